This design comes from an exercise in tuning for small area on the open sky130 flow, not from production work.
Where RTL was checked, it was by simulation tests only, not by an equivalence proof against the original.
Runs are listed by start time; runs that overlapped did not see each other's results, and the first one shown may already differ from the original design.
The series may have gaps, and a smaller design here may also do less where the tests do not look.
Function not checked in runs 3, 4 and 6: the RTL went through the layout flow alone.
The clock cells of runs 6 and 8 to 15 come from the design's own scripts or RTL, not from TritonCTS.
The flow treats the clock pin as an ideal source. Dropping or thinning the clock tree relies on that and would not hold on a real chip.
No activity file was given, so power comes from the tool's default toggle rates.

<file path="design/flow/run.sh">
#!/bin/bash
# synth_recipe.tcl (not shown) runs the flow's synth.tcl, then flattens the netlist and writes it again
# the make line also repeats each setting of config.mk as NAME=value (left out here)
make -C /OpenROAD-flow-scripts/flow DESIGN_CONFIG=/design/flow/config.mk WORK_HOME=/design/flow/orfs CLKGATE_MAP_FILE= SYNTH_SCRIPT=/design/flow/synth_recipe.tcl finish
</file>
<file path="design/flow/config.mk">
export PLATFORM = sky130hd
export DESIGN_NAME = video
export DESIGN_NICKNAME = video
export VERILOG_FILES = /design/flow/design.v
export SDC_FILE = /design/flow/constraint.sdc
export NUM_CORES = 4
export LEC_CHECK = 0
export CAP_MARGIN = 20
export CORE_MARGIN = 2
export CORE_UTILIZATION = 40
export SLEW_MARGIN = 20
</file>
<file path="design/flow/constraint.sdc">
create_clock -name core_clock -period 5.0 [get_ports {clk}]
set_input_delay 1.0000 -clock core_clock [delete_from_list [all_inputs] [get_ports {clk}]]
set_output_delay 1.0000 -clock core_clock [all_outputs]
set_load 0.01 [all_outputs]
</file>
<file path="design/flow/design.v">
module video(input clk, reset,
             input [1:0] pixelmem_data,
             output reg [16:0] pixelmem_address,
             output reg [1:0] dacout);
reg [31:0] counter;  
reg [16:0] line;  
reg [16:0] x; 
reg [16:0] pixelmem_address_pre;
always @(posedge clk)
begin
    if(reset == 1'b1)
    begin
            counter <= 32'b0;
            {line, pixelmem_address, 
            pixelmem_address_pre, x} <= 17'b0;
            dacout <= 2'b0;
    end
    else if(reset == 1'b0)
    begin
        counter <= counter + 1;
        if(counter <= 32'd46)
            dacout <= 2'b00;
        else if(counter > 32'd46)
        begin
            if(counter <= 32'd105)
            begin
                dacout <= 2'b01;
            end
            else if(counter <= 32'd620)
            begin
                    x <= x + 1;
                    if(((x > 17'd320) || (line > 17'd239)))
                    begin
                        pixelmem_address_pre <= pixelmem_address;
                        if(line > 17'd241) begin
                            dacout <= 2'b00;
                        end
                        else
                            dacout <= 2'b01;
                    end
                    else
                    begin
                        pixelmem_address <= (x + pixelmem_address_pre);
                        dacout <= pixelmem_data;
                    end
            end
            else if(counter < 32'd634)
            begin
                dacout <= 2'b01;
            end
            if(counter == 32'd634)
            begin
                x <= 17'd0;
                counter <= 32'd00;
                if(line == 17'd262)
                begin
                    line <= 17'd0;
                    pixelmem_address_pre <= 17'd0;
                end
                else
                    line <= line + 1;
            end
        end
    end
end
endmodule  
</file>
==> flow_metrics.tcl, run 1 <==
set metrics [dict create \
    grt_pass1_wl_mm 19.49 \
    setup_viol 0 \
    fin_ws_ns 1.905 \
    ys_types 62 \
    drv_cap 0 \
    area_growth_pct 11.37 \
    clkSinkCount 102 \
    async_reset_ff_share_pct 0 \
    cp.arrival_ns 3.37 \
    tns_ns 0 \
    timing.rr.start "counter[1]" \
    grt_start_max_net_pins 49 \
    hold_viol_final 0 \
    netSwitchingFraction_pct 20.62 \
    diodes 0 \
    internal_power_uw 1184 \
    vias 4311 \
    cts_tree "yes" \
    overflow 0 \
    hold-path-cell-count 2 \
    num_rows 42 \
    netlist_instances 619 \
    wl_per_cell_um 14.10 \
    total_power_uw 1492 \
    ys_ff_latch 102 \
    place_hpwl_mm 8.027 \
    gp_congestion 0.8361 \
    period_share_pct 61.91 \
    seqPwrFrac_pct 54.9 \
    worst_r2r_path_depth 8 \
    synth.largest_area_cell "dfxtp_1" \
    root_buffer "clkbuf_16" \
    finClkSkew_ns 0.007805 \
    clk_transition_reported_paths_ns 0.06 \
    die_h_um 119.7 \
    hold_buffers 0 \
    post-route-drc-count 0 \
    fmax_mhz 323.1 \
    postCtsSetupRepairBufs 0 \
    dp.cells 797 \
    crit_fanout 15 \
    yosys_warnings 1 \
    numCtsBuffers 9 \
    powerDensity_nw_per_um2 250.4 \
    antenna_found_initial 0 \
    grt_pass1_vias 4026 \
    drive_above_1_share_pct 5.189 \
    start_util_pct 40.72 \
    drv_slew 0 \
    ios 23 \
    worstMarginPinSlew_ns 0.9875 \
    hp-start "pixelmem_address[8]" \
    n_fill_cell 1308 \
    peakVddDrop_v 0.0001563 \
    grt_util_all_layers_pct 16.71 \
    cts_resized 0 \
    vias_per_cell 5.309 \
    core_area_um2 13140 \
    dieArea_um2 14320 \
    dr.pass1.iters 5 \
    yosys_most_used_dff "dfxtp_1" \
    drt_first_iter_violations 203 \
    synth_edf_count 0 \
    synthTopCellsByCount "nor2_1, dfxtp_1, xnor2_1" \
    crit_path_end_kind "flip-flop" \
    h-tree-depth 3 \
    fp.dieW_um 119.7 \
    final_cell_count_no_fill 812 \
    r2r_slack_ns 1.90 \
    p_sw_uw 307.6 \
    power_frac_clock_pct 43.3 \
    crit_type "flip-flop to flip-flop" \
    hold_end "pixelmem_address[8]" \
    finish.net_count 662 \
    leakagePower_uw 0.002265 \
    layout_min_cycle_time_ns 3.095 \
    run_status "finished clean" \
    preCtsSetupSlack_ns 1.644 \
    synth.avg_cell_area_um2 8.643 \
    regToRegEndpoint "pixelmem_address[13]" \
    p_comb_share_pct 1.8 \
    holdCritPathClass "flip-flop to flip-flop" \
    clk_path_buf_depth 2 \
    synth_top_area_share_pct 38.17 \
    setup.worst_path.start_class "flip-flop" \
    netlist_area_um2 5350 \
    ys_seq_area_share_pct 38.17 \
    synthesis.nets 649 \
    worstPathRequired_ns 5.27 \
    insertion_delay_ns 0.35 \
    port-buffer-count 22 \
    relSlewSlack_pct 33.96 \
    final_core_util_pct 45.35 \
    grt_setup_unrepaired "no" \
    post-synth-top-count-cell "nor2_1" \
    ant_nets 0 \
    synth_area_leaders "dfxtp_1, nor2_1, xnor2_1" \
    wl_mm 11.45 \
]
==> cell type report <==
type	count	area, µm²	share of cell area, %
clock buffers	14	264.0	4.431
well taps	176	220.2	3.696
repair buffers	24	235.2	3.948
inverters	18	67.56	1.134
flip-flops and latches	102	2042	34.27
clock inverters	1	5.005	0.08400
multi-input cells	477	3124	52.44
==> through the flow <==
stage          hold WS, ns  instance area, µm²
5_1_grt             0.5025                5958
6_report            0.4767                5958
3_5_place_dp        0.4643                5689
2_1_floorplan       0.4627                5350
3_3_place_gp        0.4659                5689
4_1_cts             0.4762                5958
==> sequential cells by signal, indices dropped and copies added (netlist names) <==
register	flops
x	17
counter	32
line	17
pixelmem_address_pre	17
pixelmem_address	17
dacout	2
==> power by group through the flow <==
stage                     clock network [µW]  registers (µW)  logic (µW)
after floorplan                            0             835        20.7
after global placement                     0             836        27.6
after detailed placement                   0             837        28.0
after CTS                                673             818        28.2
after global routing                     700             818        31.1
final                                    646             819        27.3
==> worst max path at each step <==
stage,from,slack (ns),endpoint,cells after the start
floorplan,x[0],2.79,pixelmem_address[16],10
global placement,reset,1.70,x[1],3
detailed placement,reset,1.64,counter[10],3
CTS,counter[1],1.90,pixelmem_address[13],8
global route,counter[1],1.62,pixelmem_address[13],8
finish,counter[1],1.90,pixelmem_address[13],8
==> worst max-delay path: stages (launching register included) <==
cell       delay [ns]
dfxtp_1          0.44
inv_1            0.12
ha_1             0.20
o21bai_1         0.13
a21oi_1          0.09
o2111ai_1        0.44
nand4_1          0.83
or2_2            0.62
o22ai_1          0.16
==> kinds of logic (layout without fill, tap and decap cells) <==
logic type	count (synthesis)	in the layout	share of synthesized area, %
AOI/OAI and AO/OA	75	75	9.191
xor gates and xnor gates	66	66	10.80
adders and majority gates	26	26	6.221
buffers and inverters	40	57	3.484
DFF	102	102	38.17
muxes	25	25	4.677
and+or+nand+nor	285	285	27.46
==> metal layers <==
layer | vias to the layer above | part of all wire [%] | GRT usage [%]
met5 | - | 0 | 0
met4 | 0 | 2.6 | 7.574
met3 | 19 | 1.8 | 2.662
met2 | 43 | 46 | 26.54
met1 | 2041 | 49 | 22.34
li1 | 2208 | - | -
==> layout by cell type, fill, tap and decap left out, types with 18 or more instances in the layout <==
| master | count |
|---|---|
| nor2_1 | 110 |
| xnor2_1 | 42 |
| clkdlybuf4s50_1 | 22 |
| nor3_1 | 18 |
| mux2i_1 | 25 |
| a21oi_1 | 22 |
| inv_1 | 18 |
| dfxtp_1 | 102 |
| nand3_1 | 21 |
| xor2_1 | 24 |
| nand2_1 | 33 |
| o21ai_0 | 18 |
| nor4_1 | 19 |
| ha_1 | 25 |
==> run 2, diff against run 1 <==
==> design/flow/design.v (replaced) <==
module video(input clk, reset,
             input [1:0] pixelmem_data,
             output reg [16:0] pixelmem_address,
             output reg [1:0] dacout);
reg [9:0] cnt;    
reg [4:0] vb;     
function le10(input [9:0] x, input [9:0] k);
    integer i;
    reg r;
    begin
        r = 1'b1;
        for (i = 0; i < 10; i = i + 1)
            r = k[i] ? (~x[i] | r) : (~x[i] & r);
        le10 = r;
    end
endfunction
reg [10:0] cc;
reg [17:0] ac;
reg [5:0]  vc;
reg [9:0]  cnt_inc;
reg [16:0] addr_inc;
reg [4:0]  vb_inc;
integer j;
always @* begin
    cc[0] = 1'b1;
    for (j = 0; j < 10; j = j + 1) begin
        cnt_inc[j] = cnt[j] ^ cc[j];
        cc[j+1] = cc[j] & cnt[j];
    end
    ac[0] = 1'b1;
    for (j = 0; j < 17; j = j + 1) begin
        addr_inc[j] = pixelmem_address[j] ^ ac[j];
        ac[j+1] = ac[j] & pixelmem_address[j];
    end
    vc[0] = 1'b1;
    for (j = 0; j < 5; j = j + 1) begin
        vb_inc[j] = vb[j] ^ vc[j];
        vc[j+1] = vc[j] & vb[j];
    end
end
wire at_end  = cnt[9] & cnt[6] & cnt[5] & cnt[4] & cnt[3] & cnt[1];  
wire hs      = le10(cnt, 10'd46);
wire act     = ~le10(cnt, 10'd105) & le10(cnt, 10'd620);
wire first   = (cnt == 10'd106);
wire early   = le10(cnt, 10'd426);
wire vis     = ~|vb;
wire last    = pixelmem_address[16] & pixelmem_address[13] &
               pixelmem_address[11] & pixelmem_address[10];  
wire vsync   = vb[4] | (vb[3] & (vb[2] | (vb[1] & vb[0])));  
always @(posedge clk) begin
    if (reset) begin
        cnt <= 10'd0;
        vb <= 5'd0;
        pixelmem_address <= 17'd0;
        dacout <= 2'b00;
    end else begin
        cnt <= at_end ? 10'd0 : cnt_inc;
        if (at_end) begin
            if (!vis)
                vb <= vb_inc;
            else if (last)
                vb <= 5'd9;
        end
        if (vis && act && early) begin
            if (first) begin
                if (last)
                    pixelmem_address <= 17'd0;
            end else
                pixelmem_address <= addr_inc;
        end
        if (hs)
            dacout <= 2'b00;
        else if (act && early && vis)
            dacout <= pixelmem_data;
        else if (act && vsync)
            dacout <= 2'b00;
        else
            dacout <= 2'b01;
    end
end
endmodule
==> flow_metrics.tcl, run 2 <==
set metrics [dict create \
    run_status "finished clean" \
    cpMostUsedCell "ha_1" \
    synth_compound_area_share_pct 16.07 \
    cts_tree "yes" \
    diodes 0 \
    largest_reg_flops 17 \
    vias_per_cell 5.412 \
    post-synth-top-count-cell "dfxtp_1" \
    finClkSkew_ns 0.004515 \
    period_share_pct 70.36 \
    ys_types 38 \
    drv_cap 0 \
    port-buffer-count 22 \
    synth.avg_cell_area_um2 9.390 \
    ys_ff_latch 34 \
    powerDensity_nw_per_um2 215.3 \
    synth_edf_count 0 \
    busiest_layer "met1" \
    drv_slew 0 \
    grt_pass1_wl_mm 6.679 \
    clk_path_buf_depth 2 \
    yosys.area_share.xor_xnor_pct 0.4572 \
    layout_min_cycle_time_ns 3.518 \
    finish.net_count 259 \
    antenna_found_initial 0 \
    synthSimpleGateAreaFrac_pct 19.60 \
    peakVddDrop_v 0.0001754 \
    holdCritPathClass "flip-flop to flip-flop" \
    tns_ns 0 \
    dieArea_um2 5358 \
    synthTopCellsByCount "dfxtp_1, ha_1, a21oi_1" \
    gp_congestion 0.7769 \
    wl_per_cell_um 13.71 \
    async_reset_ff_share_pct 0 \
    grt_start_max_net_pins 20 \
    synthAdderAreaFrac_pct 20.90 \
    fin_ws_ns 1.482 \
    reg.largest.list "pixelmem_address: 17 flops, cnt: 10 flops, vb: 5 flops" \
    wl_mm 3.799 \
    final_cell_mix "dfxtp_1, ha_1, clkdlybuf4s50_1, a21oi_1, nand4_1" \
    synth_top_family_by_area "adder cells" \
    hold_viol_final 0 \
    crit_path_end_kind "flip-flop" \
    h-tree-depth 2 \
    cts_resized 0 \
    synthesis.nets 240 \
    largest_register "pixelmem_address" \
    crit_type "flip-flop to flip-flop" \
    grt_util_all_layers_pct 15.86 \
    yosys_most_used_dff "dfxtp_1" \
    ios 23 \
    die_h_um 73.20 \
    gr-usage-met1_pct 23.01 \
    fp.dieW_um 73.20 \
    numCtsBuffers 5 \
    final_core_util_pct 47.65 \
    relSlewSlack_pct 45.64 \
    crit_fanout 4 \
    grtUsageMet2_pct 22.32 \
    drive_above_1_share_pct 6.278 \
    final_common_cell "dfxtp_1" \
    worst_hold_slack_ns 0.4899 \
    postCtsSetupRepairBufs 0 \
    muxShareOfSynthArea_pct 1.045 \
    place_hpwl_mm 2.695 \
    clk_transition_reported_paths_ns 0.07 \
    ant_nets 0 \
    ys_seq_area_share_pct 35.53 \
    cp_slowest_cell "dfxtp_1" \
    synth.largest_area_cell "dfxtp_1" \
    grt_pass1_vias 1414 \
    max_stage_delay_ns 0.33 \
    netlist_area_um2 1916 \
    root_buffer "clkbuf_8" \
    insertion_delay_ns 0.28 \
    overflow 0 \
    dr.pass1.iters 4 \
    worstPathRequired_ns 5.14 \
    vias 1499 \
    start_util_pct 41.10 \
    synth_area_leaders "dfxtp_1, ha_1, a21oi_1" \
    area_growth_pct 15.94 \
    setup_viol 0 \
    drt_first_iter_violations 99 \
    setup.worst_path.start_class "flip-flop" \
    yosys_warnings 1 \
    grt_setup_unrepaired "no" \
    netlist_instances 204 \
    preCtsSetupSlack_ns 1.466 \
    leakagePower_uw 0.0009288 \
    core_area_um2 4661 \
    clkSinkCount 34 \
    hold_buffers 0 \
    cp.arrival_ns 3.66 \
    path_cells "ha_1 > ha_1 > ha_1 > ha_1 > ha_1 > ha_1 > ha_1 > ha_1 > ha_1 > ha_1 > ha_1 > ha_1 > ha_1 > ha_1 > ha_1 > nor3b_1 > nand2_1 > o221ai_2" \
    grt_util_met3_pct 4.420 \
    fmax_mhz 284.3 \
    worstMarginPinSlew_ns 0.8108 \
    num_rows 25 \
    post-route-drc-count 0 \
    synth_top_area_share_pct 35.53 \
]
==> run 2: layout make-up <==
type	count	area [µm²]
multi-input combinational	144	1112
clock buffer	7	76.32
sequential	34	680.7
timing repair buffer	23	227.7
tap	54	67.56
fill	454	2440
inverter	15	56.30
==> run 2: critical path: cells and delay by family (launching register included) <==
kind / cells / cell delay [ns]
AO/OA/AOI/OAI: 1 / 0.10
adder cells (fa/ha/maj): 15 / 2.72
flip-flops: 1 / 0.33
AND/OR/NAND/NOR: 2 / 0.25
==> run 2: cell families (layout without fill, tap and decap cells) <==
kind of cell / Yosys count / count (layout)
and+or+nand+nor: 60 / 60
AOI/OAI and AO/OA: 49 / 49
xor gates and xnor gates: 1 / 1
adders and majority gates: 32 / 32
muxes: 2 / 2
buffers and inverters: 26 / 45
DFF: 34 / 34
==> run 2: where the power goes <==
| group | internal, µW | total (µW) | switching [µW] |
|---|---|---|---|
| Sequential | 273 | 275 | 2.45 |
| Clock | 95.8 | 187 | 91.3 |
| Combinational | 6.69 | 15.7 | 9.02 |
| Total | 375 | 478 | 103 |
==> run 2: final timing paths <==
kind,startpoint,to,slack (ns),cells after the start
max,pixelmem_address[0],pixelmem_address[16],1.48,18
min,cnt[0],cnt[0],0.49,1
max reg2reg,pixelmem_address[0],pixelmem_address[16],1.48,18
min reg2reg,cnt[0],cnt[0],0.49,1
==> run 2: per-layer routing <==
layer / up-vias / wire (µm)
met5: - / 0
li1: 773 / -
met1: 691 / 1912
met4: 0 / 41
met3: 6 / 143
met2: 29 / 1702
==> run 2: metrics by stage <==
stage | cell area (µm²) | instances | total power, µW
final | 2221 | 277 | 478.2
after global routing | 2221 | 277 | 502.2
after CTS | 2221 | 277 | 489.5
after detailed placement | 2145 | 270 | 297.2
after global placement | 2145 | 270 | 297.0
after floorplan | 1916 | 204 | 290.9
==> run 3, diff against run 2 <==
==> design/flow/design.v (replaced) <==
module video(input clk, reset,
             input [1:0] pixelmem_data,
             output reg [16:0] pixelmem_address,
             output reg [1:0] dacout);
reg [9:0] cnt;    
reg [4:0] vb;     
function le10(input [9:0] x, input [9:0] k);
    integer i;
    reg r;
    begin
        r = 1'b1;
        for (i = 0; i < 10; i = i + 1)
            r = k[i] ? (~x[i] | r) : (~x[i] & r);
        le10 = r;
    end
endfunction
wire at_end  = cnt[9] & cnt[6] & cnt[5] & cnt[4] & cnt[3] & cnt[1];  
wire hs      = le10(cnt, 10'd46);
wire act     = ~le10(cnt, 10'd105) & le10(cnt, 10'd620);    
wire a1      = ~le10(cnt, 10'd105) & le10(cnt, 10'd426);    
wire a1i     = ~le10(cnt, 10'd106) & le10(cnt, 10'd426);    
wire vis     = ~(vb[4] | vb[3]);
wire last    = pixelmem_address[16] & pixelmem_address[13] &
               pixelmem_address[11] & pixelmem_address[10];  
wire vsync   = vb[4] | vb[2] | (vb[1] & vb[0]);              
reg [10:0] cc;
reg [17:0] ac;
reg [5:0]  vc;
reg [9:0]  cnt_inc;
reg [16:0] addr_inc;
reg [4:0]  vb_inc;
integer j;
always @* begin
    cc[0] = 1'b1;
    for (j = 0; j < 10; j = j + 1) begin
        cnt_inc[j] = cnt[j] ^ cc[j];
        cc[j+1] = cc[j] & cnt[j];
    end
    ac[0] = vis & a1i;
    for (j = 0; j < 17; j = j + 1) begin
        addr_inc[j] = pixelmem_address[j] ^ ac[j];
        ac[j+1] = ac[j] & pixelmem_address[j];
    end
    vc[0] = at_end & ~vis;
    for (j = 0; j < 5; j = j + 1) begin
        vb_inc[j] = vb[j] ^ vc[j];
        vc[j+1] = vc[j] & vb[j];
    end
end
wire wrap = vis & a1 & last;     
wire vload = at_end & vis & last;   
always @(posedge clk) begin
    if (reset) begin
        cnt <= 10'd0;
        vb <= 5'd0;
        pixelmem_address <= 17'd0;
        dacout <= 2'b00;
    end else begin
        cnt <= at_end ? 10'd0 : cnt_inc;
        vb <= vb_inc | {1'b0, vload, 2'b00, vload};
        pixelmem_address <= addr_inc & ~{wrap, 2'b00, wrap, 1'b0, wrap, wrap, 10'b0};
        if (hs)
            dacout <= 2'b00;
        else if (a1 && vis)
            dacout <= pixelmem_data;
        else if (act && vsync)
            dacout <= 2'b00;
        else
            dacout <= 2'b01;
    end
end
endmodule
==> design/flow/flow/run.sh (new file) <==
#!/bin/bash
# Standard layout, but with the smallest buffer on the ports.
export BUFFER_PORTS_ARGS="-buffer_cell sky130_fd_sc_hd__buf_1"
bash standard.sh finish > standard_flow.log 2>&1
==> design/flow/standard.sh (new file) <==
#!/bin/bash
# synth_recipe.tcl (not shown) runs the flow's synth.tcl, then flattens the netlist and writes it again
# the make line also repeats each setting of config.mk as NAME=value (left out here)
make -C /OpenROAD-flow-scripts/flow DESIGN_CONFIG=/design/flow/config.mk WORK_HOME=/design/flow/orfs CLKGATE_MAP_FILE= SYNTH_SCRIPT=/design/flow/synth_recipe.tcl "${@:-finish}"
--- a/design/flow/config.mk
+++ b/design/flow/config.mk
@@ -9,3 +9,6 @@
 export CORE_MARGIN = 2
 export CORE_UTILIZATION = 40
+export CTS_BUF_LIST = sky130_fd_sc_hd__clkbuf_8
+export CTS_CLUSTER_DIAMETER = 200
+export CTS_CLUSTER_SIZE = 40
 export SLEW_MARGIN = 20
removed: design/flow/run.sh
==> flow_metrics.tcl, run 3 <==
set metrics [dict create \
    yosys_most_used_dff "dfxtp_1" \
    synth_top_family_by_area "adder cells" \
    port-buffer-count 22 \
    timing.rr.start "cnt[1]" \
    clk_transition_reported_paths_ns 0.06 \
    dieArea_um2 4543 \
    final_common_cell "dfxtp_1" \
    final_cell_mix "dfxtp_1, ha_1, buf_1, nor2b_1, and2_1" \
    hp-start "cnt[0]" \
    drv_slew 0 \
    vias 1090 \
    cts_resized 0 \
    synthesis.nets 185 \
    worstMarginPinSlew_ns 0.4066 \
    post-synth-top-count-cell "dfxtp_1" \
    yosys_warnings 1 \
    synth_compound_area_share_pct 8.249 \
    setup.worst_path.start_class "flip-flop" \
    wl_per_cell_um 11.96 \
    powerDensity_nw_per_um2 261.8 \
    startpoint "cnt[1]" \
    largest_register "pixelmem_address" \
    h-tree-depth 2 \
    largest_reg_flops 17 \
    busiest_layer "met2" \
    async_reset_ff_share_pct 0 \
    synthAdderAreaFrac_pct 24.12 \
    synthSimpleGateAreaFrac_pct 21.01 \
    drive_above_1_share_pct 8.523 \
    num_rows 23 \
    netSwitchingFraction_pct 20.21 \
    muxShareOfSynthArea_pct 0 \
    netlist_area_um2 1608 \
    yosys.area_share.xor_xnor_pct 1.634 \
    seqPwrFrac_pct 57.1 \
    run_status "finished clean" \
    multi_input_area_um2 892.1 \
    crit_path_end_kind "flip-flop" \
    finClkSkew_ns 0.004119 \
    cts_tree "yes" \
    postCtsSetupRepairBufs 0 \
    grt_util_all_layers_pct 13.32 \
    n_fill_cell 376 \
    relSlewSlack_pct 72.64 \
    grt_util_met3_pct 6.333 \
    preCtsSetupSlack_ns 0.2137 \
    die_h_um 67.40 \
    area_growth_pct 14.32 \
    synth_top_area_share_pct 42.33 \
    ios 23 \
    synth.avg_cell_area_um2 10.72 \
    overflow 0 \
    grt_setup_unrepaired "no" \
    synth.largest_area_cell "dfxtp_1" \
    reg.largest.list "pixelmem_address: 17 flops, cnt: 10 flops, vb: 5 flops" \
    period_share_pct 93.40 \
    place_hpwl_mm 2.109 \
    vias_per_cell 4.823 \
    diodes 0 \
    crit_type "flip-flop to flip-flop" \
    fp.dieW_um 67.40 \
    synth_area_leaders "dfxtp_1, ha_1, nor2b_1" \
    hold_viol_final 0 \
    ys_ff_latch 34 \
    grtUsageMet2_pct 20.67 \
    numCtsBuffers 5 \
    layout_min_cycle_time_ns 4.670 \
    dr.pass1.iters 4 \
    hold_buffers 0 \
    grt_pass1_vias 968 \
    synthTopCellsByCount "dfxtp_1, ha_1, nor2b_1" \
    netlist_instances 150 \
    worstPathRequired_ns 5.17 \
    start_util_pct 40.78 \
    grt_start_max_net_pins 25 \
    antenna_found_initial 0 \
    internal_power_uw 383.9 \
    fin_ws_ns 0.3301 \
    root_buffer "clkbuf_8" \
    drt_first_iter_violations 38 \
    fmax_mhz 214.1 \
    post-route-drc-count 0 \
    insertion_delay_ns 0.28 \
    grt_pass1_wl_mm 4.312 \
    synth_edf_count 0 \
    wl_mm 2.703 \
    peakVddDrop_v 0.0001522 \
    ys_seq_area_share_pct 42.33 \
    leakagePower_uw 0.0008832 \
    ant_nets 0 \
    finish.net_count 212 \
    drv_cap 0 \
    power_frac_clock_pct 40.1 \
    crit_fanout 4 \
    gr-usage-met1_pct 15.83 \
    cp.arrival_ns 4.84 \
    ys_types 33 \
    p_sw_uw 97.22 \
    holdCritPathClass "flip-flop to flip-flop" \
    seq_area_um2 680.7 \
    core_area_um2 3943 \
    tns_ns 0 \
    clkSinkCount 34 \
    p_comb_share_pct 2.7 \
    setup_viol 0 \
    gp_congestion 0.8586 \
    clk_path_buf_depth 2 \
]
[run 3: changes by cell type after synthesis, moves of 3 or more]
| cell | delta |
|---|---|
| buf_2 | -3 |
| nor2b_1 | +16 |
| inv_1 | -7 |
| a21oi_1 | -20 |
| o21ai_0 | -6 |
| nand2_1 | -5 |
| and2_1 | +4 |
| o21ai_1 | -9 |
| nand4_1 | -14 |
[run 3: cell type report]
type / count / share of cell area [%]
Inverter: 8 / 1.634
Tap cell: 50 / 3.404
Sequential cell: 34 / 37.03
Multi-Input combinational cell: 105 / 48.54
Clock buffer: 6 / 4.493
Timing Repair Buffer: 23 / 4.901
[run 3: critical path, stage by stage (launching register included)]
cell and delay (ns):
dfxtp_1 0.38, ha_1 0.19, inv_1 0.05, ha_1 0.21, nor2b_4 0.16, o2111ai_4 0.15
nand2b_4 0.12, a21oi_1 0.06, ha_1 0.19, ha_1 0.18, ha_1 0.18, ha_1 0.19
ha_1 0.18, ha_1 0.18, ha_1 0.18, ha_1 0.18, ha_1 0.18, ha_1 0.18
ha_1 0.18, ha_1 0.19, ha_1 0.19, ha_1 0.18, ha_1 0.18, ha_1 0.19
xor2_1 0.16, and2_1 0.15
[run 3: stage by stage]
step | hold WS (ns) | total power, µW | util [%] | cell area (µm²) | instances
3_3_place_gp | 0.4563 | 292.2 | 44.34 | 1748 | 220
5_1_grt | 0.5011 | 504.3 | 46.62 | 1838 | 226
4_1_cts | 0.4687 | 487.3 | 46.43 | 1831 | 226
2_1_floorplan | 0.4244 | 288.1 | - | 1608 | 150
6_report | 0.4725 | 481.2 | 46.62 | 1838 | 226
3_5_place_dp | 0.4553 | 293.6 | 44.34 | 1748 | 220
[run 3: logic make-up after synthesis]
kind of cell	count (synthesis)
compound gates	13
xor+xnor	3
fa+ha+maj	31
buf+inv	11
flops	34
simple gates	58
[run 3: worst paths after layout]
| path | endpoint | slack, ns | cells past startpoint |
|---|---|---|---|
| min reg2reg | cnt[0] | 0.47 | 1 |
| max | pixelmem_address[16] | 0.33 | 25 |
| min | cnt[0] | 0.47 | 1 |
| max reg2reg | pixelmem_address[16] | 0.33 | 25 |
[run 3: per-layer routing]
layer  vias to the layer above  part of all wire, %
met5                         -                    0
met2                        23                   45
met3                         5                  6.8
li1                        567                    -
met1                       495                   47
met4                         0                  1.4
[run 3: power by group through the flow]
stage	Combinational (µW)	Clock, µW	Sequential [µW]
after floorplan	7.62	0	280
after global placement	11.4	0	281
after detailed placement	12.6	0	281
after CTS	12.8	200	275
after global routing	14.8	215	275
final	13.0	193	275
==> run 4, diff against run 3 <==
==> design/flow/run.sh (new file) <==
#!/bin/bash
# synth_recipe.tcl (not shown) runs the flow's synth.tcl, then flattens the netlist and writes it again
# the make line also repeats each setting of config.mk as NAME=value (left out here)
make -C /OpenROAD-flow-scripts/flow DESIGN_CONFIG=/design/flow/config.mk WORK_HOME=/design/flow/orfs CLKGATE_MAP_FILE= SYNTH_SCRIPT=/design/flow/synth_recipe.tcl finish
--- a/design/flow/config.mk
+++ b/design/flow/config.mk
@@ -9,5 +9,5 @@
 export CORE_MARGIN = 2
 export CORE_UTILIZATION = 40
-export CTS_BUF_LIST = sky130_fd_sc_hd__clkbuf_8
+export CTS_BUF_LIST = sky130_fd_sc_hd__clkbuf_4
 export CTS_CLUSTER_DIAMETER = 200
 export CTS_CLUSTER_SIZE = 40
removed: design/flow/flow/run.sh
removed: design/flow/standard.sh
==> flow_metrics.tcl, run 4 <==
set metrics [dict create \
    drive_above_1_share_pct 7.345 \
    post-route-drc-count 0 \
    p_sw_uw 92.59 \
    grtUsageMet2_pct 23.27 \
    largest_reg_flops 17 \
    grt_pass1_wl_mm 4.788 \
    gp_congestion 0.8664 \
    post-synth-top-count-cell "dfxtp_1" \
    cts_tree "yes" \
    core_area_um2 3943 \
    tns_ns 0 \
    grt_start_max_net_pins 25 \
    finish.net_count 211 \
    wl_per_cell_um 11.75 \
    clk_transition_reported_paths_ns 0.09 \
    wl_mm 2.668 \
    synth_area_leaders "dfxtp_1, ha_1, nor2b_1" \
    dieArea_um2 4543 \
    worst_r2r_path_depth 25 \
    fmax_mhz 214.6 \
    worstPathRequired_ns 5.23 \
    max_stage_delay_ns 0.38 \
    place_hpwl_mm 2.130 \
    cpMostUsedCell "ha_1" \
    die_h_um 67.40 \
    worstMarginPinSlew_ns 0.8315 \
    start_util_pct 40.78 \
    netlist_instances 150 \
    synthTopCellsByCount "dfxtp_1, ha_1, nor2b_1" \
    netlist_area_um2 1608 \
    peakVddDrop_v 0.0001001 \
    regToRegEndpoint "pixelmem_address[16]" \
    cp.arrival_ns 4.89 \
    cp_slowest_cell "dfxtp_1" \
    ys_seq_area_share_pct 42.33 \
    hold_buffers 0 \
    num_rows 23 \
    crit_fanout 4 \
    period_share_pct 93.20 \
    antenna_found_initial 0 \
    grt_pass1_vias 1042 \
    crit_path_end_kind "flip-flop" \
    root_buffer "clkbuf_4" \
    synth.avg_cell_area_um2 10.72 \
    clk_path_buf_depth 2 \
    ant_nets 0 \
    preCtsSetupSlack_ns 0.2292 \
    insertion_delay_ns 0.33 \
    seqPwrFrac_pct 65.2 \
    setup_viol 0 \
    grt_setup_unrepaired "no" \
    r2r_slack_ns 0.34 \
    crit_type "flip-flop to flip-flop" \
    ys_ff_latch 34 \
    p_comb_share_pct 3.0 \
    ios 23 \
    netSwitchingFraction_pct 22.00 \
    internal_power_uw 328.3 \
    yosys_most_used_dff "dfxtp_1" \
    hp-start "cnt[0]" \
    drt_first_iter_violations 33 \
    holdCritPathClass "flip-flop to flip-flop" \
    n_fill_cell 363 \
    multi_input_area_um2 887.1 \
    synthesis.nets 185 \
    startpoint "cnt[1]" \
    power_frac_clock_pct 31.8 \
    synth.largest_area_cell "dfxtp_1" \
    relSlewSlack_pct 44.39 \
    drv_cap 0 \
    yosys_warnings 1 \
    async_reset_ff_share_pct 0 \
    area_growth_pct 20.00 \
    overflow 0 \
    ys_types 33 \
    final_cell_count_no_fill 227 \
    synth_top_area_share_pct 42.33 \
    design_area_um2 1929 \
    vias 1093 \
    fp.dieW_um 67.40 \
    gr-usage-met1_pct 17.59 \
    drv_slew 0 \
    layout_min_cycle_time_ns 4.660 \
    timing.rr.start "cnt[1]" \
    busiest_layer "met2" \
    leakagePower_uw 0.0009130 \
    dr.pass1.iters 4 \
    grt_util_all_layers_pct 14.62 \
    synth_edf_count 0 \
    seq_area_um2 680.7 \
    run_status "finished clean" \
    clkSinkCount 34 \
    diodes 0 \
    fin_ws_ns 0.3401 \
    final_cell_mix "dfxtp_1, ha_1, clkdlybuf4s50_1, nor2b_1, and2_1" \
    h-tree-depth 2 \
    port-buffer-count 22 \
    place_area_um2 1878 \
    grt_util_met3_pct 5.667 \
    vias_per_cell 4.815 \
    setup.worst_path.start_class "flip-flop" \
    reg.largest.list "pixelmem_address: 17 flops, cnt: 10 flops, vb: 5 flops" \
    powerDensity_nw_per_um2 218.2 \
    crit_end "pixelmem_address[16]" \
    hold_viol_final 0 \
    final_common_cell "dfxtp_1" \
    finClkSkew_ns 0.009927 \
    dp.cells 219 \
    largest_register "pixelmem_address" \
    numCtsBuffers 5 \
]
run 4: cell type report:
cell class | count | share of cell area [%]
well taps | 50 | 3.243
clock buffers | 5 | 1.946
flip-flops and latches | 34 | 35.28
repair buffers | 22 | 11.41
clock inverters | 3 | 0.5837
multi-input cells | 105 | 45.98
inverters | 8 | 1.556
run 4: worst min path at each step:
stage / end / slack (ns) / cells past startpoint
final: cnt[0] / 0.47 / 1
after global routing: cnt[0] / 0.51 / 1
after CTS: cnt[0] / 0.47 / 1
after detailed placement: cnt[0] / 0.45 / 1
after global placement: cnt[0] / 0.45 / 1
after floorplan: cnt[0] / 0.42 / 1
run 4: layer usage:
| metal | wire length (µm) | vias up |
|---|---|---|
| met3 | 132 | 6 |
| met1 | 1242 | 497 |
| met2 | 1241 | 21 |
| li1 | - | 569 |
| met4 | 52 | 0 |
| met5 | 0 | - |
run 4: power by group through the flow:
stage	registers, µW	logic [µW]	clock network, µW
finish	275	12.7	134
detailed placement	281	12.7	0
global placement	281	12.9	0
floorplan	280	7.62	0
CTS	275	12.9	144
global route	275	14.8	156
run 4: critical path: cells and delay by family, from the launching register on:
| kind | cells | cell delay [ns] |
|---|---|---|
| compound gates | 2 | 0.21 |
| xor+xnor | 1 | 0.15 |
| fa+ha+maj | 18 | 3.31 |
| buf+inv | 1 | 0.05 |
| flops | 1 | 0.38 |
| simple gates | 3 | 0.48 |
run 4: kinds of logic after synthesis:
family | count (synthesis) | share of synthesized area (%)
AO/OA/AOI/OAI | 13 | 8.249
XOR/XNOR | 3 | 1.635
adder cells (fa/ha/maj) | 31 | 24.12
buffers and inverters | 11 | 2.646
flip-flops | 34 | 42.33
AND/OR/NAND/NOR | 58 | 21.01
run 4: per-stage QoR:
step	hold WS (ns)	utilization [%]	power [µW]
finish	0.4655	48.94	420.9
CTS	0.4720	48.87	431.3
global placement	0.4463	47.64	293.7
global route	0.5122	48.94	446.0
detailed placement	0.4518	47.64	293.7
floorplan	0.4244	-	288.1
run 4: timing repair:
| item | in CTS | in global routing |
|---|---|---|
| setup endpoints to repair | 0 | 1 |
| buffers inserted | 0 | 0 |
| hold endpoints to repair | 0 | 0 |
| gates resized for setup | 0 | 1 |
==> run 5, diff against run 4 <==
==> design/flow/design.v (replaced) <==
module video(input clk, reset,
             input [1:0] pixelmem_data,
             output reg [16:0] pixelmem_address,
             output reg [1:0] dacout);
reg [9:0] k;
reg [4:0] vb;
reg [10:0] kc;
reg [17:0] ac;
reg [5:0]  vc;
reg [9:0]  k_inc;
reg [16:0] a_inc;
reg [4:0]  vb_inc;
integer j;
wire vis   = ~(vb[4] | vb[3]);
wire a1i   = k[9] & (~k[8] | (~k[7] & ~k[6]));             
wire a1    = a1i | (~k[9] & kc[7]);                         
wire act   = k[9] | kc[7] | ~(k[7] | k[3] | k[2] | k[1]);   
wire hs    = ~k[9] & ((k[8] & ~k[6]) |
                      (k[6] & ~(k[5] | k[4] | k[3] | k[2])));  
wire at_end = ~k[9] & ~k[8] & kc[4];                        
wire last  = pixelmem_address[16] & pixelmem_address[13] &
             pixelmem_address[11] & pixelmem_address[10];   
wire vsync = vb[4] | vb[2] | (vb[1] & vb[0]);               
wire wrap  = vis & a1 & last;     
wire vload = at_end & vis & last;   
always @* begin
    kc[0] = 1'b1;
    for (j = 0; j < 10; j = j + 1) begin
        k_inc[j] = k[j] ^ kc[j];
        kc[j+1] = kc[j] & k[j];
    end
    ac[0] = vis & a1i;
    for (j = 0; j < 17; j = j + 1) begin
        a_inc[j] = pixelmem_address[j] ^ ac[j];
        ac[j+1] = ac[j] & pixelmem_address[j];
    end
    vc[0] = at_end & ~vis;
    for (j = 0; j < 5; j = j + 1) begin
        vb_inc[j] = vb[j] ^ vc[j];
        vc[j+1] = vc[j] & vb[j];
    end
end
always @(posedge clk) begin
    if (reset) begin
        k <= 10'd405;
        vb <= 5'd0;
        pixelmem_address <= 17'd0;
        dacout <= 2'b00;
    end else begin
        k <= k_inc | {1'b0, at_end, at_end, 4'b0, at_end, 1'b0, at_end};
        vb <= vb_inc | {1'b0, vload, 2'b00, vload};
        pixelmem_address <= a_inc & ~{wrap, 2'b00, wrap, 1'b0, wrap, wrap, 10'b0};
        dacout[1] <= vis & a1 & pixelmem_data[1];
        dacout[0] <= (vis & a1) ? pixelmem_data[0] : ~(hs | (act & vsync));
    end
end
endmodule
--- a/design/flow/config.mk
+++ b/design/flow/config.mk
@@ -9,6 +9,3 @@
 export CORE_MARGIN = 2
 export CORE_UTILIZATION = 40
-export CTS_BUF_LIST = sky130_fd_sc_hd__clkbuf_4
-export CTS_CLUSTER_DIAMETER = 200
-export CTS_CLUSTER_SIZE = 40
 export SLEW_MARGIN = 20
==> flow_metrics.tcl, run 5 <==
set metrics [dict create \
    run_status "finished clean" \
    largest_register "pixelmem_address" \
    yosys_warnings 1 \
    netSwitchingFraction_pct 19.41 \
    ant_nets 0 \
    fmax_mhz 250.6 \
    die_h_um 64.03 \
    gp_congestion 0.7334 \
    leakagePower_uw 0.0008099 \
    port-buffer-count 22 \
    gr-usage-met1_pct 14.63 \
    numCtsBuffers 5 \
    ys_seq_area_share_pct 47.22 \
    clk_path_buf_depth 2 \
    p_comb_share_pct 2.8 \
    drt_first_iter_violations 33 \
    hold_end "k[0]" \
    final_cell_count_no_fill 197 \
    largest_reg_flops 17 \
    drv_cap 0 \
    ys_ff_latch 34 \
    root_buffer "clkbuf_4" \
    overflow 0 \
    hp-start "k[0]" \
    netlist_area_um2 1441 \
    core_area_um2 3390 \
    area_growth_pct 22.92 \
    worstPathRequired_ns 5.22 \
    cp.arrival_ns 4.21 \
    crit_path_end_kind "flip-flop" \
    dr.pass1.iters 3 \
    tns_ns 0 \
    crit_fanout 4 \
    post-route-drc-count 0 \
    start_util_pct 42.52 \
    fp.dieW_um 64.03 \
    wl_per_cell_um 11.31 \
    yosys_most_used_dff "dfxtp_1" \
    synthTopCellsByCount "dfxtp_1, ha_1, nor2b_1" \
    drv_slew 0 \
    busiest_layer "met2" \
    synth_area_leaders "dfxtp_1, ha_1, nor2b_1" \
    hold-path-cell-count 1 \
    clkSinkCount 34 \
    netlist_instances 126 \
    timing.rr.start "k[8]" \
    synth.largest_area_cell "dfxtp_1" \
    vias 924 \
    worstMarginPinSlew_ns 0.5427 \
    startpoint "k[8]" \
    finish.net_count 183 \
    ys_types 30 \
    seqPwrFrac_pct 56.3 \
    dieArea_um2 4100 \
    grtUsageMet2_pct 20.44 \
    synth_edf_count 0 \
    regToRegEndpoint "pixelmem_address[16]" \
    diodes 0 \
    reg.largest.list "pixelmem_address: 17 flops, k: 10 flops, vb: 5 flops" \
    postCtsSetupRepairBufs 0 \
    holdCritPathClass "flip-flop to flip-flop" \
    h-tree-depth 2 \
    grt_util_met3_pct 7.218 \
    synthesis.nets 158 \
    worst_r2r_path_depth 20 \
    finClkSkew_ns 0.007175 \
    place_hpwl_mm 1.637 \
    post-synth-top-count-cell "dfxtp_1" \
    clk_transition_reported_paths_ns 0.10 \
    vias_per_cell 4.690 \
    r2r_slack_ns 1.01 \
    drive_above_1_share_pct 9.934 \
    powerDensity_nw_per_um2 279.0 \
    relSlewSlack_pct 63.82 \
    dp.cells 190 \
    layout_min_cycle_time_ns 3.990 \
    wl_mm 2.228 \
    crit_type "flip-flop to flip-flop" \
    n_fill_cell 306 \
    synth.avg_cell_area_um2 11.44 \
    grt_pass1_vias 951 \
    setup.worst_path.start_class "flip-flop" \
    seq_area_um2 680.7 \
    grt_pass1_wl_mm 4.050 \
    final_cell_mix "dfxtp_1, ha_1, clkdlybuf4s50_1, nor2b_1, clkbuf_4" \
    hold_buffers 0 \
    power_frac_clock_pct 40.9 \
    final_common_cell "dfxtp_1" \
    period_share_pct 79.81 \
    cts_tree "yes" \
    p_sw_uw 95.92 \
    total_power_uw 494.2 \
    hold_viol_final 0 \
    peakVddDrop_v 0.0001445 \
    ios 23 \
    synth_top_area_share_pct 47.22 \
    insertion_delay_ns 0.32 \
    antenna_found_initial 0 \
    setup_viol 0 \
    async_reset_ff_share_pct 0 \
    grt_util_all_layers_pct 13.11 \
    internal_power_uw 398.3 \
    cts_resized 0 \
    num_rows 21 \
    grt_setup_unrepaired "no" \
    multi_input_area_um2 725.7 \
    grt_start_max_net_pins 32 \
]
[run 5: cell families after synthesis]
kind of cell / count (synthesis) / synth area share (%)
DFF: 34 / 47.22
buffers and inverters: 7 / 2.430
adders and majority gates: 28 / 24.31
AOI/OAI and AO/OA: 10 / 4.775
xor gates and xnor gates: 3 / 1.823
and+or+nand+nor: 44 / 19.44
[run 5: how the worst max path moves through the flow]
stage | end | slack, ns
floorplan | pixelmem_address[16] | 1.24
global placement | pixelmem_address[16] | 1.03
detailed placement | pixelmem_address[16] | 1.02
CTS | pixelmem_address[16] | 0.98
global route | pixelmem_address[16] | 0.76
finish | pixelmem_address[16] | 1.01
[run 5: worst max-delay path: stages (launching register included)]
cell and delay (ns):
dfxtp_1 0.40, o21ai_1 0.12, and3_1 0.21, ha_1 0.18, ha_1 0.18, ha_1 0.18, ha_1 0.18, ha_1 0.18
ha_1 0.18, ha_1 0.18, ha_1 0.18, ha_1 0.18, ha_1 0.18, ha_1 0.18, ha_1 0.18, ha_1 0.18
ha_1 0.18, ha_1 0.17, ha_1 0.18, xor2_1 0.14, and2_1 0.15
[run 5: layout make-up]
class	count	area share [%]
Multi-Input combinational cell	85	40.96
Sequential cell	34	38.42
Timing Repair Buffer	22	12.15
Tap cell	46	3.249
Clock buffer	6	2.895
Clock inverter	1	1.695
Inverter	3	0.6356
[run 5: per-stage QoR]
| stage | utilization (%) | worst slack (ns) | instance area, µm² | hold slack [ns] |
|---|---|---|---|---|
| after floorplan | - | 1.239 | 1441 | 0.3623 |
| after global placement | 50.02 | 1.030 | 1695 | 0.3713 |
| after detailed placement | 50.02 | 1.021 | 1695 | 0.3780 |
| after CTS | 52.42 | 0.9821 | 1777 | 0.4021 |
| after global routing | 52.27 | 0.7568 | 1772 | 0.4257 |
| final | 52.27 | 1.010 | 1772 | 0.3976 |
[run 5: power groups by stage]
stage                     Clock, µW  Sequential, µW  Combinational, µW
after floorplan                   0             284               9.90
after global placement            0             285               13.9
after detailed placement          0             285               14.3
after CTS                       211             279               14.6
after global routing            227             279               16.7
final                           202             278               13.7
[run 5: routing by layer]
metal / wire length (µm) / up-vias
li1: - / 482
met1: 1080 / 420
met2: 992 / 17
met3: 109 / 5
met4: 44 / 0
met5: 0 / -
==> run 6, diff against run 5 <==
==> design/flow/design.v (replaced) <==
module video(input clk, reset,
             input [1:0] pixelmem_data,
             output [16:0] pixelmem_address,
             output reg [1:0] dacout);
reg [9:0]  k;
reg [16:0] a;
reg        blank;
assign pixelmem_address = {a[16:5], a[4:0] & {5{~blank}}};
reg [10:0] kc;
reg [17:0] ac;
reg [9:0]  k_inc;
reg [16:0] a_inc;
integer j;
wire vis   = ~blank;
wire a1i   = k[9] & (~k[8] | (~k[7] & ~k[6]));             
wire a1    = a1i | (~k[9] & kc[7]);                         
wire act   = k[9] | kc[7] | ~(k[7] | k[3] | k[2] | k[1]);   
wire hs    = ~k[9] & ((k[8] & ~k[6]) |
                      (k[6] & ~(k[5] | k[4] | k[3] | k[2])));  
wire at_end = ~k[9] & ~k[8] & kc[4];                        
wire last  = a[16] & a[13] & a[11] & a[10];                 
wire vsync = blank & (a[4] | a[3] | a[2] | a[1]);           
wire wrap  = vis & a1 & last;            
wire bstart = vis & at_end & last;       
wire bend  = blank & at_end & a[4] & a[2] & a[1];   
always @* begin
    kc[0] = 1'b1;
    for (j = 0; j < 10; j = j + 1) begin
        k_inc[j] = k[j] ^ kc[j];
        kc[j+1] = kc[j] & k[j];
    end
    ac[0] = (vis & a1i) | (blank & at_end);
    for (j = 0; j < 17; j = j + 1) begin
        a_inc[j] = a[j] ^ ac[j];
        ac[j+1] = ac[j] & a[j];
    end
end
always @(posedge clk) begin
    if (reset) begin
        k <= 10'd405;
        a <= 17'd0;
        blank <= 1'b0;
        dacout <= 2'b00;
    end else begin
        k <= k_inc | {1'b0, at_end, at_end, 4'b0, at_end, 1'b0, at_end};
        a <= a_inc & ~{wrap, 2'b00, wrap, 1'b0, wrap, wrap, 5'b0, {5{bend}}};
        blank <= bstart | (blank & ~bend);
        dacout[1] <= vis & a1 & pixelmem_data[1];
        dacout[0] <= (vis & a1) ? pixelmem_data[0] : ~(hs | (act & vsync));
    end
end
endmodule
==> design/flow/flow/run.sh (new file) <==
#!/bin/bash
# Own layout flow: the standard flow (standard synthesis unchanged) with
#  - the smallest buffer (buf_1) on every input and output port,
#  - combinational cells downsized to drive strength 1 before the floorplan's
#    timing repair, which sizes back up whatever the timing needs,
#  - a single clock buffer from the clock port to all registers instead of
#    TritonCTS's H-tree (34 registers need no tree).
# Each tool's output lands in the ORFS logs under orfs/logs; make's own output
# goes to standard_flow.log here.
set -euo pipefail
F="$(cd "$(dirname "$0")" && pwd)"
export BUFFER_PORTS_ARGS="-buffer_cell sky130_fd_sc_hd__buf_1"
export PRE_FLOORPLAN_TCL="$F/downsize.tcl"
export PRE_CTS_TCL="$F/cts_single.tcl"
export CLOCK_BUFFER_CELL="${CLOCK_BUFFER_CELL:-sky130_fd_sc_hd__clkbuf_16}"
bash standard.sh finish > standard_flow.log 2>&1
==> design/flow/flow/cts_single.tcl (new file) <==
# Replace TritonCTS with one clock buffer: clk -> buffer -> every register.
set block [ord::get_db_block]
set db [ord::get_db]
set clknet [$block findNet clk]
set master [$db findMaster $::env(CLOCK_BUFFER_CELL)]
set buf [odb::dbInst_create $block $master clkbuf_root]
set newnet [odb::dbNet_create $block clknet_root]
$newnet setSigType CLOCK
foreach it [$clknet getITerms] {
  $it disconnect
  $it connect $newnet
}
[$buf findITerm A] connect $clknet
[$buf findITerm X] connect $newnet
set sx 0; set sy 0; set n 0
foreach it [$newnet getITerms] {
  set i [$it getInst]
  if {[$i getName] eq "clkbuf_root"} { continue }
  set bb [$i getBBox]
  incr sx [expr {([$bb xMin] + [$bb xMax]) / 2}]
  incr sy [expr {([$bb yMin] + [$bb yMax]) / 2}]
  incr n
}
$buf setLocation [expr {$sx / $n}] [expr {$sy / $n}]
$buf setPlacementStatus PLACED
puts "cts_single.tcl: $::env(CLOCK_BUFFER_CELL) drives $n clock pins"
proc clock_tree_synthesis {args} {
  puts "cts_single.tcl: clock_tree_synthesis skipped (single buffer inserted)"
}
==> design/flow/flow/downsize.tcl (new file) <==
# Downsize every combinational cell to its drive-strength-1 variant.
set n 0
foreach inst [get_cells *] {
  set ref [get_property $inst ref_name]
  if {[regexp {^(sky130_fd_sc_hd__([a-z0-9]+))_([0-9]+)$} $ref -> base fn drive]} {
    if {$drive == 1 || [string match df* $fn] || [string match *clk* $fn] || [string match conb $fn]} { continue }
    set cand [get_lib_cells -quiet */${base}_1]
    if {$cand ne ""} {
      replace_cell $inst [lindex $cand 0]
      incr n
    }
  }
}
puts "downsize.tcl: downsized $n cells"
==> design/flow/standard.sh (new file) <==
#!/bin/bash
# synth_recipe.tcl (not shown) runs the flow's synth.tcl, then flattens the netlist and writes it again
# the make line also repeats each setting of config.mk as NAME=value (left out here)
make -C /OpenROAD-flow-scripts/flow DESIGN_CONFIG=/design/flow/config.mk WORK_HOME=/design/flow/orfs CLKGATE_MAP_FILE= SYNTH_SCRIPT=/design/flow/synth_recipe.tcl "${@:-finish}"
removed: design/flow/run.sh
==> flow_metrics.tcl, run 6 <==
set metrics [dict create \
    crit_fanout 2 \
    reg.largest.list "a: 17 flops, k: 10 flops, dacout: 2 flops" \
    drive_above_1_share_pct 1.471 \
    crit_type "flip-flop to flip-flop" \
    dr_wl_met2_um 974 \
    relSlewSlack_pct 41.49 \
    insertion_delay_ns 0.17 \
    hold_buffers 0 \
    cts_resized 0 \
    place_area_um2 1430 \
    finish.net_count 166 \
    final_common_cell "dfxtp_1" \
    path_cells "ha_1 > ha_1 > ha_1 > nor3b_1 > a22o_1 > ha_1 > ha_1 > ha_1 > ha_1 > ha_1 > ha_1 > ha_1 > ha_1 > ha_1 > ha_1 > ha_1 > ha_1 > ha_1 > ha_1 > ha_1 > ha_1 > xor2_1 > and2_1" \
    largest_register "a" \
    cpMostUsedCell "ha_1" \
    port-buffer-count 22 \
    run_status "finished clean" \
    grt_start_max_net_pins 31 \
    overflow 0 \
    leakagePower_uw 0.0007043 \
    post-route-drc-count 0 \
    highest_layer "met4" \
    place_hpwl_mm 1.583 \
    grt_util_all_layers_pct 10.91 \
    dieArea_um2 3836 \
    fmax_mhz 217.5 \
    core_area_um2 3284 \
    grt_setup_unrepaired "no" \
    antenna_found_initial 0 \
    design_area_um2 1455 \
    worstPathRequired_ns 5.07 \
    timing.rr.start "k[0]" \
    n_fill_cell 338 \
    holdCritPathClass "flip-flop to flip-flop" \
    layout_min_cycle_time_ns 4.597 \
    drv_cap 0 \
    netlist_instances 128 \
    gp_congestion 0.8165 \
    period_share_pct 91.94 \
    routed-wl-met3_um 84 \
    ios 23 \
    r2r_slack_ns 0.40 \
    clk_transition_reported_paths_ns 0.11 \
    worstMarginPinSlew_ns 0.8776 \
    wl_met1_um 891 \
    vias_per_cell 4.720 \
    grt_pass1_wl_mm 3.256 \
    wl_mm 1.982 \
    synthesis.nets 156 \
    setup_viol 0 \
    final_cell_mix "dfxtp_1, ha_1, buf_1, nor2b_1, and2_1" \
    peakVddDrop_v 0.0001450 \
    hp-start "k[0]" \
    drv_slew 0 \
    dr.pass1.iters 4 \
    num_rows 21 \
    regToRegEndpoint "a[16]" \
    hold_end "k[0]" \
    grt_pass1_vias 760 \
    diodes 0 \
    setup.worst_path.start_class "flip-flop" \
    postCtsSetupRepairBufs 0 \
    start_util_pct 40.88 \
    fp.dieW_um 61.94 \
    vias 859 \
    cp.arrival_ns 4.67 \
    tns_ns 0 \
    finClkSkew_ns 0.003556 \
    largest_reg_flops 17 \
    die_h_um 61.94 \
    yosys_warnings 1 \
    hold_viol_final 0 \
    max_stage_delay_ns 0.33 \
    powerDensity_nw_per_um2 242.8 \
    cp_slowest_cell "dfxtp_1" \
    ant_nets 0 \
    crit_path_end_kind "flip-flop" \
    wl_per_cell_um 10.89 \
    worst_r2r_path_depth 23 \
    drt_first_iter_violations 28 \
    hold-path-cell-count 1 \
]
run 6: cell types whose count changed in the layout (fill, tap and decap cells not counted), moves of 4 or more:
cell	before	now
and2_1	4	10
buf_1	0	22
clkbuf_4	5	0
clkdlybuf4s50_1	21	0
dfxtp_1	34	30
ha_1	28	24
run 6: power breakdown:
group          switching, µW  internal, µW  leakage (µW)  total [µW]
clock network           57.7          37.2     0.0000123        94.8
registers               2.84           243      0.000243         246
logic                   6.46          5.80      0.000449        12.3
total                   67.0           286      0.000704         353
run 6: cell type report:
type / instances / area (µm²) / share of cell area (%)
tap: 46 / 57.56 / 3.955
buffer: 1 / 25.02 / 1.720
sequential: 30 / 600.6 / 41.27
multi-input combinational: 82 / 681.9 / 46.86
timing repair buffer: 23 / 90.09 / 6.191
run 6: worst max path at each step:
| stage | startpoint | end | cells after the start | slack, ns |
|---|---|---|---|---|
| 6_report | k[0] | a[16] | 23 | 0.40 |
| 5_1_grt | k[0] | a[16] | 23 | 0.18 |
| 4_1_cts | k[0] | a[16] | 23 | 0.36 |
| 3_5_place_dp | k[0] | a[16] | 23 | 0.37 |
| 3_3_place_gp | k[0] | a[16] | 23 | 0.46 |
| 2_1_floorplan | k[0] | a[16] | 23 | 0.60 |
run 6: layer usage:
| layer | global-route usage (%) | vias to the layer above |
|---|---|---|
| li1 | - | 446 |
| met1 | 12.91 | 395 |
| met2 | 21.65 | 16 |
| met5 | 0 | - |
| met3 | 0.8282 | 2 |
| met4 | 1.520 | 0 |
run 6: critical path, delay by kind of cell, from the launching register on:
family / cells / cell delay, ns
AOI/OAI and AO/OA: 1 / 0.26
xor gates and xnor gates: 1 / 0.16
adders and majority gates: 19 / 3.45
DFF: 1 / 0.33
and+or+nand+nor: 2 / 0.30
run 6: metrics by stage:
stage,std cells,setup WS [ns],hold slack (ns),total power (µW),util (%)
floorplan,128,0.5978,0.3623,260.7,-
finish,182,0.4028,0.4036,353.4,44.30
global placement,181,0.4581,0.3719,264.2,43.54
CTS,182,0.3609,0.3814,337.4,44.30
global route,182,0.1835,0.4270,371.7,44.30
detailed placement,181,0.3712,0.3820,264.6,43.54
==> run 7, diff against run 6 <==
==> design/flow/design.v (replaced) <==
module video(input clk, reset,
             input [1:0] pixelmem_data,
             output [16:0] pixelmem_address,
             output reg [1:0] dacout);
reg [9:0]  k;
reg [10:0] h;
reg [10:0] kc;
reg [11:0] hc;
reg [9:0]  k_inc;
reg [10:0] h_inc;
integer j;
wire last   = h[10] & h[7] & (h[6] | (h[5] & h[4]));       
wire blank  = last & (h[6] | h[3] | h[2] | h[1] | h[0]);   
wire vis    = ~blank;
wire vsync  = last & (h[6] | h[3] | h[2] | (h[1] & h[0]));  
wire a1i    = k[9] & (~k[8] | (~k[7] & ~k[6]));            
wire a1     = a1i | (~k[9] & kc[7]);                        
wire act    = k[9] | kc[7] | ~(k[7] | k[3] | k[2] | k[1]);  
wire hs     = ~k[9] & ((k[8] & ~k[6]) |
                       (k[6] & ~(k[5] | k[4] | k[3] | k[2])));  
wire at_end = ~k[9] & ~k[8] & kc[4];                       
wire wrap   = vis & a1 & last;            
wire bend   = at_end & last & h[6] & h[2] & h[1] & h[0];   
wire inc    = (vis & a1i & kc[6]) | (last & at_end);
wire lowon  = vis & a1i;                  
assign pixelmem_address = {h[10:7], h[6] & ~last, h[5:4] | {2{last}},
                           h[3:0] & {4{~last}}, k[5:0] & {6{lowon}}};
always @* begin
    kc[0] = 1'b1;
    for (j = 0; j < 10; j = j + 1) begin
        k_inc[j] = k[j] ^ kc[j];
        kc[j+1] = kc[j] & k[j];
    end
    hc[0] = inc;
    for (j = 0; j < 11; j = j + 1) begin
        h_inc[j] = h[j] ^ hc[j];
        hc[j+1] = hc[j] & h[j];
    end
end
always @(posedge clk) begin
    if (reset) begin
        k <= 10'd405;
        h <= 11'd0;
        dacout <= 2'b00;
    end else begin
        k <= k_inc | {1'b0, at_end, at_end, 4'b0, at_end, 1'b0, at_end};
        h <= (h_inc & ~{wrap, 2'b00, wrap, bend, wrap, wrap, bend, 3'b000})
                    | {5'b0, bend, bend, 4'b0};
        dacout[1] <= vis & a1 & pixelmem_data[1];
        dacout[0] <= (vis & a1) ? pixelmem_data[0] : ~(hs | (act & vsync));
    end
end
endmodule
==> design/flow/flow/run.sh (replaced) <==
#!/bin/bash
# Own layout flow: the standard flow (standard synthesis unchanged) with
#  - the synthesized logic re-mapped for area before the floorplan
#    (pre_floorplan.tcl, run as ORFS's PRE_FLOORPLAN_TCL hook),
#  - the smallest buffer (buf_1) on every input and output port,
#  - a single clock buffer from the clock port to all registers instead of
#    TritonCTS's H-tree (cts_single.tcl, run as the PRE_CTS_TCL hook).
# Each ORFS step writes its full log under orfs/logs; make's own output goes
# to standard_flow.log here.
set -euo pipefail
F="$(cd "$(dirname "$0")" && pwd)"
export BUFFER_PORTS_ARGS="-buffer_cell sky130_fd_sc_hd__buf_1"
export PRE_FLOORPLAN_TCL="$F/pre_floorplan.tcl"
export PRE_CTS_TCL="$F/cts_single.tcl"
export CLOCK_BUFFER_CELL="${CLOCK_BUFFER_CELL:-sky130_fd_sc_hd__clkbuf_16}"
bash standard.sh finish > standard_flow.log 2>&1
==> design/flow/flow/pre_floorplan.tcl (new file) <==
# Runs before the floorplan's timing repair (PRE_FLOORPLAN_TCL hook):
#  1. remove the buffers that synthesis's delay-oriented mapping inserted,
#  2. re-map the combinational logic for area with OpenROAD's restructure,
#  3. downsize what is left to drive strength 1.
# The floorplan's repair_timing then sizes up whatever the timing needs.
proc comb_area {} {
  set a 0
  foreach i [[ord::get_db_block] getInsts] {
    set m [$i getMaster]
    set a [expr {$a + [$m getWidth] * [$m getHeight]}]
  }
  return [expr {$a / 1e6}]
}
if {[env_var_exists_and_non_empty DONT_USE_CELLS]} {
  set_dont_use $::env(DONT_USE_CELLS)
}
puts "pre_floorplan.tcl: area after synthesis [comb_area]"
remove_buffers
puts "pre_floorplan.tcl: area after remove_buffers [comb_area]"
set rs_dir $::env(OBJECTS_DIR)/restructure
file mkdir $rs_dir
set tielo [join $::env(TIELO_CELL_AND_PORT) /]
set tiehi [join $::env(TIEHI_CELL_AND_PORT) /]
restructure -target area -liberty_file [lindex $::env(LIB_FILES) 0] \
  -tielo_port $tielo -tiehi_port $tiehi -work_dir $rs_dir \
  -abc_logfile $::env(LOG_DIR)/restructure_abc.log
puts "pre_floorplan.tcl: area after restructure [comb_area]"
set n 0
foreach inst [get_cells *] {
  set ref [get_property $inst ref_name]
  if {[regexp {^(sky130_fd_sc_hd__([a-z0-9]+))_([0-9]+)$} $ref -> base fn drive]} {
    if {$drive <= 1 || [string match df* $fn] || [string match conb $fn]} { continue }
    set cand [get_lib_cells -quiet */${base}_1]
    if {$cand ne "" && ![get_property [lindex $cand 0] dont_use]} {
      replace_cell $inst [lindex $cand 0]
      incr n
    }
  }
}
puts "pre_floorplan.tcl: downsized $n cells, area [comb_area]"
# refuse to go on with a cell the platform marks don't-use
foreach inst [[ord::get_db_block] getInsts] {
  set name [[$inst getMaster] getName]
  foreach pat $::env(DONT_USE_CELLS) {
    if {[string match $pat $name]} { error "pre_floorplan.tcl: don't-use cell $name in the netlist" }
  }
}
removed: design/flow/flow/downsize.tcl
==> flow_metrics.tcl, run 7 <==
set metrics [dict create \
    yosys_warnings 1 \
    run_status "stopped before the end" \
    stop_error "Error: floorplan.tcl, 5 pre_floorplan.tcl: don't-use cell sky130_fd_sc_hd__lpflow_inputiso1p_1 in the netlist" \
    flow.stopped_at "2_1_floorplan" \
]
==> run 8, diff against run 7 <==
==> design/flow/flow/filter_lib.py (new file) <==
#!/usr/bin/env python3
"""Copy a Liberty file without the cells whose names match any of the given
glob patterns (the platform's don't-use list), so that restructure's ABC
mapping cannot pick them."""
import fnmatch
import re
import sys

src, dst, pats = sys.argv[1], sys.argv[2], sys.argv[3:]
text = open(src).read()
out = []
pos = 0
dropped = 0
for m in re.finditer(r'\n(\s*)cell\s*\(\s*"?([A-Za-z0-9_]+)"?\s*\)\s*\{', text):
    if m.start() < pos:
        continue
    name = m.group(2)
    if not any(fnmatch.fnmatchcase(name, p) for p in pats):
        continue
    # skip to the matching closing brace
    depth = 0
    i = m.end() - 1
    while True:
        ch = text[i]
        if ch == '{':
            depth += 1
        elif ch == '}':
            depth -= 1
            if depth == 0:
                break
        i += 1
    out.append(text[pos:m.start()])
    pos = i + 1
    dropped += 1
out.append(text[pos:])
open(dst, 'w').write(''.join(out))
print(f"filter_lib.py: dropped {dropped} cells")
--- a/design/flow/flow/pre_floorplan.tcl
+++ b/design/flow/flow/pre_floorplan.tcl
@@ -22,5 +22,10 @@
 set tielo [join $::env(TIELO_CELL_AND_PORT) /]
 set tiehi [join $::env(TIEHI_CELL_AND_PORT) /]
-restructure -target area -liberty_file [lindex $::env(LIB_FILES) 0] \
+# restructure's ABC reads the Liberty file itself and ignores set_dont_use,
+# so hand it a copy without the don't-use cells
+set rs_lib $rs_dir/no_dont_use.lib
+exec python3 [file join [file dirname [info script]] filter_lib.py] \
+  [lindex $::env(LIB_FILES) 0] $rs_lib {*}$::env(DONT_USE_CELLS) >@ stdout
+restructure -target area -liberty_file $rs_lib \
   -tielo_port $tielo -tiehi_port $tiehi -work_dir $rs_dir \
   -abc_logfile $::env(LOG_DIR)/restructure_abc.log
--- a/design/flow/config.mk
+++ b/design/flow/config.mk
@@ -7,5 +7,5 @@
 export LEC_CHECK = 0
 export CAP_MARGIN = 20
-export CORE_MARGIN = 2
-export CORE_UTILIZATION = 40
+export CORE_AREA = 2.76 2.72 72.22 72.08
+export DIE_AREA = 0 0 75 75
 export SLEW_MARGIN = 20
==> flow_metrics.tcl, run 8 <==
set metrics [dict create \
    core_area_um2 4723 \
    area_growth_pct 19.95 \
    grt_pass1_wl_mm 3.753 \
    hold_viol_final 0 \
    dr.pass1.iters 4 \
    layout_min_cycle_time_ns 2.964 \
    ios 23 \
    finClkSkew_ns 0.005756 \
    die_h_um 75 \
    dp.cells 216 \
    grt_setup_unrepaired "no" \
    dieArea_um2 5625 \
    drive_above_1_share_pct 1.333 \
    wl_mm 2.308 \
    hold-path-cell-count 1 \
    powerDensity_nw_per_um2 238.8 \
    post-route-drc-count 0 \
    place_hpwl_mm 1.790 \
    yosys_warnings 1 \
    setup.worst_path.start_class "flip-flop" \
    final_cell_mix "dfxtp_1, buf_1, nor2_1, clkinv_1" \
    synth.avg_cell_area_um2 7.914 \
    netlist_instances 126 \
    timing.rr.start "h[5]" \
    grt_start_max_net_pins 24 \
    setup_viol 0 \
    seq_area_um2 460.4 \
    port-buffer-count 22 \
    final_common_cell "dfxtp_1" \
    total_power_uw 285.6 \
    antenna_found_initial 0 \
    crit_end "h[10]" \
    drv_slew 0 \
    clk_transition_reported_paths_ns 0.09 \
    relSlewSlack_pct 62.55 \
    tns_ns 0 \
    leakagePower_uw 0.0004007 \
    startpoint "h[5]" \
    ant_nets 0 \
    start_util_pct 21.11 \
    regToRegEndpoint "h[10]" \
    fp.dieW_um 75 \
    crit_path_end_kind "flip-flop" \
    grt_pass1_vias 822 \
    final_cell_count_no_fill 217 \
    diodes 0 \
    netlist_area_um2 997.2 \
    vias_per_cell 4.281 \
    holdCritPathClass "flip-flop to flip-flop" \
    drt_first_iter_violations 37 \
    num_rows 25 \
    largest_reg_flops 11 \
    synthesis.nets 130 \
    wl_per_cell_um 10.64 \
    grt_util_all_layers_pct 8.121 \
    worstMarginPinSlew_ns 0.5618 \
    postCtsSetupRepairBufs 0 \
    reg.largest.list "h: 11 flops, k: 10 flops, dacout: 2 flops" \
    worst_hold_slack_ns 0.4321 \
    cp.arrival_ns 3.02 \
    crit_type "flip-flop to flip-flop" \
    worst_r2r_path_depth 15 \
    gp_congestion 0.7644 \
    finish.net_count 156 \
    hold_buffers 0 \
    insertion_delay_ns 0.16 \
    multi_input_area_um2 469.2 \
    hp-start "k[0]" \
    largest_register "h" \
    n_fill_cell 521 \
    cts_resized 0 \
    worstPathRequired_ns 5.05 \
    period_share_pct 59.28 \
    overflow 0 \
    vias 929 \
    fmax_mhz 337.4 \
    run_status "finished clean" \
    crit_fanout 10 \
    peakVddDrop_v 0.0001296 \
    r2r_slack_ns 2.04 \
    drv_cap 0 \
    final_core_util_pct 25.32 \
]
## run 8: power by group
part | total [µW] | leakage (µW) | internal, µW | switching, µW
clock network | 84.1 | 0.0000123 | 36.7 | 47.4
logic | 11.1 | 0.000202 | 3.90 | 7.23
registers | 190 | 0.000186 | 187 | 3.84
total | 286 | 0.000401 | 227 | 58.5
## run 8: worst min-delay path by stage
| stage | slack (ns) | endpoint |
|---|---|---|
| finish | 0.43 | k[0] |
| global route | 0.47 | k[0] |
| CTS | 0.41 | k[0] |
| global placement | 0.41 | k[0] |
| detailed placement | 0.41 | k[0] |
| floorplan | 0.39 | k[0] |
## run 8: per-stage QoR
| step | cell area (µm²) | setup slack (ns) |
|---|---|---|
| global route | 1196 | 1.633 |
| detailed placement | 1171 | 2.044 |
| CTS | 1196 | 2.021 |
| floorplan | 997.2 | 2.395 |
| global placement | 1171 | 2.052 |
| finish | 1196 | 2.036 |
## run 8: layer usage
layer / routed length [µm] / vias up / global-route usage (%)
met2: 1022 / 23 / 14.33
met3: 160 / 2 / 1.071
li1: - / 492 / -
met4: 34 / 0 / 0.9921
met1: 1090 / 412 / 10.87
met5: 0 / - / 0
## run 8: cell type report
type	instances	share of cell area (%)
inverters	18	5.649
well taps	67	7.008
flip-flops and latches	23	38.49
plain buffers	1	2.092
multi-input cells	85	39.23
repair buffers	23	7.531
## run 8: critical path, cell delays in order (launching register included)
cell      delay (ns)
dfxtp_1         0.34
a21oi_1         0.16
nor3_1          0.06
buf_4           0.16
nor2b_1         0.14
or3_1           0.44
o21a_1          0.25
nor2_1          0.17
clkinv_1        0.10
nor2_1          0.16
nand3_1         0.14
nor2_1          0.21
and3_1          0.24
nand2_1         0.09
o21ai_0         0.15
a21oi_1         0.05
==> run 9, diff against run 8 <==
--- a/design/flow/flow/run.sh
+++ b/design/flow/flow/run.sh
@@ -13,4 +13,4 @@
 export PRE_FLOORPLAN_TCL="$F/pre_floorplan.tcl"
 export PRE_CTS_TCL="$F/cts_single.tcl"
-export CLOCK_BUFFER_CELL="${CLOCK_BUFFER_CELL:-sky130_fd_sc_hd__clkbuf_16}"
+export CLOCK_BUFFER_CELL="${CLOCK_BUFFER_CELL:-sky130_fd_sc_hd__buf_12}"
 bash standard.sh finish > standard_flow.log 2>&1
==> flow_metrics.tcl, run 9 <==
set metrics [dict create \
    crit_type "flip-flop to flip-flop" \
    grt_pass1_wl_mm 3.753 \
    crit_fanout 10 \
    ant_nets 0 \
    peakVddDrop_v 0.0001232 \
    grt_pass1_vias 822 \
    grt_util_all_layers_pct 8.121 \
    cp_slowest_cell "or3_1" \
    cp.arrival_ns 2.99 \
    place_hpwl_mm 1.790 \
    dieArea_um2 5625 \
    drt_first_iter_violations 35 \
    wl_per_cell_um 10.65 \
    power_frac_clock_pct 28.4 \
    fin_ws_ns 2.034 \
    crit_path_end_kind "flip-flop" \
    fp.dieW_um 75 \
    final_cell_mix "dfxtp_1, buf_1, nor2_1, clkinv_1" \
    fmax_mhz 337.2 \
    overflow 0 \
    preCtsSetupSlack_ns 2.044 \
    antenna_found_initial 0 \
    cts_resized 0 \
    dr.pass1.iters 4 \
    wl_mm 2.312 \
    cpMostUsedCell "nor2_1" \
    start_util_pct 21.11 \
    ios 23 \
    leakagePower_uw 0.0003978 \
    seqPwrFrac_pct 67.6 \
    drv_cap 0 \
    critPathBufInv 2 \
    yosys_warnings 1 \
    hold_buffers 0 \
    run_status "finished clean" \
    largest_reg_flops 11 \
    holdCritPathClass "flip-flop to flip-flop" \
    die_h_um 75 \
    p_sw_uw 58.52 \
    relSlewSlack_pct 62.60 \
    vias_per_cell 4.276 \
    tns_ns 0 \
    drive_above_1_share_pct 1.333 \
    hold_viol_final 0 \
    vias 928 \
    crit_family "simple AND/OR/NAND/NOR gates" \
    num_rows 25 \
    final_common_cell "dfxtp_1" \
    diodes 0 \
    clk_transition_reported_paths_ns 0.09 \
    gp_congestion 0.7644 \
    drv_slew 0 \
    setup.worst_path.start_class "flip-flop" \
    grt_start_max_net_pins 24 \
    post-route-drc-count 0 \
    reg.largest.list "h: 11 flops, k: 10 flops, dacout: 2 flops" \
    setup_viol 0 \
    powerDensity_nw_per_um2 236.4 \
    internal_power_uw 223.1 \
    period_share_pct 59.32 \
    worstPathRequired_ns 5.03 \
    path_cells "a21oi_1 > nor3_1 > buf_4 > nor2b_1 > or3_1 > o21a_1 > nor2_1 > clkinv_1 > nor2_1 > nand3_1 > nor2_1 > and3_1 > nand2_1 > o21ai_0 > a21oi_1" \
    grt_setup_unrepaired "no" \
    finClkSkew_ns 0.003998 \
    total_power_uw 281.6 \
    synth.avg_cell_area_um2 7.914 \
    finish.net_count 156 \
    p_comb_share_pct 3.9 \
    final_core_util_pct 25.22 \
    core_area_um2 4723 \
    synthesis.nets 130 \
    n_fill_cell 521 \
    netlist_instances 126 \
    largest_register "h" \
    layout_min_cycle_time_ns 2.966 \
    netSwitchingFraction_pct 20.78 \
    max_stage_delay_ns 0.44 \
    netlist_area_um2 997.2 \
    insertion_delay_ns 0.13 \
    port-buffer-count 22 \
    worstMarginPinSlew_ns 0.5610 \
    area_growth_pct 19.45 \
    postCtsSetupRepairBufs 0 \
]
run 9: worst paths after layout:
check | from | to | slack, ns | depth (start not counted)
worst min-delay path | k[0] | k[0] | 0.43 | 1
worst min register to register | k[0] | k[0] | 0.43 | 1
worst max register to register | h[5] | h[10] | 2.03 | 15
worst max-delay path | h[5] | h[10] | 2.03 | 15
run 9: metal layers:
layer / up-vias / global-route usage, % / share of wire, %
met5: - / 0 / 0
met3: 2 / 1.071 / 6.6
met1: 411 / 10.87 / 47
met4: 0 / 0.9921 / 1.5
met2: 21 / 14.33 / 44
li1: 494 / - / -
run 9: area by class of cell:
cell class	instances	area, µm²	share of cell area [%]
multi-input cells	85	469.2	39.39
inverters	18	67.56	5.672
plain buffers	1	20.02	1.681
well taps	67	83.83	7.038
repair buffers	23	90.09	7.563
flip-flops and latches	23	460.4	38.66
run 9: stage by stage:
step | hold slack, ns | instance area (µm²) | cells
global placement | 0.4052 | 1171 | 216
floorplan | 0.3882 | 997.2 | 126
CTS | 0.4127 | 1191 | 217
finish | 0.4327 | 1191 | 217
global route | 0.4738 | 1191 | 217
detailed placement | 0.4121 | 1171 | 216
run 9: power by group through the flow:
stage	sequential, µW	combinational (µW)	clock, µW
after detailed placement	195	11.4	0
after global routing	191	13.0	87.9
after CTS	195	11.4	60.0
after floorplan	194	7.20	0
final	190	11.1	80.1
after global placement	194	11.3	0
==> run 10, diff against run 9 <==
--- a/design/flow/flow/run.sh
+++ b/design/flow/flow/run.sh
@@ -13,4 +13,4 @@
 export PRE_FLOORPLAN_TCL="$F/pre_floorplan.tcl"
 export PRE_CTS_TCL="$F/cts_single.tcl"
-export CLOCK_BUFFER_CELL="${CLOCK_BUFFER_CELL:-sky130_fd_sc_hd__buf_12}"
+export CLOCK_BUFFER_CELL="${CLOCK_BUFFER_CELL:-sky130_fd_sc_hd__buf_8}"
 bash standard.sh finish > standard_flow.log 2>&1
--- a/design/flow/config.mk
+++ b/design/flow/config.mk
@@ -9,3 +9,5 @@
 export CORE_AREA = 2.76 2.72 72.22 72.08
 export DIE_AREA = 0 0 75 75
+export GPL_TIMING_DRIVEN = 0
+export PLACE_DENSITY = 0.9
 export SLEW_MARGIN = 20
==> flow_metrics.tcl, run 10 <==
set metrics [dict create \
    reg.largest.list "h: 11 flops, k: 10 flops, dacout: 2 flops" \
    synth.avg_cell_area_um2 7.914 \
    relSlewSlack_pct 39.69 \
    worstPathRequired_ns 4.00 \
    run_status "finished clean" \
    drt_first_iter_violations 18 \
    largest_register "h" \
    setup_viol 0 \
    drv_cap 0 \
    diodes 0 \
    netlist_area_um2 997.2 \
    grt_util_all_layers_pct 7.927 \
    start_util_pct 21.11 \
    n_fill_cell 510 \
    drive_above_1_share_pct 0.6711 \
    p_sw_uw 57.98 \
    seqPwrFrac_pct 70.2 \
    cts_resized 0 \
    total_power_uw 271.4 \
    gp_congestion 0.8364 \
    worstMarginPinSlew_ns 0.8978 \
    grt_setup_unrepaired "no" \
    period_share_pct 63.00 \
    antenna_found_initial 0 \
    final_common_cell "dfxtp_1" \
    port-buffer-count 22 \
    crit_fanout 10 \
    post-route-drc-count 0 \
    wl_per_cell_um 10.09 \
    postCtsSetupRepairBufs 0 \
    vias 963 \
    powerDensity_nw_per_um2 230.3 \
    grt_pass1_vias 860 \
    ant_nets 0 \
    crit_type "flip-flop to primary output" \
    peakVddDrop_v 0.0001508 \
    netSwitchingFraction_pct 21.36 \
    tns_ns 0 \
    power_frac_clock_pct 25.8 \
    vias_per_cell 4.458 \
    worst_hold_slack_ns 0.4527 \
    finClkSkew_ns 0.005118 \
    cp.arrival_ns 2.15 \
    seq_area_um2 460.4 \
    yosys_warnings 1 \
    ios 23 \
    insertion_delay_ns 0.15 \
    fin_ws_ns 1.850 \
    hold_buffers 0 \
    p_comb_share_pct 4.1 \
    leakagePower_uw 0.0003903 \
    final_cell_mix "dfxtp_1, buf_1, nor2_1, clkinv_1" \
    internal_power_uw 213.5 \
    netlist_instances 126 \
    finish.net_count 155 \
    layout_min_cycle_time_ns 3.150 \
    num_rows 25 \
    fp.dieW_um 75 \
    dieArea_um2 5625 \
    drv_slew 0 \
    grt_start_max_net_pins 24 \
    synthesis.nets 130 \
    largest_reg_flops 11 \
    grt_pass1_wl_mm 3.698 \
    multi_input_area_um2 469.2 \
    area_growth_pct 18.19 \
    crit_path_end_kind "primary output" \
    clk_transition_reported_paths_ns 0.12 \
    core_area_um2 4723 \
    fmax_mhz 317.4 \
    holdCritPathClass "flip-flop to flip-flop" \
    die_h_um 75 \
    setup.worst_path.start_class "flip-flop" \
    place_hpwl_mm 1.753 \
    dr.pass1.iters 4 \
    hold_viol_final 0 \
    preCtsSetupSlack_ns 1.877 \
    overflow 0 \
    wl_mm 2.180 \
]
[run 10: cell types whose count changed in the layout (fill, tap and decap cells not counted), sizes merged]
cell  delta
buf      -1
[run 10: through the flow]
step	utilization, %	cells	area (µm²)
3_5_place_dp	24.64	215	1164
3_3_place_gp	24.64	215	1164
4_1_cts	24.95	216	1179
6_report	24.95	216	1179
2_1_floorplan	-	126	997.2
5_1_grt	24.95	216	1179
[run 10: worst paths after layout]
path,cells past startpoint,slack [ns],endpoint,from
max reg2reg,13,1.87,h[10],h[7]
min reg2reg,1,0.45,k[0],k[0]
min,1,0.45,k[0],k[0]
max,6,1.85,pixelmem_address[5],h[7]
[run 10: worst max-delay path, cell delays in order (launching register included)]
cell and delay, ns:
dfxtp_1 0.41, clkinv_1 0.13, nor3_1 0.75, nor2b_1 0.24, or3_1 0.26, nor2b_1 0.08, buf_1 0.13
[run 10: layout make-up]
class / count / area share (%)
inverter: 18 / 5.732
tap: 67 / 7.113
timing repair buffer: 22 / 7.006
buffer: 1 / 1.274
sequential: 23 / 39.07
multi-input combinational: 85 / 39.81
[run 10: metal layers]
layer | share of wire [%] | up-vias | GRT usage, %
met1 | 46 | 447 | 10.63
met5 | 0 | - | 0
met2 | 47 | 20 | 13.94
li1 | - | 492 | -
met4 | 1.5 | 0 | 0.9921
met3 | 5.2 | 4 | 1.071
[run 10: power by group through the flow]
stage | Clock [µW] | Combinational [µW] | Sequential (µW)
finish | 69.9 | 11.0 | 190
global route | 75.0 | 12.9 | 191
CTS | 50.7 | 11.2 | 195
detailed placement | 0 | 11.2 | 195
global placement | 0 | 10.8 | 194
floorplan | 0 | 7.20 | 194
==> run 11, diff against run 10 <==
--- a/design/flow/design.v
+++ b/design/flow/design.v
@@ -11,7 +11,7 @@
 integer j;
 wire last   = h[10] & h[7] & (h[6] | (h[5] & h[4]));       
-wire blank  = last & (h[6] | h[3] | h[2] | h[1] | h[0]);   
+wire blank  = last & ((~h[6] & (h[3] | h[2] | h[1] | h[0])) | (h[6] & ~h[3]));  
 wire vis    = ~blank;
-wire vsync  = last & (h[6] | h[3] | h[2] | (h[1] & h[0]));  
+wire vsync  = last & ((~h[6] & (h[3] | h[2] | (h[1] & h[0]))) | (h[6] & ~h[3]));  
 wire a1i    = k[9] & (~k[8] | (~k[7] & ~k[6]));            
 wire a1     = a1i | (~k[9] & kc[7]);                        
@@ -21,7 +21,6 @@
 wire at_end = ~k[9] & ~k[8] & kc[4];                       
 wire wrap   = vis & a1 & last;            
-wire bend   = at_end & last & h[6] & h[2] & h[1] & h[0];   
-wire inc    = (vis & a1i & kc[6]) | (last & at_end);
-wire lowon  = vis & a1i;                  
+wire inc    = (~last & a1i & kc[6]) | (last & at_end);
+wire lowon  = ~last & a1i;                  
 assign pixelmem_address = {h[10:7], h[6] & ~last, h[5:4] | {2{last}},
                            h[3:0] & {4{~last}}, k[5:0] & {6{lowon}}};
@@ -45,6 +44,5 @@
     end else begin
         k <= k_inc | {1'b0, at_end, at_end, 4'b0, at_end, 1'b0, at_end};
-        h <= (h_inc & ~{wrap, 2'b00, wrap, bend, wrap, wrap, bend, 3'b000})
-                    | {5'b0, bend, bend, 4'b0};
+        h <= h_inc & ~{wrap, 2'b00, wrap, wrap, 2'b00, wrap, 3'b000};
         dacout[1] <= vis & a1 & pixelmem_data[1];
         dacout[0] <= (vis & a1) ? pixelmem_data[0] : ~(hs | (act & vsync));
--- a/design/flow/flow/run.sh
+++ b/design/flow/flow/run.sh
@@ -4,5 +4,5 @@
 #    (pre_floorplan.tcl, run as ORFS's PRE_FLOORPLAN_TCL hook),
 #  - the smallest buffer (buf_1) on every input and output port,
-#  - a single clock buffer from the clock port to all registers instead of
+#  - a few clock buffers from the clock port to the registers instead of
 #    TritonCTS's H-tree (cts_single.tcl, run as the PRE_CTS_TCL hook).
 # Each ORFS step writes its full log under orfs/logs; make's own output goes
@@ -13,4 +13,5 @@
 export PRE_FLOORPLAN_TCL="$F/pre_floorplan.tcl"
 export PRE_CTS_TCL="$F/cts_single.tcl"
-export CLOCK_BUFFER_CELL="${CLOCK_BUFFER_CELL:-sky130_fd_sc_hd__buf_8}"
+export CLOCK_BUFFER_CELL="${CLOCK_BUFFER_CELL:-sky130_fd_sc_hd__clkbuf_4}"
+export CLOCK_BUFFER_COUNT="${CLOCK_BUFFER_COUNT:-2}"
 bash standard.sh finish > standard_flow.log 2>&1
==> design/flow/flow/cts_single.tcl (replaced) <==
# Replace TritonCTS's H-tree with CLOCK_BUFFER_COUNT clock buffers fed by the
# clock port, each driving one group of registers: the registers are split
# into equal groups along the axis on which they spread most, and each
# buffer is placed at its group's centroid (cts.tcl legalises it).
set block [ord::get_db_block]
set db [ord::get_db]
set clknet [$block findNet clk]
set master [$db findMaster $::env(CLOCK_BUFFER_CELL)]
set nbuf $::env(CLOCK_BUFFER_COUNT)
set sinks {}
foreach it [$clknet getITerms] {
  set bb [[$it getInst] getBBox]
  lappend sinks [list $it [expr {([$bb xMin] + [$bb xMax]) / 2}] [expr {([$bb yMin] + [$bb yMax]) / 2}]]
}
set xs [lmap s $sinks {lindex $s 1}]
set ys [lmap s $sinks {lindex $s 2}]
set dx [expr {[tcl::mathfunc::max {*}$xs] - [tcl::mathfunc::min {*}$xs]}]
set dy [expr {[tcl::mathfunc::max {*}$ys] - [tcl::mathfunc::min {*}$ys]}]
set axis [expr {$dx >= $dy ? 1 : 2}]
set sinks [lsort -integer -index $axis $sinks]
set n [llength $sinks]
for {set b 0} {$b < $nbuf} {incr b} {
  set lo [expr {$b * $n / $nbuf}]
  set hi [expr {($b + 1) * $n / $nbuf - 1}]
  set group [lrange $sinks $lo $hi]
  set buf [odb::dbInst_create $block $master clkbuf_root_$b]
  set net [odb::dbNet_create $block clknet_root_$b]
  $net setSigType CLOCK
  set sx 0; set sy 0
  foreach s $group {
    set it [lindex $s 0]
    $it disconnect
    $it connect $net
    incr sx [lindex $s 1]
    incr sy [lindex $s 2]
  }
  [$buf findITerm A] connect $clknet
  [$buf findITerm X] connect $net
  $buf setLocation [expr {$sx / [llength $group]}] [expr {$sy / [llength $group]}]
  $buf setPlacementStatus PLACED
  puts "cts_single.tcl: $::env(CLOCK_BUFFER_CELL) clkbuf_root_$b drives [llength $group] clock pins"
}
proc clock_tree_synthesis {args} {
  puts "cts_single.tcl: clock_tree_synthesis skipped (clock buffers inserted)"
}
--- a/design/flow/config.mk
+++ b/design/flow/config.mk
@@ -6,4 +6,5 @@
 export NUM_CORES = 4
 export LEC_CHECK = 0
+export ABC_AREA = 1
 export CAP_MARGIN = 20
 export CORE_AREA = 2.76 2.72 72.22 72.08
==> flow_metrics.tcl, run 11 <==
set metrics [dict create \
    leakagePower_uw 0.0004045 \
    hold_viol_final 0 \
    antenna_found_initial 0 \
    max_stage_delay_ns 0.40 \
    crit_fanout 4 \
    cp.depth 18 \
    largest_reg_flops 11 \
    hold_buffers 0 \
    crit_type "flip-flop to flip-flop" \
    powerDensity_nw_per_um2 230.5 \
    overflow 0 \
    drt_first_iter_violations 32 \
    finish.net_count 156 \
    startpoint "k[0]" \
    final_common_cell "dfxtp_1" \
    fp.dieW_um 75 \
    grt_setup_unrepaired "no" \
    worst_r2r_path_depth 18 \
    place_hpwl_mm 1.680 \
    worstMarginPinSlew_ns 0.8307 \
    grt_util_all_layers_pct 7.208 \
    regToRegEndpoint "h[10]" \
    grt_start_max_net_pins 13 \
    synthesis.nets 130 \
    drv_cap 0 \
    area_growth_pct 18.49 \
    power_frac_clock_pct 24.6 \
    clk_transition_reported_paths_ns 0.12 \
    drv_slew 0 \
    largest_register "h" \
    crit_family "simple AND/OR/NAND/NOR gates" \
    peakVddDrop_v 0.00006667 \
    path_cells "clkinv_1 > nor3_1 > nand2_1 > nor2_1 > nand2_1 > nor2_1 > a21oi_1 > nor3_1 > clkinv_1 > nor2_1 > clkinv_1 > nor2_1 > nand4_1 > nor2_1 > and2_0 > nand2_1 > o21ai_0 > a21oi_1" \
    dieArea_um2 5625 \
    worstPathRequired_ns 5.09 \
    ant_nets 0 \
    cts_resized 0 \
    reg.largest.list "h: 11 flops, k: 10 flops, dacout: 2 flops" \
    drive_above_1_share_pct 1.333 \
    vias_per_cell 4.267 \
    seqPwrFrac_pct 71.1 \
    cpMostUsedCell "nor2_1" \
    netSwitchingFraction_pct 21.56 \
    holdCritPathClass "flip-flop to flip-flop" \
    wl_mm 2.136 \
    insertion_delay_ns 0.18 \
    internal_power_uw 210.1 \
    die_h_um 75 \
    critPathBufInv 3 \
    relSlewSlack_pct 44.19 \
    p_sw_uw 57.76 \
    vias 926 \
    crit_path_end_kind "flip-flop" \
    fmax_mhz 286.9 \
    place_area_um2 1147 \
    layout_min_cycle_time_ns 3.486 \
    postCtsSetupRepairBufs 0 \
    timing.rr.start "k[0]" \
    netlist_instances 126 \
    final_cell_mix "dfxtp_1, buf_1, nor2_1, clkinv_1, a21oi_1" \
    p_comb_share_pct 4.3 \
    crit_end "h[10]" \
    tns_ns 0 \
    cp.arrival_ns 3.57 \
    port-buffer-count 22 \
    wl_per_cell_um 9.843 \
    finClkSkew_ns 0.009826 \
    ios 23 \
    grt_pass1_wl_mm 3.305 \
    r2r_slack_ns 1.51 \
    design_area_um2 1162 \
    yosys_warnings 1 \
    synth.avg_cell_area_um2 7.785 \
    cp_slowest_cell "dfxtp_1" \
    grt_pass1_vias 822 \
    setup_viol 0 \
    setup.worst_path.start_class "flip-flop" \
    netlist_area_um2 980.9 \
    dr.pass1.iters 4 \
    start_util_pct 20.77 \
    diodes 0 \
    num_rows 25 \
    run_status "finished clean" \
    period_share_pct 69.71 \
    gp_congestion 0.7886 \
    core_area_um2 4723 \
    post-route-drc-count 0 \
]
==> run 11: cell count changes in the layout (fill, tap and decap cells not counted), sizes merged, moves of 2 or more <==
| cell | before | now |
|---|---|---|
| and2 | 0 | 2 |
| and3 | 3 | 0 |
| a2111oi | 2 | 0 |
| a21oi | 7 | 11 |
| clkbuf | 0 | 2 |
| nor2 | 19 | 21 |
| nor2b | 5 | 2 |
==> run 11: per-stage QoR <==
stage          hold slack (ns)  instances  utilization [%]  power [µW]  worst slack [ns]
3_3_place_gp            0.4005        215            24.29       205.7             1.718
5_1_grt                 0.4732        217            24.61       280.7             1.040
3_5_place_dp            0.4112        215            24.29       206.2             1.566
2_1_floorplan           0.3882        126                -       201.6             2.092
4_1_cts                 0.4114        217            24.61       253.3             1.541
6_report                0.4350        217            24.61       267.9             1.514
==> run 11: area by class of cell <==
cell class	count	area (µm²)
tap	67	83.83
multi-input combinational	84	449.2
inverter	19	71.32
buffer	2	15.01
fill	510	3561
sequential	23	460.4
timing repair buffer	22	82.58
==> run 11: worst min path at each step <==
| stage | from | end | slack [ns] | depth (start not counted) |
|---|---|---|---|---|
| 2_1_floorplan | k[0] | k[0] | 0.39 | 1 |
| 3_3_place_gp | k[0] | k[0] | 0.40 | 1 |
| 3_5_place_dp | k[0] | k[0] | 0.41 | 1 |
| 4_1_cts | k[0] | k[0] | 0.41 | 1 |
| 5_1_grt | k[0] | k[0] | 0.47 | 1 |
| 6_report | k[0] | k[0] | 0.43 | 1 |
==> run 11: power by group through the flow <==
stage	combinational [µW]	sequential, µW	clock (µW)
floorplan	7.90	194	0
global placement	11.4	194	0
detailed placement	11.8	194	0
CTS	11.7	195	47.1
global route	13.7	191	76.0
finish	11.6	190	65.9
==> run 11: layer usage <==
| metal | global-route usage, % | up-vias | share of wire [%] |
|---|---|---|---|
| met5 | 0 | - | 0 |
| met4 | 2.183 | 0 | 1.4 |
| met3 | 0.5355 | 3 | 4.2 |
| met2 | 12.96 | 20 | 49 |
| met1 | 9.165 | 414 | 46 |
| li1 | - | 489 | - |
==> run 12, diff against run 11 <==
--- a/design/flow/flow/run.sh
+++ b/design/flow/flow/run.sh
@@ -13,5 +13,5 @@
 export PRE_FLOORPLAN_TCL="$F/pre_floorplan.tcl"
 export PRE_CTS_TCL="$F/cts_single.tcl"
-export CLOCK_BUFFER_CELL="${CLOCK_BUFFER_CELL:-sky130_fd_sc_hd__clkbuf_4}"
+export CLOCK_BUFFER_CELL="${CLOCK_BUFFER_CELL:-sky130_fd_sc_hd__buf_4}"
 export CLOCK_BUFFER_COUNT="${CLOCK_BUFFER_COUNT:-2}"
 bash standard.sh finish > standard_flow.log 2>&1
==> flow_metrics.tcl, run 12 <==
set metrics [dict create \
    start_util_pct 20.77 \
    setup.worst_path.start_class "flip-flop" \
    reg.largest.list "h: 11 flops, k: 10 flops, dacout: 2 flops" \
    die_h_um 75 \
    finish.net_count 156 \
    hold_buffers 0 \
    leakagePower_uw 0.0004049 \
    final_cell_mix "dfxtp_1, buf_1, nor2_1, clkinv_1, a21oi_1" \
    startpoint "k[0]" \
    crit_type "flip-flop to flip-flop" \
    final_core_util_pct 24.61 \
    fmax_mhz 288.1 \
    design_area_um2 1162 \
    crit_path_end_kind "flip-flop" \
    wl_per_cell_um 9.806 \
    gp_congestion 0.7886 \
    finClkSkew_ns 0.008535 \
    final_common_cell "dfxtp_1" \
    grt_pass1_vias 819 \
    synth.avg_cell_area_um2 7.785 \
    powerDensity_nw_per_um2 232.0 \
    n_fill_cell 510 \
    overflow 0 \
    period_share_pct 69.42 \
    drive_above_1_share_pct 1.333 \
    netlist_instances 126 \
    place_hpwl_mm 1.680 \
    crit_fanout 4 \
    grt_util_all_layers_pct 7.208 \
    yosys_warnings 1 \
    fp.dieW_um 75 \
    wl_mm 2.128 \
    port-buffer-count 22 \
    grt_start_max_net_pins 13 \
    largest_register "h" \
    hp-start "k[0]" \
    tns_ns 0 \
    place_area_um2 1147 \
    antenna_found_initial 0 \
    clk_transition_reported_paths_ns 0.11 \
    vias_per_cell 4.249 \
    post-route-drc-count 0 \
    ios 23 \
    peakVddDrop_v 0.00006796 \
    postCtsSetupRepairBufs 0 \
    num_rows 25 \
    grt_pass1_wl_mm 3.298 \
    area_growth_pct 18.49 \
    diodes 0 \
    holdCritPathClass "flip-flop to flip-flop" \
    layout_min_cycle_time_ns 3.471 \
    hold_viol_final 0 \
    drv_cap 0 \
    largest_reg_flops 11 \
    ant_nets 0 \
    vias 922 \
    worstPathRequired_ns 5.05 \
    run_status "finished clean" \
    relSlewSlack_pct 43.22 \
    cts_resized 0 \
    insertion_delay_ns 0.15 \
    setup_viol 0 \
    total_power_uw 269.7 \
    dieArea_um2 5625 \
    dr.pass1.iters 4 \
    netlist_area_um2 980.9 \
    timing.rr.start "k[0]" \
    worstMarginPinSlew_ns 0.8452 \
    drv_slew 0 \
    synthesis.nets 130 \
    drt_first_iter_violations 32 \
    grt_setup_unrepaired "no" \
    cp.arrival_ns 3.52 \
    core_area_um2 4723 \
]
## run 12: cell type report
type	count	area (µm²)	share of cell area, %
Sequential cell	23	460.4	39.61
Multi-Input combinational cell	84	449.2	38.64
Tap cell	67	83.83	7.212
Timing Repair Buffer	22	82.58	7.104
Inverter	19	71.32	6.136
Buffer	2	15.01	1.292
## run 12: power by group
part	leakage, µW	total [µW]	switching, µW	internal [µW]
clock	0.00000961	67.8	46.6	21.1
sequential	0.000186	190	3.73	187
combinational	0.000209	11.6	7.43	4.19
total	0.000405	270	57.8	212
## run 12: worst max-delay path, cell delays in order, from the launching register on
cell	delay, ns
dfxtp_1	0.39
clkinv_1	0.11
nor3_1	0.39
nand2_1	0.16
nor2_1	0.19
nand2_1	0.14
nor2_1	0.12
a21oi_1	0.07
nor3_1	0.28
clkinv_1	0.13
nor2_1	0.15
clkinv_1	0.11
nor2_1	0.23
nand4_1	0.21
nor2_1	0.18
and2_0	0.20
nand2_1	0.10
o21ai_0	0.16
a21oi_1	0.05
## run 12: per-layer routing
layer	part of all wire (%)	GRT usage [%]
met2	49	12.96
met3	4.4	0.5355
met5	0	0
met1	45	9.165
met4	1.4	2.183
## run 12: final timing paths
check	slack [ns]	cells past startpoint	endpoint
max	1.53	18	h[10]
min	0.43	1	k[0]
max reg2reg	1.53	18	h[10]
min reg2reg	0.43	1	k[0]
## run 12: through the flow
stage | hold slack [ns] | setup WS, ns | instances
final | 0.4326 | 1.529 | 217
after global routing | 0.4712 | 1.041 | 217
after CTS | 0.4114 | 1.541 | 217
after detailed placement | 0.4112 | 1.566 | 215
after global placement | 0.4005 | 1.718 | 215
after floorplan | 0.3882 | 2.092 | 126
==> run 13, diff against run 12 <==
--- a/design/flow/design.v
+++ b/design/flow/design.v
@@ -11,7 +11,8 @@
 integer j;
 wire last   = h[10] & h[7] & (h[6] | (h[5] & h[4]));       
-wire blank  = last & ((~h[6] & (h[3] | h[2] | h[1] | h[0])) | (h[6] & ~h[3]));  
+wire h1224  = h[10] & h[7] & h[6] & h[3];                 
+wire blank  = last & ~h1224;                              
 wire vis    = ~blank;
-wire vsync  = last & ((~h[6] & (h[3] | h[2] | (h[1] & h[0]))) | (h[6] & ~h[3]));  
+wire vsync  = last & (h[6] | h[3] | h[2] | (h[1] & h[0]));  
 wire a1i    = k[9] & (~k[8] | (~k[7] & ~k[6]));            
 wire a1     = a1i | (~k[9] & kc[7]);                        
@@ -21,6 +22,6 @@
 wire at_end = ~k[9] & ~k[8] & kc[4];                       
 wire wrap   = vis & a1 & last;            
-wire inc    = (~last & a1i & kc[6]) | (last & at_end);
-wire lowon  = ~last & a1i;                  
+wire inc    = (vis & a1i & kc[6]) | (last & at_end);
+wire lowon  = vis & a1i;                  
 assign pixelmem_address = {h[10:7], h[6] & ~last, h[5:4] | {2{last}},
                            h[3:0] & {4{~last}}, k[5:0] & {6{lowon}}};
==> flow_metrics.tcl, run 13 <==
set metrics [dict create \
    antenna_found_initial 0 \
    wl_mm 2.113 \
    grt_pass1_wl_mm 3.629 \
    grt_pass1_vias 906 \
    grt_setup_unrepaired "no" \
    crit_path_end_kind "flip-flop" \
    port-buffer-count 22 \
    vias 920 \
    area_growth_pct 18.73 \
    dr.pass1.iters 4 \
    max_stage_delay_ns 0.41 \
    clk_transition_reported_paths_ns 0.11 \
    cpMostUsedCell "nor2_1" \
    diodes 0 \
    path_cells "clkinv_1 > nor3_1 > nand2_1 > nor2_1 > nand2_1 > a2bb2oi_1 > nor3_1 > clkinv_1 > nor2_1 > clkinv_1 > nor2_1 > nand3_1 > nor2_1 > and3_1 > and2_0 > o21ai_0 > a21oi_1" \
    die_h_um 75 \
    seq_area_um2 460.4 \
    place_hpwl_mm 1.670 \
    yosys_warnings 1 \
    fp.dieW_um 75 \
    routed-wl-met3_um 79 \
    synthesis.nets 129 \
    final_cell_mix "dfxtp_1, buf_1, nor2_1, clkinv_1" \
    period_share_pct 69.21 \
    grt_util_all_layers_pct 7.786 \
    crit_family "simple AND/OR/NAND/NOR gates" \
    start_util_pct 20.50 \
    largest_register "h" \
    postCtsSetupRepairBufs 0 \
    insertion_delay_ns 0.14 \
    dieArea_um2 5625 \
    num_rows 25 \
    preCtsSetupSlack_ns 1.605 \
    drt_first_iter_violations 19 \
    holdCritPathClass "flip-flop to flip-flop" \
    overflow 0 \
    setup.worst_path.start_class "flip-flop" \
    fin_ws_ns 1.540 \
    run_status "finished clean" \
    finClkSkew_ns 0.0007856 \
    synth.avg_cell_area_um2 7.747 \
    core_area_um2 4723 \
    hold_viol_final 0 \
    netlist_area_um2 968.4 \
    multi_input_area_um2 436.7 \
    worstPathRequired_ns 5.09 \
    largest_reg_flops 11 \
    cp_slowest_cell "dfxtp_1" \
    powerDensity_nw_per_um2 233.7 \
    vias_per_cell 4.259 \
    drv_slew 0 \
    cp.arrival_ns 3.55 \
    wl_per_cell_um 9.782 \
    grt_start_max_net_pins 13 \
    relSlewSlack_pct 53.40 \
    final_core_util_pct 24.34 \
    crit_fanout 4 \
    dr_wl_met2_mm 1.086 \
    tns_ns 0 \
    netlist_instances 125 \
    peakVddDrop_v 0.00008814 \
    reg.largest.list "h: 11 flops, k: 10 flops, dacout: 2 flops" \
    drv_cap 0 \
    final_common_cell "dfxtp_1" \
    gp_congestion 0.7766 \
    n_fill_cell 522 \
    worstMarginPinSlew_ns 0.6989 \
    critPathBufInv 3 \
    finish.net_count 155 \
    fmax_mhz 289.0 \
    ios 23 \
    highest_layer "met4" \
    cts_resized 0 \
    ant_nets 0 \
    hold_buffers 0 \
    crit_type "flip-flop to flip-flop" \
    setup_viol 0 \
    post-route-drc-count 0 \
    layout_min_cycle_time_ns 3.460 \
    leakagePower_uw 0.0003962 \
    drive_above_1_share_pct 1.342 \
    wl_met1_um 916 \
]
-- run 13: layer usage --
layer / vias to the layer above / global-route usage [%]
met5: - / 0
met2: 15 / 14.62
met3: 3 / 0.8032
met4: 0 / 1.984
met1: 425 / 9.395
li1: 477 / -
-- run 13: worst register-to-register path: cells and delay by family (launching register included) --
| kind | cells | cell delay [ns] |
|---|---|---|
| and+or+nand+nor | 11 | 2.23 |
| DFF | 1 | 0.41 |
| buffers and inverters | 3 | 0.36 |
| AOI/OAI and AO/OA | 3 | 0.41 |
-- run 13: final cells by class --
type                            count  share of cell area, %
Buffer                              2                  1.306
Inverter                           19                  6.202
Multi-Input combinational cell     83                  37.98
Sequential cell                    23                  40.04
Tap cell                           67                  7.291
Timing Repair Buffer               22                  7.182
-- run 13: final timing paths --
check,startpoint,endpoint,slack (ns),cells past startpoint
min,k[0],k[0],0.43,1
min reg2reg,k[0],k[0],0.43,1
max reg2reg,k[1],h[10],1.54,17
max,k[1],h[10],1.54,17
-- run 13: power by group --
group | switching [µW] | internal [µW] | total [µW]
clock | 46.3 | 21.1 | 67.5
sequential | 3.82 | 187 | 190
combinational | 6.93 | 3.98 | 10.9
-- run 13: through the flow --
step	cells	hold WS [ns]	total power (µW)	cell area, µm²
after CTS	216	0.4116	254.5	1150
after floorplan	125	0.3880	201.1	968.4
after detailed placement	214	0.4125	205.6	1135
after global placement	214	0.4008	205.1	1135
final	216	0.4336	268.7	1150
after global routing	216	0.4463	281.8	1150
==> run 14, diff against run 13 <==
--- a/design/flow/design.v
+++ b/design/flow/design.v
@@ -12,5 +12,5 @@
 wire last   = h[10] & h[7] & (h[6] | (h[5] & h[4]));       
 wire h1224  = h[10] & h[7] & h[6] & h[3];                 
-wire blank  = last & ~h1224;                              
+wire blank  = last & ~h1224;     
 wire vis    = ~blank;
 wire vsync  = last & (h[6] | h[3] | h[2] | (h[1] & h[0]));  
==> flow_metrics.tcl, run 14 <==
set metrics [dict create \
    diodes 0 \
    cp.depth 17 \
    fmax_mhz 289.0 \
    peakVddDrop_v 0.00008814 \
    worst_r2r_path_depth 17 \
    wl_mm 2.113 \
    cts_resized 0 \
    vias 920 \
    netlist_instances 125 \
    drv_cap 0 \
    fp.dieW_um 75 \
    path_cells "clkinv_1 > nor3_1 > nand2_1 > nor2_1 > nand2_1 > a2bb2oi_1 > nor3_1 > clkinv_1 > nor2_1 > clkinv_1 > nor2_1 > nand3_1 > nor2_1 > and3_1 > and2_0 > o21ai_0 > a21oi_1" \
    worst_hold_slack_ns 0.4336 \
    tns_ns 0 \
    crit_family "simple AND/OR/NAND/NOR gates" \
    num_rows 25 \
    drive_above_1_share_pct 1.342 \
    postCtsSetupRepairBufs 0 \
    hold_viol_final 0 \
    hp-start "k[0]" \
    post-route-drc-count 0 \
    finClkSkew_ns 0.0007856 \
    largest_register "h" \
    largest_reg_flops 11 \
    max_stage_delay_ns 0.41 \
    hold_buffers 0 \
    grt_setup_unrepaired "no" \
    setup.worst_path.start_class "flip-flop" \
    final_common_cell "dfxtp_1" \
    final_cell_mix "dfxtp_1, buf_1, nor2_1, clkinv_1" \
    layout_min_cycle_time_ns 3.460 \
    place_area_um2 1135 \
    dieArea_um2 5625 \
    die_h_um 75 \
    drv_slew 0 \
    dr.pass1.iters 4 \
    grt_pass1_vias 906 \
    port-buffer-count 22 \
    yosys_warnings 1 \
    drt_first_iter_violations 19 \
    worstPathRequired_ns 5.09 \
    design_area_um2 1150 \
    p_sw_uw 57.09 \
    crit_fanout 4 \
    critPathBufInv 3 \
    power_frac_clock_pct 25.1 \
    synth.avg_cell_area_um2 7.747 \
    grt_util_all_layers_pct 7.786 \
    period_share_pct 69.21 \
    cpMostUsedCell "nor2_1" \
    regToRegEndpoint "h[10]" \
    seqPwrFrac_pct 70.8 \
    vias_per_cell 4.259 \
    crit_type "flip-flop to flip-flop" \
    worstMarginPinSlew_ns 0.6989 \
    gp_congestion 0.7766 \
    synthesis.nets 129 \
    grt_pass1_wl_mm 3.629 \
    crit_path_end_kind "flip-flop" \
    seq_area_um2 460.4 \
    overflow 0 \
    finish.net_count 155 \
    start_util_pct 20.50 \
    reg.largest.list "h: 11 flops, k: 10 flops, dacout: 2 flops" \
    crit_end "h[10]" \
    multi_input_area_um2 436.7 \
    setup_viol 0 \
    run_status "finished clean" \
    core_area_um2 4723 \
    r2r_slack_ns 1.54 \
    antenna_found_initial 0 \
    ios 23 \
    cp_slowest_cell "dfxtp_1" \
    netlist_area_um2 968.4 \
    relSlewSlack_pct 53.40 \
    clk_transition_reported_paths_ns 0.11 \
    powerDensity_nw_per_um2 233.7 \
    place_hpwl_mm 1.670 \
    holdCritPathClass "flip-flop to flip-flop" \
    startpoint "k[1]" \
    insertion_delay_ns 0.14 \
    grt_start_max_net_pins 13 \
    leakagePower_uw 0.0003962 \
    cp.arrival_ns 3.55 \
    netSwitchingFraction_pct 21.24 \
    n_fill_cell 522 \
    timing.rr.start "k[1]" \
    ant_nets 0 \
    internal_power_uw 211.7 \
    wl_per_cell_um 9.782 \
    p_comb_share_pct 4.1 \
    area_growth_pct 18.73 \
]
run 14: per-stage QoR:
stage                     total power, µW  instances  worst slack (ns)  util, %
after floorplan                     201.1        125             2.104        -
after detailed placement            205.6        214             1.605    24.03
after global routing                281.8        216             1.082    24.34
final                               268.7        216             1.540    24.34
after CTS                           254.5        216             1.570    24.34
after global placement              205.1        214             1.695    24.03
run 14: power by group through the flow:
| stage | clock network [µW] | registers (µW) | logic, µW |
|---|---|---|---|
| global placement | 0 | 194 | 10.7 |
| floorplan | 0 | 194 | 7.40 |
| global route | 78.5 | 191 | 12.4 |
| CTS | 48.8 | 195 | 11.0 |
| finish | 67.5 | 190 | 10.9 |
| detailed placement | 0 | 195 | 11.0 |
run 14: worst min path at each step:
stage	to	slack, ns	cells after the start
after floorplan	k[0]	0.39	1
after global placement	k[0]	0.40	1
after detailed placement	k[0]	0.41	1
after CTS	k[0]	0.41	1
after global routing	k[0]	0.45	1
final	k[0]	0.43	1
run 14: worst reg2reg max path, cell delays in order (launching register included):
cell and delay [ns]:
dfxtp_1 0.41, clkinv_1 0.12, nor3_1 0.37, nand2_1 0.16
nor2_1 0.20, nand2_1 0.14, a2bb2oi_1 0.19, nor3_1 0.26
clkinv_1 0.13, nor2_1 0.15, clkinv_1 0.11, nor2_1 0.19
nand3_1 0.15, nor2_1 0.19, and3_1 0.22, and2_0 0.20
o21ai_0 0.10, a21oi_1 0.12
run 14: metal layers:
| metal | GRT usage [%] | routed length, µm | vias to the layer above |
|---|---|---|---|
| met3 | 0.8032 | 79 | 3 |
| met4 | 1.984 | 30 | 0 |
| met1 | 9.395 | 916 | 425 |
| li1 | - | - | 477 |
| met2 | 14.62 | 1086 | 15 |
| met5 | 0 | 0 | - |
run 14: area by class of cell:
class | instances | share of cell area, %
flip-flops and latches | 23 | 40.04
plain buffers | 2 | 1.306
inverters | 19 | 6.202
repair buffers | 22 | 7.182
well taps | 67 | 7.291
multi-input cells | 83 | 37.98
==> run 15, diff against run 14 <==
==> design/flow/design.v (replaced) <==
module video(input clk, reset,
             input [1:0] pixelmem_data,
             output reg [16:0] pixelmem_address,
             output reg [1:0] dacout);
reg [9:0] k;
reg [4:0] vb;
reg [10:0] kc;
reg [17:0] ac;
reg [5:0]  vc;
reg [9:0]  k_inc;
reg [16:0] a_inc;
reg [4:0]  vb_inc;
integer j;
wire vis   = ~(vb[4] | vb[3]);
wire a1i   = k[9] & (~k[8] | (~k[7] & ~k[6]));             
wire a1    = a1i | (~k[9] & kc[7]);                         
wire act   = k[9] | kc[7] | ~(k[7] | k[3] | k[2] | k[1]);   
wire hs    = ~k[9] & ((k[8] & ~k[6]) |
                      (k[6] & ~(k[5] | k[4] | k[3] | k[2])));  
wire at_end = ~k[9] & ~k[8] & kc[4];                        
wire last  = pixelmem_address[16] & pixelmem_address[13] &
             pixelmem_address[11] & pixelmem_address[10];   
wire vsync = vb[4] | vb[2] | (vb[1] & vb[0]);               
wire wrap  = vis & a1 & last;     
wire vload = at_end & vis & last;   
always @* begin
    kc[0] = 1'b1;
    for (j = 0; j < 10; j = j + 1) begin
        k_inc[j] = k[j] ^ kc[j];
        kc[j+1] = kc[j] & k[j];
    end
    ac[0] = vis & a1i;
    for (j = 0; j < 17; j = j + 1) begin
        a_inc[j] = pixelmem_address[j] ^ ac[j];
        ac[j+1] = ac[j] & pixelmem_address[j];
    end
    vc[0] = at_end & ~vis;
    for (j = 0; j < 5; j = j + 1) begin
        vb_inc[j] = vb[j] ^ vc[j];
        vc[j+1] = vc[j] & vb[j];
    end
end
always @(posedge clk) begin
    if (reset) begin
        k <= 10'd405;
        vb <= 5'd0;
        pixelmem_address <= 17'd0;
        dacout <= 2'b00;
    end else begin
        k <= k_inc | {1'b0, at_end, at_end, 4'b0, at_end, 1'b0, at_end};
        vb <= vb_inc | {1'b0, vload, 2'b00, vload};
        pixelmem_address <= a_inc & ~{wrap, 2'b00, wrap, 1'b0, wrap, wrap, 10'b0};
        dacout[1] <= vis & a1 & pixelmem_data[1];
        dacout[0] <= (vis & a1) ? pixelmem_data[0] : ~(hs | (act & vsync));
    end
end
endmodule
--- a/design/flow/flow/run.sh
+++ b/design/flow/flow/run.sh
@@ -14,4 +14,4 @@
 export PRE_CTS_TCL="$F/cts_single.tcl"
 export CLOCK_BUFFER_CELL="${CLOCK_BUFFER_CELL:-sky130_fd_sc_hd__buf_4}"
-export CLOCK_BUFFER_COUNT="${CLOCK_BUFFER_COUNT:-2}"
+export CLOCK_BUFFER_COUNT="${CLOCK_BUFFER_COUNT:-3}"
 bash standard.sh finish > standard_flow.log 2>&1
==> flow_metrics.tcl, run 15 <==
set metrics [dict create \
    grt_pass1_wl_mm 3.988 \
    power_frac_clock_pct 25.6 \
    insertion_delay_ns 0.15 \
    postCtsSetupRepairBufs 0 \
    netlist_instances 148 \
    fin_ws_ns 2.093 \
    antenna_found_initial 0 \
    grtUsageMet2_pct 15.98 \
    r2r_slack_ns 2.09 \
    path_cells "o21ai_0 > and3_1 > and3_1 > and3_1 > and3_1 > and3_1 > and3_1 > and3_1 > and2_0 > and3_1 > nand2_1 > o211a_1" \
    ios 23 \
    preCtsSetupSlack_ns 2.173 \
    ant_nets 0 \
    setup_viol 0 \
    largest_register "pixelmem_address" \
    yosys_warnings 1 \
    vias_per_cell 4.563 \
    worstMarginPinSlew_ns 0.9792 \
    synth.avg_cell_area_um2 8.598 \
    cp_slowest_cell "dfxtp_1" \
    final_cell_mix "dfxtp_1, nor2_1, buf_1, nor3_1, clkinv_1" \
    largest_reg_flops 17 \
    relSlewSlack_pct 34.72 \
    reg.largest.list "pixelmem_address: 17 flops, k: 10 flops, vb: 5 flops" \
    drv_cap 0 \
    grt_util_met3_pct 0.9371 \
    internal_power_uw 309.1 \
    diodes 0 \
    area_growth_pct 14.85 \
    hold_buffers 0 \
    powerDensity_nw_per_um2 264.8 \
    core_area_um2 4723 \
    fp.dieW_um 75 \
    p_comb_share_pct 2.7 \
    port-buffer-count 22 \
    place_hpwl_mm 1.852 \
    die_h_um 75 \
    grt_util_all_layers_pct 8.430 \
    hold_viol_final 0 \
    cp.arrival_ns 2.96 \
    vias 1095 \
    seqPwrFrac_pct 71.7 \
    gp_congestion 0.7715 \
    fmax_mhz 344.0 \
    busiest_layer "met2" \
    p_sw_uw 77.88 \
    final_common_cell "dfxtp_1" \
    dr.pass1.iters 4 \
    drv_slew 0 \
    peakVddDrop_v 0.00007138 \
    finish.net_count 179 \
    dieArea_um2 5625 \
    num_rows 25 \
    grt_start_max_net_pins 22 \
    max_stage_delay_ns 0.35 \
    synthesis.nets 152 \
    holdCritPathClass "flip-flop to flip-flop" \
    post-route-drc-count 0 \
    tns_ns 0 \
    overflow 0 \
    period_share_pct 58.14 \
    cts_resized 0 \
    drive_above_1_share_pct 1.734 \
    wl_mm 2.459 \
    cpMostUsedCell "and3_1" \
    crit_path_end_kind "flip-flop" \
    drt_first_iter_violations 41 \
    finClkSkew_ns 0.01139 \
    gr-usage-met1_pct 10.48 \
    netSwitchingFraction_pct 20.13 \
    grt_pass1_vias 986 \
    layout_min_cycle_time_ns 2.907 \
    start_util_pct 26.94 \
    crit_type "flip-flop to flip-flop" \
    run_status "finished clean" \
    netlist_area_um2 1272 \
    crit_fanout 5 \
    grt_setup_unrepaired "no" \
    worstPathRequired_ns 5.05 \
    leakagePower_uw 0.0005178 \
    setup.worst_path.start_class "flip-flop" \
    wl_per_cell_um 10.25 \
    clk_transition_reported_paths_ns 0.11 \
]
-- run 15: cell count changes in the layout (fill, tap and decap cells not counted), moves of 5 or more --
cell / delta
and3_1: +9
nor3_1: +11
clkinv_1: -7
a21oi_1: -7
nor2_1: +7
and2_0: +6
o21ai_0: -5
dfxtp_1: +11
-- run 15: per-layer routing --
layer	up-vias	wire length [µm]
met1	504	1178
li1	570	-
met4	0	19
met2	19	1157
met3	2	104
met5	-	0
-- run 15: worst paths after layout --
kind,from,to,depth (start not counted)
max,k[7],pixelmem_address[15],12
min,k[0],k[0],1
max reg2reg,k[7],pixelmem_address[15],12
min reg2reg,k[0],k[0],1
-- run 15: stage by stage --
stage / power, µW / util, % / instance area [µm²] / std cells / hold WS [ns]
after global routing: 403.2 / 30.94 / 1461 / 240 / 0.4733
after CTS: 367.1 / 30.94 / 1461 / 240 / 0.4095
after floorplan: 288.8 / - / 1272 / 148 / 0.3931
after detailed placement: 294.4 / 30.46 / 1439 / 237 / 0.4099
final: 386.9 / 30.94 / 1461 / 240 / 0.4315
after global placement: 293.9 / 30.46 / 1439 / 237 / 0.4077
-- run 15: power groups by stage --
stage               Sequential [µW]  Combinational, µW  Clock [µW]
finish                          277               10.6        99.0
global placement                283               10.4           0
floorplan                       283               5.87           0
CTS                             284               10.7        72.6
detailed placement              284               10.6           0
global route                    278               12.1         113
-- run 15: critical path, delay by kind of cell, from the launching register on --
kind,cells,cell delay (ns)
AO/OA/AOI/OAI,2,0.34
AND/OR/NAND/NOR,10,2.12
flip-flops,1,0.35
-- run 15: area by class of cell --
cell class                      count  area [µm²]
Fill cell                         499        3262
Buffer                              3       22.52
Tap cell                           67       83.83
Multi-Input combinational cell    102       546.8
Inverter                           12       45.04
Sequential cell                    34       680.7
Timing Repair Buffer               22       82.58

==> static timing again, ports no longer ideal <==
The results above use ideal ports. As a check the final layouts listed here were re-extracted and re-timed, cells and wires unchanged. Step 1: set_driving_cell puts a clkbuf_16 on clk and a buf_2 on each other input, an assumption about the parent block. Step 2, shift: input delay + t, output delay - t, t = (earliest + latest rising clock arrival at the registers) / 2. This alone moves slack from input paths to output paths. Slacks: ideal / step 1 / step 2; pairs: ideal / step 1.
run | t (ns) | setup WS [ns] | worst setup path after step 2 | worst data-port slew with drivers (ns)
run 1 | 0.382 | 1.905 / 1.905 / 1.705 | input to register | 0.03
run 2 | 0.300 | 1.482 / 1.482 / 1.482 | register to register | 0.03
run 3 | 0.301 | 0.330 / 0.330 / 0.330 | register to register | 0.03
run 4 | 0.347 | 0.340 / 0.340 / 0.340 | register to register | 0.03
run 5 | 0.346 | 1.010 / 1.010 / 1.010 | register to register | 0.03
run 6 | 0.194 | 0.403 / 0.403 / 0.403 | register to register | 0.03
run 8 | 0.183 | 2.036 / 2.036 / 2.036 | register to register | 0.03
run 9 | 0.160 | 2.034 / 2.034 / 2.034 | register to register | 0.03
run 10 | 0.172 | 1.850 / 1.821 / 1.866 | register to register | 0.04
run 11 | 0.200 | 1.514 / 1.514 / 1.514 | register to register | 0.03
run 12 | 0.172 | 1.529 / 1.529 / 1.529 | register to register | 0.03
run 13 | 0.171 | 1.540 / 1.540 / 1.540 | register to register | 0.03
run 14 | 0.171 | 1.540 / 1.540 / 1.540 | register to register | 0.03
run 15 | 0.177 | 2.093 / 2.093 / 2.093 | register to register | 0.03
After both steps setup and hold are still met in every run listed. For run 1, which loses most, drivers alone change the setup slack by 0.000 ns; drivers and shift together by -0.200 ns.
